This design comes from an exercise in tuning for small area and a short achievable clock period on the open sky130 flow, not from production work. Only simulation tests tie the RTL to the original design; equivalence was not proved. The runs stand in the order in which they began. Some may have run side by side, so a run need not build on the results above it, and the first need not be the original design. The series may have gaps, and a smaller design here may also do less where the tests do not look. Power figures rest on the tool's default switching activity, not on a simulated workload.

**flow/config.mk**
```make
export PLATFORM = sky130hd
export DESIGN_NAME = RS_ArithmeticLogical
export DESIGN_NICKNAME = RS_ArithmeticLogical
export VERILOG_FILES = /design/flow/design.v
export SDC_FILE = /design/flow/constraint.sdc
export NUM_CORES = 4
export LEC_CHECK = 0
export CAP_MARGIN = 20
export CORE_MARGIN = 2
export CORE_UTILIZATION = 30
export PLACE_DENSITY = 0.4
export SETUP_SLACK_MARGIN = 0.5
export SLEW_MARGIN = 20
```
**flow/constraint.sdc**
```tcl
create_clock -name core_clock -period 28.0 [get_ports {clk}]
set_input_delay 5.6000 -clock core_clock [delete_from_list [all_inputs] [get_ports {clk}]]
set_output_delay 5.6000 -clock core_clock [all_outputs]
set_load 0.01 [all_outputs]
```
**flow/design.v**
```verilog
module RS_ArithmeticLogical #(
    parameter RS_AL_ENTRY_SIZE = 145
    ) (
    input  wire         clk,
    input  wire         reset,
    input  wire         stall,
    input  wire         flush,           
    input  wire         RS_AL_V1,
    input  wire [RS_AL_ENTRY_SIZE-1:0] RS_AL_1,
    input  wire         RS_AL_V2,
    input  wire [RS_AL_ENTRY_SIZE-1:0] RS_AL_2,
    input  wire         ALU1_D_W,
    input  wire [15:0]  ALU1_D,
    input  wire [6:0]   ALU1_D_RR,
    input  wire         ALU2_D_W,
    input  wire [15:0]  ALU2_D,
    input  wire [6:0]   ALU2_D_RR,
    input  wire         LS_D_W,
    input  wire [15:0]  LS_D,
    input  wire [6:0]   LS_D_RR,
    output wire         rs_stall,  
    output reg         ALU1_V,
    output reg [3:0]   ALU1_opcode,
    output reg [15:0]  ALU1_opr1,
    output reg [15:0]  ALU1_opr2,
    output reg [15:0]  ALU1_imm,
    output reg         ALU1_carry,
    output reg         ALU1_zero,
    output reg         ALU1_neg_opr2,
    output reg [1:0]   ALU1_CZ_cond,
    output reg [6:0]   ALU1_dest,
    output reg [2:0]   ALU1_arch_dest,
    output reg [15:0]  ALU1_prev_dest,
    output reg [15:0]  ALU1_PC,
    output reg [7:0]   ALU1_C_dest,
    output reg [7:0]   ALU1_Z_dest,
    output reg         ALU1_branch_pred,
    output reg [6:0]   ALU1_ROB_index,
    output reg         ALU2_V,
    output reg [3:0]   ALU2_opcode,
    output reg [15:0]  ALU2_opr1,
    output reg [15:0]  ALU2_opr2,
    output reg [15:0]  ALU2_imm,
    output reg         ALU2_carry,
    output reg         ALU2_zero,
    output reg         ALU2_neg_opr2,
    output reg [1:0]   ALU2_CZ_cond,
    output reg [6:0]   ALU2_dest,
    output reg [2:0]   ALU2_arch_dest,
    output reg [15:0]  ALU2_prev_dest,
    output reg [15:0]  ALU2_PC,
    output reg [7:0]   ALU2_C_dest,
    output reg [7:0]   ALU2_Z_dest,
    output reg         ALU2_branch_pred,
    output reg [6:0]   ALU2_ROB_index,
    output reg [4:0]   empty_pos1,
    output reg [4:0]   empty_pos2
);
reg         valid       [15:0];
reg [3:0]   opcode      [15:0];
reg         cw          [15:0];
reg         zw          [15:0];
reg [15:0]  opr1        [15:0];
reg         opr1_valid  [15:0];
reg [15:0]  opr2        [15:0];
reg         opr2_valid  [15:0];
reg [15:0]  imm         [15:0];
reg         neg2        [15:0];
reg         carry_cond  [15:0];
reg         zero_cond   [15:0];
reg [7:0]   carry_flag  [15:0];
reg         carry_valid [15:0];
reg [7:0]   zero_flag   [15:0];
reg         zero_valid  [15:0];
reg [6:0]   rrf_dest    [15:0];
reg [15:0]  prev_dest   [15:0];
reg         prev_dest_valid [15:0];
reg [7:0]   r_cz_carry_dest [15:0];
reg [7:0]   r_cz_zero_dest  [15:0];
reg         branch_pred [15:0];
reg [15:0]  pc          [15:0];
reg [6:0]   rob_index   [15:0];
reg [2:0]   arf_dest    [15:0];
integer i;
integer issued;
integer free_count;
always @(*) begin
    free_count = 0;
    for (i = 0; i < 16; i = i + 1) begin
        if (!valid[i]) free_count = free_count + 1;
    end
end
assign rs_stall = (free_count < 2);
integer idx1, idx2;
integer readyx1, readyx2;
task automatic find_two_free_entries(output integer out1, output integer out2);
    integer j;
    begin
        out1 = -1;
        out2 = -1;
        for (j = 0; j < 16; j = j + 1) begin
            if (!valid[j]) begin
                if (out1 == -1) out1 = j;
                else if (out2 == -1) out2 = j;
            end
        end
    end
endtask
task automatic find_two_ready_entries(output integer out1, output integer out2);
    integer j;
    begin
        out1 = -1;
        out2 = -1;
        for (j = 0; j < 16; j = j + 1) begin
            if (valid[j] && opr1_valid[j] && opr2_valid[j]) begin
                if (out1 == -1) out1 = j;
                else if (out2 == -1) out2 = j;
            end
        end
    end
endtask
always @(posedge clk or posedge reset) begin
    if (reset) begin
        for (i = 0; i < 16; i = i + 1) begin
            valid[i] <= 0;
            opcode[i] <= 0;
            cw[i] <= 0;
            zw[i] <= 0;
            opr1[i] <= 0;
            opr1_valid[i] <= 0;
            opr2[i] <= 0;
            opr2_valid[i] <= 0;
            imm[i] <= 0;
            neg2[i] <= 0;
            carry_cond[i] <= 0;
            zero_cond[i] <= 0;
            carry_flag[i] <= 0;
            carry_valid[i] <= 0;
            zero_flag[i] <= 0;
            zero_valid[i] <= 0;
            rrf_dest[i] <= 0;
            prev_dest[i] <= 0;
            prev_dest_valid[i] <= 0;
            r_cz_carry_dest[i] <= 0;
            r_cz_zero_dest[i] <= 0;
            branch_pred[i] <= 0;
            pc[i] <= 0;
            rob_index[i] <= 0;
            arf_dest[i] <= 0;
        end
        ALU1_V <= 0;
        ALU2_V <= 0;
        issued = 0;
    end else begin
        ALU1_V <= 0;
        ALU2_V <= 0;
        for (i = 0; i < 16; i = i + 1) begin
            if (valid[i]) begin
                if (!opr1_valid[i]) begin
                    if (ALU1_D_W && ALU1_D_RR == opr1[i][6:0]) begin
                        opr1[i] <= ALU1_D;
                        opr1_valid[i] <= 1;
                    end else if (ALU2_D_W && ALU2_D_RR == opr1[i][6:0]) begin
                        opr1[i] <= ALU2_D;
                        opr1_valid[i] <= 1;
                    end else if (LS_D_W && LS_D_RR == opr1[i][6:0]) begin
                        opr1[i] <= LS_D;
                        opr1_valid[i] <= 1;
                    end
                end
                if (!opr2_valid[i]) begin
                    if (ALU1_D_W && ALU1_D_RR == opr2[i][6:0]) begin
                        opr2[i] <= ALU1_D;
                        opr2_valid[i] <= 1;
                    end else if (ALU2_D_W && ALU2_D_RR == opr2[i][6:0]) begin
                        opr2[i] <= ALU2_D;
                        opr2_valid[i] <= 1;
                    end else if (LS_D_W && LS_D_RR == opr2[i][6:0]) begin
                        opr2[i] <= LS_D;
                        opr2_valid[i] <= 1;
                    end
                end
            end
        end
        issued = 0;
        readyx1 = -1;
        readyx2 = -1;
        find_two_ready_entries(readyx1, readyx2);
        if (!ALU1_V && readyx1 != -1) begin
            ALU1_V <= 1;
            ALU1_opcode <= opcode[readyx1];
            ALU1_opr1 <= opr1[readyx1];
            ALU1_opr2 <= opr2[readyx1];
            ALU1_imm <= imm[readyx1];
            ALU1_carry <= carry_valid[readyx1];
            ALU1_zero <= zero_valid[readyx1];
            ALU1_neg_opr2 <= neg2[readyx1];
            ALU1_CZ_cond <= {carry_cond[readyx1], zero_cond[readyx1]};
            ALU1_dest <= rrf_dest[readyx1];
            ALU1_arch_dest <= arf_dest[readyx1];
            ALU1_prev_dest <= prev_dest[readyx1];
            ALU1_PC <= pc[readyx1];
            ALU1_C_dest <= r_cz_carry_dest[readyx1];
            ALU1_Z_dest <= r_cz_zero_dest[readyx1];
            ALU1_branch_pred <= branch_pred[readyx1];
            ALU1_ROB_index <= rob_index[readyx1];
            valid[readyx1] <= 0;
            issued = issued + 1;
        end
        if (!ALU2_V && readyx2 != -1) begin
            ALU2_V <= 1;
            ALU2_opcode <= opcode[readyx2];
            ALU2_opr1 <= opr1[readyx2];
            ALU2_opr2 <= opr2[readyx2];
            ALU2_imm <= imm[readyx2];
            ALU2_carry <= carry_valid[readyx2];
            ALU2_zero <= zero_valid[readyx2];
            ALU2_neg_opr2 <= neg2[readyx2];
            ALU2_CZ_cond <= {carry_cond[readyx2], zero_cond[readyx2]};
            ALU2_dest <= rrf_dest[readyx2];
            ALU2_arch_dest <= arf_dest[readyx2];
            ALU2_prev_dest <= prev_dest[readyx2];
            ALU2_PC <= pc[readyx2];
            ALU2_C_dest <= r_cz_carry_dest[readyx2];
            ALU2_Z_dest <= r_cz_zero_dest[readyx2];
            ALU2_branch_pred <= branch_pred[readyx2];
            ALU2_ROB_index <= rob_index[readyx2];
            valid[readyx2] <= 0;
            issued = issued + 1;
        end
        if (!stall && free_count >= 2) begin
            idx1 = -1;
            idx2 = -1;
            find_two_free_entries(idx1, idx2);
            empty_pos1 <= (idx1 == -1) ? 5'b11111 : idx1[4:0];
            empty_pos2 <= (idx2 == -1) ? 5'b11111 : idx2[4:0];
            if (RS_AL_V1) begin
                if (idx1 != -1) begin
                    valid[idx1]          <= RS_AL_1[144];
                    opcode[idx1]         <= RS_AL_1[143:140];
                    cw[idx1]             <= RS_AL_1[139];
                    zw[idx1]             <= RS_AL_1[138];
                    opr1[idx1]           <= RS_AL_1[137:122];
                    opr1_valid[idx1]     <= RS_AL_1[121];
                    opr2[idx1]           <= RS_AL_1[120:105];
                    opr2_valid[idx1]     <= RS_AL_1[104];
                    imm[idx1]            <= RS_AL_1[103:88];
                    neg2[idx1]           <= RS_AL_1[87];
                    carry_cond[idx1]     <= RS_AL_1[86];
                    zero_cond[idx1]      <= RS_AL_1[85];
                    carry_flag[idx1]     <= RS_AL_1[84:77];
                    carry_valid[idx1]    <= RS_AL_1[76];
                    zero_flag[idx1]      <= RS_AL_1[75:68];
                    zero_valid[idx1]     <= RS_AL_1[67];
                    rrf_dest[idx1]       <= RS_AL_1[66:60];
                    prev_dest[idx1]      <= RS_AL_1[59:44];
                    prev_dest_valid[idx1]<= RS_AL_1[43];
                    r_cz_carry_dest[idx1]<= RS_AL_1[42:35];
                    r_cz_zero_dest[idx1] <= RS_AL_1[34:27];
                    branch_pred[idx1]    <= RS_AL_1[26];
                    pc[idx1]             <= RS_AL_1[25:10];
                    rob_index[idx1]      <= RS_AL_1[9:3];
                    arf_dest[idx1]       <= RS_AL_1[2:0];
                end
            end
            if (RS_AL_V2) begin
                if (idx2 != -1) begin
                    valid[idx2]          <= RS_AL_2[144];
                    opcode[idx2]         <= RS_AL_2[143:140];
                    cw[idx2]             <= RS_AL_2[139];
                    zw[idx2]             <= RS_AL_2[138];
                    opr1[idx2]           <= RS_AL_2[137:122];
                    opr1_valid[idx2]     <= RS_AL_2[121];
                    opr2[idx2]           <= RS_AL_2[120:105];
                    opr2_valid[idx2]     <= RS_AL_2[104];
                    imm[idx2]            <= RS_AL_2[103:88];
                    neg2[idx2]           <= RS_AL_2[87];
                    carry_cond[idx2]     <= RS_AL_2[86];
                    zero_cond[idx2]      <= RS_AL_2[85];
                    carry_flag[idx2]     <= RS_AL_2[84:77];
                    carry_valid[idx2]    <= RS_AL_2[76];
                    zero_flag[idx2]      <= RS_AL_2[75:68];
                    zero_valid[idx2]     <= RS_AL_2[67];
                    rrf_dest[idx2]       <= RS_AL_2[66:60];
                    prev_dest[idx2]      <= RS_AL_2[59:44];
                    prev_dest_valid[idx2]<= RS_AL_2[43];
                    r_cz_carry_dest[idx2]<= RS_AL_2[42:35];
                    r_cz_zero_dest[idx2] <= RS_AL_2[34:27];
                    branch_pred[idx2]    <= RS_AL_2[26];
                    pc[idx2]             <= RS_AL_2[25:10];
                    rob_index[idx2]      <= RS_AL_2[9:3];
                    arf_dest[idx2]       <= RS_AL_2[2:0];
                end
            end
        end
    end
end
endmodule
```
**flow/run.sh**
```bash
#!/bin/bash
# synth_recipe.tcl (not shown) runs the flow's synth.tcl, then flattens the netlist and writes it again
# the make line also repeats each setting of config.mk as NAME=value (left out here)
make -C /OpenROAD-flow-scripts/flow DESIGN_CONFIG=/design/flow/config.mk WORK_HOME=/design/flow/orfs CLKGATE_MAP_FILE= SYNTH_SCRIPT=/design/flow/synth_recipe.tcl finish
```
==> results.yml, run 1 <==
sta:
  finalHoldViolCount: 0
  period_needed_ns: 18.67
  finalSetupTns_ns: 0
  tightest_slew_ns: 1.350
  finClkSkew_ns: 0.05416
  slew_violations: 0
  timing.final.crit_share_pct: 66.69
  fmax_mhz: 53.56
  rsz0062_at_grt: "false"
  relSlewSlack_pct: 9.969
  setup-violations-final: 0
critical_path:
  end_kind: "output pin"
  crit_family: "adder cells"
  max_stage_delay_ns: 0.76
  path_class: "reg2out"
  crit_fanout: 16
  critPathMostFrequentCell: "ha_1"
  start_kind: "register"
  critPathRequiredTime_ns: 22.40
  cp.arrival_ns: 13.07
  worst-path-buf-inv: 4
  cp_slowest_cell: "fa_1"
floorplan:
  ios: 627
  die_area_um2: 506900
  fp-row-count: 260
  initial_core_util_pct: 30.05
  coreArea_um2: 500300
  die_y_um: 712.0
  die_w_um: 712.0
route:
  drt_wl_total_um: 1038000
  dr.pass1.iters: 10
  drtIter0Drc: 26280
  ant_nets: 0
  post_drt_wl_per_cell_um: 45.03
  route.detailed.drc: 0
  route.vias.total: 165400
  viasPerCell: 7.175
logic_synthesis:
  avgSynthCellArea_um2: 8.726
  synth_cells: 17230
  post-synth-top-count-cell: "dfrtp_1"
  ys.flop_type: "dfrtp_1"
  yosysSeqAreaShare_pct: 38.70
  ys_ff_latch: 2274
  yosys-top-cells-area: "dfrtp_1 (34%), o22ai_1 (8.0%), a2bb2oi_1 (7.4%)"
  async_flop_share_pct: 88.74
  syn_area_um2: 150400
  synth_top_area_share_pct: 33.58
  synth_common_cells: "dfrtp_1 (2018), o22ai_1 (1925), clkbuf_1 (1853), nor2_1 (1377), a2bb2oi_1 (1265)"
  synth_cell_types: 98
  yosys_warnings: 26
  yosysTopAreaCell: "dfrtp_1"
  synth-edff-count: 256
job:
  cap_violations: 0
cts:
  cts_resized: 0
  cts_tree: "done"
  clkTransAtPathRegs_ns: 0.06
  post-cts-setup-buffers: 0
  cts_inserted_buffers: 311
  clk_path_buf_depth: 4
  cts_sinks: 2274
  cts_hold_buf: 0
  cts_root_buffer: "clkbuf_16"
  h-tree-depth: 5
  clk_latency_ns: 1.04
run_status:
  status: "no timing/DRC/antenna violations"
placement:
  postPlaceCellArea_um2: 159500
  gp_congestion: 0.9468
  post-dp-hpwl_um: 579500
  port_buffers: 587
global_routing:
  globalRouteOverflowTotal: 0
  grt.total_usage_pct: 38.97
  antenna_found_initial: 136
  grt_pass1_wl_um: 1397000
  grt_pass1_vias: 155500
  grt_max_degree: 193
cells_and_area:
  multi_input_area_um2: 82700
  seq_area_um2: 58190
  finish.instance_area_um2: 170100
  layout-drive-gt1-share_pct: 8.506
  syn_to_final_growth_pct: 13.12
  finalNetCount: 16420
  fillers: 51810
min_path:
  hp-class: "reg2reg"
==> flip-flops by register name, indices dropped and copies added, names as in the netlist, 48 cells and up <==
| name | flops |
|---|---|
| imm | 256 |
| rob_index | 112 |
| pc | 256 |
| r_cz_carry_dest | 128 |
| opr2 | 256 |
| prev_dest | 256 |
| opcode | 64 |
| r_cz_zero_dest | 128 |
| rrf_dest | 112 |
| opr1 | 256 |
| arf_dest | 48 |
==> through the flow <==
| stage | hold slack [ns] | std cells | util, % | worst slack (ns) |
|---|---|---|---|---|
| after global placement | 0.4972 | 22390 | 31.87 | 10.17 |
| after floorplan | 0.4768 | 17230 | - | -5.618 |
| after detailed placement | 0.5003 | 22390 | 31.89 | 10.25 |
| after CTS | 0.5189 | 22960 | 33.92 | 9.160 |
| after global routing | 0.5338 | 22990 | 33.96 | 8.567 |
| final | 0.5172 | 23050 | 33.99 | 9.328 |
==> final timing paths <==
kind                                 start         endpoint  slack, ns  cells after the start
min                        prev_dest[3][6]  prev_dest[3][6]       0.52                      1
max reg2reg                       valid[2]         pc[0][6]      12.20                     51
min in group asynchronous            reset   opr1_valid[14]       5.97                      2
max in group asynchronous            reset        pc[10][5]      17.37                      7
max                               valid[2]         rs_stall       9.33                     46
min reg2reg                prev_dest[3][6]  prev_dest[3][6]       0.52                      1
==> cells in the final DEF, fill, tap and decap left out, drive strengths merged, types with 32 or more instances in the layout <==
master	n
a211oi	180
a21oi	1128
a221o	137
a221oi	432
a222oi	241
a22oi	1228
a2bb2oi	1275
a31oi	164
buf	629
clkbuf	451
clkdlybuf4s50	512
clkinv	77
dfrtp	2018
diode	89
edfxtp	256
inv	62
mux2i	647
nand2	1160
nand3	214
nand4	201
nor2	1377
nor2b	32
nor3	34
o211ai	226
o21ai	477
o22ai	1925
o2bb2ai	92
xnor2	637
xor2	72
==> kinds of logic after synthesis <==
family,share of synthesized area [%]
AO/OA/AOI/OAI,36.30
XOR/XNOR,4.315
AND/OR/NAND/NOR,8.821
flip-flops,38.70
adder cells (fa/ha/maj),0.2247
multiplexers,4.374
buffers and inverters,7.269
==> metal layers <==
metal,vias to the layer above,wire (um),global-route usage (%)
met5,-,464,0.02828
met4,70,72110,23.73
met3,3276,117600,11.77
met2,12740,439000,57.01
met1,85080,408800,50.30
li1,64230,-,-
==> layout make-up <==
type / count / share of cell area [%]
tap: 6681 / 4.915
timing repair buffer: 1141 / 6.020
sequential: 2274 / 34.21
clock inverter: 113 / 0.7364
clock buffer: 451 / 5.260
antenna: 89 / 0.1309
multi-input combinational: 12260 / 48.62
inverter: 47 / 0.1059
Power of run 1 is left out: the tool's default activity adds up to more than one toggle a clock period on the data nets, which glitch-free logic cannot reach.
==> run 2: changes to the inputs <==
==> flow/design.v (replaced) <==
module RS_ArithmeticLogical #(
    parameter RS_AL_ENTRY_SIZE = 145
    ) (
    input  wire         clk,
    input  wire         reset,
    input  wire         stall,
    input  wire         flush,
    input  wire         RS_AL_V1,
    input  wire [RS_AL_ENTRY_SIZE-1:0] RS_AL_1,
    input  wire         RS_AL_V2,
    input  wire [RS_AL_ENTRY_SIZE-1:0] RS_AL_2,
    input  wire         ALU1_D_W,
    input  wire [15:0]  ALU1_D,
    input  wire [6:0]   ALU1_D_RR,
    input  wire         ALU2_D_W,
    input  wire [15:0]  ALU2_D,
    input  wire [6:0]   ALU2_D_RR,
    input  wire         LS_D_W,
    input  wire [15:0]  LS_D,
    input  wire [6:0]   LS_D_RR,
    output reg          rs_stall,
    output reg          ALU1_V,
    output wire [3:0]   ALU1_opcode,
    output wire [15:0]  ALU1_opr1,
    output wire [15:0]  ALU1_opr2,
    output wire [15:0]  ALU1_imm,
    output wire         ALU1_carry,
    output wire         ALU1_zero,
    output wire         ALU1_neg_opr2,
    output wire [1:0]   ALU1_CZ_cond,
    output wire [6:0]   ALU1_dest,
    output wire [2:0]   ALU1_arch_dest,
    output wire [15:0]  ALU1_prev_dest,
    output wire [15:0]  ALU1_PC,
    output wire [7:0]   ALU1_C_dest,
    output wire [7:0]   ALU1_Z_dest,
    output wire         ALU1_branch_pred,
    output wire [6:0]   ALU1_ROB_index,
    output reg          ALU2_V,
    output wire [3:0]   ALU2_opcode,
    output wire [15:0]  ALU2_opr1,
    output wire [15:0]  ALU2_opr2,
    output wire [15:0]  ALU2_imm,
    output wire         ALU2_carry,
    output wire         ALU2_zero,
    output wire         ALU2_neg_opr2,
    output wire [1:0]   ALU2_CZ_cond,
    output wire [6:0]   ALU2_dest,
    output wire [2:0]   ALU2_arch_dest,
    output wire [15:0]  ALU2_prev_dest,
    output wire [15:0]  ALU2_PC,
    output wire [7:0]   ALU2_C_dest,
    output wire [7:0]   ALU2_Z_dest,
    output wire         ALU2_branch_pred,
    output wire [6:0]   ALU2_ROB_index,
    output wire [4:0]   empty_pos1,
    output wire [4:0]   empty_pos2
);
localparam PW = 91;    
function [PW-1:0] payload;
    input [RS_AL_ENTRY_SIZE-1:0] e;
    payload = {e[143:140], e[103:88], e[87], e[86], e[85], e[76], e[67],
               e[66:60], e[59:44], e[42:35], e[34:27], e[26], e[25:10],
               e[9:3], e[2:0]};
endfunction
wire [PW-1:0] pay_a = payload(RS_AL_1);
wire [PW-1:0] pay_b = payload(RS_AL_2);
reg  [15:0]   valid;
reg  [15:0]   ov1, ov2;
reg  [PW-1:0] pay  [0:15];
reg  [15:0]   opr1 [0:15];
reg  [15:0]   opr2 [0:15];
reg  [15:0]   sel1, sel2;
reg  [3:0]    ep1, ep2;
assign empty_pos1 = {1'b0, ep1};
assign empty_pos2 = {1'b0, ep2};
wire [15:0] free  = ~valid;
wire [15:0] ready = valid & ov1 & ov2;
reg [15:0] f1oh, f2oh, r1oh, r2oh;
reg [3:0]  f1, f2;
reg        seen_f, seen2_f, seen_r, seen2_r;
integer j;
always @(*) begin
    seen_f = 1'b0; seen2_f = 1'b0; seen_r = 1'b0; seen2_r = 1'b0;
    f1 = 4'd0; f2 = 4'd0;
    for (j = 0; j < 16; j = j + 1) begin
        f1oh[j] = free[j] & ~seen_f;
        f2oh[j] = free[j] & seen_f & ~seen2_f;
        if (f1oh[j]) f1 = j;
        if (f2oh[j]) f2 = j;
        seen2_f = seen2_f | (free[j] & seen_f);
        seen_f  = seen_f | free[j];
        r1oh[j] = ready[j] & ~seen_r;
        r2oh[j] = ready[j] & seen_r & ~seen2_r;
        seen2_r = seen2_r | (ready[j] & seen_r);
        seen_r  = seen_r | ready[j];
    end
end
wire iss1 = ~ALU1_V & seen_r;
wire iss2 = ~ALU2_V & seen2_r;
wire [15:0] clr = (iss1 ? r1oh : 16'd0) | (iss2 ? r2oh : 16'd0);
wire disp = ~stall & ~rs_stall;
wire [15:0] setv = disp ? ((RS_AL_V1 & RS_AL_1[144] ? f1oh : 16'd0) |
                           (RS_AL_V2 & RS_AL_2[144] ? f2oh : 16'd0)) : 16'd0;
wire [15:0] valid_n = (valid & ~clr) | setv;
reg [4:0] nfree_n;
integer k;
always @(*) begin
    nfree_n = 5'd0;
    for (k = 0; k < 16; k = k + 1) nfree_n = nfree_n + {4'd0, ~valid_n[k]};
end
always @(posedge clk or posedge reset) begin
    if (reset) begin
        valid    <= 16'd0;
        ALU1_V   <= 1'b0;
        ALU2_V   <= 1'b0;
        rs_stall <= 1'b0;
    end else begin
        valid    <= valid_n;
        ALU1_V   <= iss1;
        ALU2_V   <= iss2;
        rs_stall <= (nfree_n < 5'd2);
    end
end
always @(posedge clk) begin
    sel1 <= r1oh;
    sel2 <= r2oh;
    if (disp) begin
        ep1 <= f1;
        ep2 <= f2;
    end
end
genvar g;
generate for (g = 0; g < 16; g = g + 1) begin : ent
    wire first = (g == 0) ? 1'b1 : &valid[(g == 0 ? 0 : g - 1):0];
    wire m11 = ALU1_D_W & (ALU1_D_RR == opr1[g][6:0]);
    wire m12 = ALU2_D_W & (ALU2_D_RR == opr1[g][6:0]);
    wire m13 = LS_D_W   & (LS_D_RR   == opr1[g][6:0]);
    wire m21 = ALU1_D_W & (ALU1_D_RR == opr2[g][6:0]);
    wire m22 = ALU2_D_W & (ALU2_D_RR == opr2[g][6:0]);
    wire m23 = LS_D_W   & (LS_D_RR   == opr2[g][6:0]);
    always @(posedge clk) begin
        if (!valid[g]) begin
            pay[g]  <= first ? pay_a : pay_b;
            opr1[g] <= first ? RS_AL_1[137:122] : RS_AL_2[137:122];
            ov1[g]  <= first ? RS_AL_1[121] : RS_AL_2[121];
            opr2[g] <= first ? RS_AL_1[120:105] : RS_AL_2[120:105];
            ov2[g]  <= first ? RS_AL_1[104] : RS_AL_2[104];
        end else begin
            if (!ov1[g] && (m11 || m12 || m13)) begin
                opr1[g] <= m11 ? ALU1_D : m12 ? ALU2_D : LS_D;
                ov1[g]  <= 1'b1;
            end
            if (!ov2[g] && (m21 || m22 || m23)) begin
                opr2[g] <= m21 ? ALU1_D : m22 ? ALU2_D : LS_D;
                ov2[g]  <= 1'b1;
            end
        end
    end
end endgenerate
reg [PW-1:0] rp1, rp2;
reg [15:0]   ro11, ro12, ro21, ro22;
integer m;
always @(*) begin
    rp1 = {PW{1'b0}}; rp2 = {PW{1'b0}};
    ro11 = 16'd0; ro12 = 16'd0; ro21 = 16'd0; ro22 = 16'd0;
    for (m = 0; m < 16; m = m + 1) begin
        rp1  = rp1  | ({PW{sel1[m]}} & pay[m]);
        ro11 = ro11 | ({16{sel1[m]}} & opr1[m]);
        ro12 = ro12 | ({16{sel1[m]}} & opr2[m]);
        rp2  = rp2  | ({PW{sel2[m]}} & pay[m]);
        ro21 = ro21 | ({16{sel2[m]}} & opr1[m]);
        ro22 = ro22 | ({16{sel2[m]}} & opr2[m]);
    end
end
assign {ALU1_opcode, ALU1_imm, ALU1_neg_opr2, ALU1_CZ_cond, ALU1_carry, ALU1_zero,
        ALU1_dest, ALU1_prev_dest, ALU1_C_dest, ALU1_Z_dest, ALU1_branch_pred,
        ALU1_PC, ALU1_ROB_index, ALU1_arch_dest} = rp1;
assign ALU1_opr1 = ro11;
assign ALU1_opr2 = ro12;
assign {ALU2_opcode, ALU2_imm, ALU2_neg_opr2, ALU2_CZ_cond, ALU2_carry, ALU2_zero,
        ALU2_dest, ALU2_prev_dest, ALU2_C_dest, ALU2_Z_dest, ALU2_branch_pred,
        ALU2_PC, ALU2_ROB_index, ALU2_arch_dest} = rp2;
assign ALU2_opr1 = ro21;
assign ALU2_opr2 = ro22;
endmodule
==> results.yml, run 2 <==
sta:
  finClkSkew_ns: 0.06503
  slew_violations: 0
  timing.final.crit_share_pct: 39.52
  relSlewSlack_pct: 8.895
  tightest_slew_ns: 1.367
  setup-violations-final: 0
  finalSetupTns_ns: 0
  finalHoldViolCount: 0
  fmax_mhz: 90.38
  period_needed_ns: 11.06
  rsz0062_at_grt: "false"
global_routing:
  globalRouteOverflowTotal: 0
  grt_pass1_wl_um: 1075000
  grt_pass1_vias: 116000
  antenna_found_initial: 115
  grt.total_usage_pct: 35.37
  grt_max_degree: 90
logic_synthesis:
  synth_cell_types: 83
  synthSimpleGateAreaFrac_pct: 12.26
  avgSynthCellArea_um2: 10.07
  synth_top_family_by_area: "compound AO/OA/AOI/OAI gates"
  synth-edff-count: 2008
  yosys_warnings: 4
  synth_compound_area_share_pct: 16.91
  synth_mux_area_share_pct: 14.04
  synth_adder_area_share_pct: 0.2455
  synth_cells: 13000
  async_flop_share_pct: 0.9232
  ys.flop_type: "edfxtp_1"
  post-synth-top-count-cell: "nand2_1"
  syn_area_um2: 131000
  synth_top_area_share_pct: 46.03
  yosysSeqAreaShare_pct: 46.87
  yosys-top-cells-area: "edfxtp_1 (46%), nand2_1 (8.2%), mux2i_1 (7.5%)"
  ys_ff_latch: 2058
  synth_common_cells: "nand2_1 (2859), edfxtp_1 (2008), clkbuf_1 (1210), mux2i_1 (983), o21ai_0 (879)"
  yosysTopAreaCell: "edfxtp_1"
  synth_xor_area_share_pct: 4.533
cells_and_area:
  reg.largest.list: "pay x1456, opr1 x256, opr2 x256"
  regMostFlops: "pay"
  finish.instance_area_um2: 149400
  layout_commonest_cell: "nand2_1"
  largest_reg_flops: 1456
  layout-drive-gt1-share_pct: 13.37
  syn_to_final_growth_pct: 14.05
  finalNetCount: 12910
  layout_common_cells: "nand2_1 (2851), edfxtp_1 (2008), mux2i_1 (983)"
cts:
  cts_hold_buf: 0
  h-tree-depth: 5
  cts_sinks: 2058
  cts_tree: "done"
  cts_root_buffer: "clkbuf_16"
  clk_latency_ns: 0.97
  cts_resized: 0
  post-cts-setup-buffers: 0
  cts_inserted_buffers: 271
  clk_path_buf_depth: 4
  clkTransAtPathRegs_ns: 0.06
route:
  drt_wl_total_um: 817000
  ant_nets: 0
  viasPerCell: 6.640
  post_drt_wl_per_cell_um: 44.07
  route.detailed.drc: 0
  dr.pass1.iters: 11
  drtIter0Drc: 21820
  route.vias.total: 123100
critical_path:
  worstSetupStartpoint: "stall"
  cp_slowest_cell: "nor2_1"
  worst_r2r_endpoint: "rs_stall"
  crit_family: "adder cells"
  critPathMostFrequentCell: "fa_1"
  critPathRequiredTime_ns: 28.81
  path_cells: "clkdlybuf4s50_1 > nor2_1 > nand3_1 > o31ai_1 > and2_1 > o311ai_0 > fa_1 > fa_1 > fa_1 > fa_1 > nand2b_1 > fa_1 > nor2_1 > a31oi_1 > nor4b_1"
  max_stage_delay_ns: 0.80
  r2r_start: "valid[1]"
  path_class: "in2reg"
  crit_fanout: 9
  r2r_slack_ns: 20.58
  worst-path-buf-inv: 1
  cp.depth: 15
  cp.arrival_ns: 11.87
  end_kind: "register"
  reg2reg_depth: 17
  start_kind: "primary input"
floorplan:
  die_w_um: 664.8
  die_y_um: 664.8
  initial_core_util_pct: 30.15
  ios: 627
  die_area_um2: 442000
  coreArea_um2: 434500
  fp-row-count: 242
power:
  p_clk_share_pct: 22.0
  netSwitchingFraction_pct: 44.62
  internal_power_mw: 8.743
  p_leak_nw: 51.27
  switchingPower_mw: 7.043
  share_comb_of_total_power_pct: 41.1
  seqPwrFrac_pct: 36.9
  irDropWorstVdd_v: 0.00008303
  power.density_nw_per_um2: 105.7
job:
  cap_violations: 0
placement:
  post-dp-hpwl_um: 437900
  port_buffers: 585
  gp_congestion: 0.9315
  postPlaceCellArea_um2: 140900
min_path:
  holdPathEnd: "ov2[2]"
  hold_depth: 1
  hp-start: "ov2[2]"
  hp-class: "reg2reg"
run_status:
  status: "no timing/DRC/antenna violations"
-- run 2: final cells by class --
| type | instances | area, um^2 |
|---|---|---|
| Antenna cell | 64 | 160.2 |
| Clock buffer | 344 | 7234 |
| Clock inverter | 140 | 1116 |
| Fill cell | 43020 | 285100 |
| Inverter | 29 | 229.0 |
| Multi-Input combinational cell | 9228 | 63280 |
| Sequential cell | 2058 | 61570 |
| Tap cell | 5734 | 7174 |
| Timing Repair Buffer | 943 | 8641 |
-- run 2: power by group through the flow --
| stage | sequential (mW) | combinational (mW) | clock (mW) |
|---|---|---|---|
| 2_1_floorplan | 4.98 | 3.25 | 0 |
| 3_3_place_gp | 5.79 | 6.29 | 0 |
| 3_5_place_dp | 5.78 | 6.31 | 0 |
| 4_1_cts | 5.73 | 6.33 | 3.50 |
| 5_1_grt | 5.83 | 6.62 | 3.60 |
| 6_report | 5.83 | 6.48 | 3.48 |
-- run 2: how the worst max path moves through the flow --
| stage | end | slack (ns) |
|---|---|---|
| finish | rs_stall | 16.94 |
| global route | rs_stall | 16.59 |
| CTS | rs_stall | 16.92 |
| detailed placement | rs_stall | 15.96 |
| global placement | rs_stall | 15.99 |
| floorplan | rs_stall | 17.97 |
-- run 2: cells by family after synthesis --
logic type,after synthesis
AOI/OAI and AO/OA,3011
xor gates and xnor gates,678
adders and majority gates,21
buffers and inverters,1718
DFF,2058
muxes,1743
other,1
and+or+nand+nor,3773
-- run 2: worst register-to-register path, stage by stage, from the launching register on --
cell,delay [ns]
dfrtp_4,0.95
buf_4,0.74
nand4_2,0.36
nor3_4,0.31
buf_4,0.82
mux2i_1,0.32
nor2_1,0.08
or4_1,0.51
a21o_1,0.20
fa_1,0.46
fa_1,0.56
fa_1,0.45
fa_1,0.55
nand2b_1,0.09
fa_1,0.44
nor2_1,0.10
a31oi_1,0.10
nor4b_1,0.28
-- run 2: through the flow --
stage                     hold slack [ns]  worst slack, ns  util (%)  cells  power, mW
after floorplan                    0.5885            17.97         -  13000      8.234
after global placement             0.5994            15.99     32.41  17990      12.07
after detailed placement           0.6171            15.96     32.43  17990      12.09
after CTS                          0.6294            16.92     34.35  18480      15.56
after global routing               0.6392            16.59     34.36  18500      16.06
final                              0.6362            16.94     34.38  18540      15.79
-- run 2: layer usage --
layer,global-route usage [%],up-vias,share of wire [%]
li1,-,47900,-
met1,45.55,61830,38
met2,52.45,10620,43
met3,8.990,2684,12
met4,23.08,68,7.5
met5,0,-,0.052
==> run 3: changes to the inputs <==
==> flow/design.v (replaced) <==
module RS_ArithmeticLogical #(
    parameter RS_AL_ENTRY_SIZE = 145
    ) (
    input  wire         clk,
    input  wire         reset,
    input  wire         stall,
    input  wire         flush,
    input  wire         RS_AL_V1,
    input  wire [RS_AL_ENTRY_SIZE-1:0] RS_AL_1,
    input  wire         RS_AL_V2,
    input  wire [RS_AL_ENTRY_SIZE-1:0] RS_AL_2,
    input  wire         ALU1_D_W,
    input  wire [15:0]  ALU1_D,
    input  wire [6:0]   ALU1_D_RR,
    input  wire         ALU2_D_W,
    input  wire [15:0]  ALU2_D,
    input  wire [6:0]   ALU2_D_RR,
    input  wire         LS_D_W,
    input  wire [15:0]  LS_D,
    input  wire [6:0]   LS_D_RR,
    output reg          rs_stall,
    output reg          ALU1_V,
    output reg  [3:0]   ALU1_opcode,
    output reg  [15:0]  ALU1_opr1,
    output reg  [15:0]  ALU1_opr2,
    output reg  [15:0]  ALU1_imm,
    output reg          ALU1_carry,
    output reg          ALU1_zero,
    output reg          ALU1_neg_opr2,
    output reg  [1:0]   ALU1_CZ_cond,
    output reg  [6:0]   ALU1_dest,
    output reg  [2:0]   ALU1_arch_dest,
    output reg  [15:0]  ALU1_prev_dest,
    output reg  [15:0]  ALU1_PC,
    output reg  [7:0]   ALU1_C_dest,
    output reg  [7:0]   ALU1_Z_dest,
    output reg          ALU1_branch_pred,
    output reg  [6:0]   ALU1_ROB_index,
    output reg          ALU2_V,
    output reg  [3:0]   ALU2_opcode,
    output reg  [15:0]  ALU2_opr1,
    output reg  [15:0]  ALU2_opr2,
    output reg  [15:0]  ALU2_imm,
    output reg          ALU2_carry,
    output reg          ALU2_zero,
    output reg          ALU2_neg_opr2,
    output reg  [1:0]   ALU2_CZ_cond,
    output reg  [6:0]   ALU2_dest,
    output reg  [2:0]   ALU2_arch_dest,
    output reg  [15:0]  ALU2_prev_dest,
    output reg  [15:0]  ALU2_PC,
    output reg  [7:0]   ALU2_C_dest,
    output reg  [7:0]   ALU2_Z_dest,
    output reg          ALU2_branch_pred,
    output reg  [6:0]   ALU2_ROB_index,
    output wire [4:0]   empty_pos1,
    output wire [4:0]   empty_pos2
);
localparam PW = 91;    
function [PW-1:0] payload;
    input [RS_AL_ENTRY_SIZE-1:0] e;
    payload = {e[143:140], e[103:88], e[87], e[86], e[85], e[76], e[67],
               e[66:60], e[59:44], e[42:35], e[34:27], e[26], e[25:10],
               e[9:3], e[2:0]};
endfunction
wire [PW-1:0] pay_a = payload(RS_AL_1);
wire [PW-1:0] pay_b = payload(RS_AL_2);
reg  [15:0]   valid;
reg  [15:0]   ov1, ov2;
reg  [PW-1:0] pay  [0:15];
reg  [15:0]   opr1 [0:15];
reg  [15:0]   opr2 [0:15];
reg  [4:0]    nfree;           
reg  [3:0]    ep1, ep2;
assign empty_pos1 = {1'b0, ep1};
assign empty_pos2 = {1'b0, ep2};
wire [15:0] free  = ~valid;
reg        bw1, bw2, bw3;
reg [15:0] bd1, bd2, bd3;
reg [6:0]  brr1, brr2, brr3;
reg [15:0] fresh;              
always @(posedge clk) begin
    bw1 <= ALU1_D_W; bd1 <= ALU1_D; brr1 <= ALU1_D_RR;
    bw2 <= ALU2_D_W; bd2 <= ALU2_D; brr2 <= ALU2_D_RR;
    bw3 <= LS_D_W;   bd3 <= LS_D;   brr3 <= LS_D_RR;
end
wire [15:0] eov1, eov2;
wire [15:0] ready = valid & eov1 & eov2;
function [31:0] pick2;
    input [15:0] x;
    reg   [15:0] o1, o2, y;
    integer q;
    begin
        for (q = 0; q < 16; q = q + 1)
            o1[q] = x[q] & ~((x << (16 - q)) != 16'd0);
        y = x & ~o1;
        for (q = 0; q < 16; q = q + 1)
            o2[q] = y[q] & ~((y << (16 - q)) != 16'd0);
        pick2 = {o2, o1};
    end
endfunction
wire [15:0] f1oh, f2oh, r1oh, r2oh;
assign {f2oh, f1oh} = pick2(free);
assign {r2oh, r1oh} = pick2(ready);
function [3:0] enc;
    input [15:0] x;
    integer q;
    begin
        enc = 4'd0;
        for (q = 0; q < 16; q = q + 1)
            if (x[q]) enc = enc | q[3:0];
    end
endfunction
wire has_r1 = |ready;
wire has_r2 = |(ready & ~r1oh);
wire iss1 = ~ALU1_V & has_r1;
wire iss2 = ~ALU2_V & has_r2;
wire [15:0] clr = (iss1 ? r1oh : 16'd0) | (iss2 ? r2oh : 16'd0);
wire disp = ~stall & ~rs_stall;
wire a1 = RS_AL_V1 & RS_AL_1[144];
wire a2 = RS_AL_V2 & RS_AL_2[144];
wire [15:0] setv = disp ? ((a1 ? f1oh : 16'd0) | (a2 ? f2oh : 16'd0)) : 16'd0;
wire [4:0] nfi = nfree + {4'd0, iss1} + {4'd0, iss2};
wire [1:0] nd  = disp ? {1'b0, a1} + {1'b0, a2} : 2'd0;
wire [4:0] nfree_n = nfi - {3'd0, nd};
wire stall_n = (nd == 2'd0) ? (nfi < 5'd2) :
               (nd == 2'd1) ? (nfi < 5'd3) : (nfi < 5'd4);
always @(posedge clk or posedge reset) begin
    if (reset) begin
        valid    <= 16'd0;
        fresh    <= 16'd0;
        nfree    <= 5'd16;
        ALU1_V   <= 1'b0;
        ALU2_V   <= 1'b0;
        rs_stall <= 1'b0;
    end else begin
        valid    <= (valid & ~clr) | setv;
        fresh    <= setv;
        nfree    <= nfree_n;
        ALU1_V   <= iss1;
        ALU2_V   <= iss2;
        rs_stall <= stall_n;
    end
end
always @(posedge clk) begin
    if (disp) begin
        ep1 <= enc(f1oh);
        ep2 <= enc(f2oh);
    end
end
wire [15:0] o1n [0:15];
wire [15:0] o2n [0:15];
genvar g;
generate for (g = 0; g < 16; g = g + 1) begin : ent
    wire first = (g == 0) ? 1'b1 : &valid[(g == 0 ? 0 : g - 1):0];
    wire sa = ~valid[g] & first;
    wire sb = ~valid[g] & ~first;
    wire m11 = bw1 & (brr1 == opr1[g][6:0]);
    wire m12 = bw2 & (brr2 == opr1[g][6:0]);
    wire m13 = bw3 & (brr3 == opr1[g][6:0]);
    wire m21 = bw1 & (brr1 == opr2[g][6:0]);
    wire m22 = bw2 & (brr2 == opr2[g][6:0]);
    wire m23 = bw3 & (brr3 == opr2[g][6:0]);
    wire w1  = ~ov1[g] & ~fresh[g];
    wire w2  = ~ov2[g] & ~fresh[g];
    assign eov1[g] = ov1[g] | (w1 & (m11 | m12 | m13));
    assign eov2[g] = ov2[g] | (w2 & (m21 | m22 | m23));
    wire s11 = w1 & m11;
    wire s12 = w1 & ~m11 & m12;
    wire s13 = w1 & ~m11 & ~m12 & m13;
    wire h1  = ~(s11 | s12 | s13);
    wire s21 = w2 & m21;
    wire s22 = w2 & ~m21 & m22;
    wire s23 = w2 & ~m21 & ~m22 & m23;
    wire h2  = ~(s21 | s22 | s23);
    assign o1n[g] = ({16{h1}} & opr1[g]) | ({16{s11}} & bd1) |
                    ({16{s12}} & bd2) | ({16{s13}} & bd3);
    assign o2n[g] = ({16{h2}} & opr2[g]) | ({16{s21}} & bd1) |
                    ({16{s22}} & bd2) | ({16{s23}} & bd3);
    always @(posedge clk) begin
        pay[g]  <= ({PW{valid[g]}} & pay[g]) | ({PW{sa}} & pay_a) | ({PW{sb}} & pay_b);
        opr1[g] <= ({16{valid[g]}} & o1n[g]) | ({16{sa}} & RS_AL_1[137:122]) |
                   ({16{sb}} & RS_AL_2[137:122]);
        ov1[g]  <= (valid[g] & eov1[g]) | (sa & RS_AL_1[121]) | (sb & RS_AL_2[121]);
        opr2[g] <= ({16{valid[g]}} & o2n[g]) | ({16{sa}} & RS_AL_1[120:105]) |
                   ({16{sb}} & RS_AL_2[120:105]);
        ov2[g]  <= (valid[g] & eov2[g]) | (sa & RS_AL_1[104]) | (sb & RS_AL_2[104]);
    end
end endgenerate
reg [PW-1:0] rp1, rp2;
reg [15:0]   ro11, ro12, ro21, ro22;
integer m;
always @(*) begin
    rp1 = {PW{1'b0}}; rp2 = {PW{1'b0}};
    ro11 = 16'd0; ro12 = 16'd0; ro21 = 16'd0; ro22 = 16'd0;
    for (m = 0; m < 16; m = m + 1) begin
        rp1  = rp1  | ({PW{r1oh[m]}} & pay[m]);
        ro11 = ro11 | ({16{r1oh[m]}} & o1n[m]);
        ro12 = ro12 | ({16{r1oh[m]}} & o2n[m]);
        rp2  = rp2  | ({PW{r2oh[m]}} & pay[m]);
        ro21 = ro21 | ({16{r2oh[m]}} & o1n[m]);
        ro22 = ro22 | ({16{r2oh[m]}} & o2n[m]);
    end
end
always @(posedge clk) begin
    {ALU1_opcode, ALU1_imm, ALU1_neg_opr2, ALU1_CZ_cond, ALU1_carry, ALU1_zero,
     ALU1_dest, ALU1_prev_dest, ALU1_C_dest, ALU1_Z_dest, ALU1_branch_pred,
     ALU1_PC, ALU1_ROB_index, ALU1_arch_dest} <= rp1;
    ALU1_opr1 <= ro11;
    ALU1_opr2 <= ro12;
    {ALU2_opcode, ALU2_imm, ALU2_neg_opr2, ALU2_CZ_cond, ALU2_carry, ALU2_zero,
     ALU2_dest, ALU2_prev_dest, ALU2_C_dest, ALU2_Z_dest, ALU2_branch_pred,
     ALU2_PC, ALU2_ROB_index, ALU2_arch_dest} <= rp2;
    ALU2_opr1 <= ro21;
    ALU2_opr2 <= ro22;
end
endmodule
==> flow/flow/run.sh (new file) <==
#!/bin/bash
# The standard layout (standard.sh), with two changes to how it is made:
#  - ports are buffered with sky130_fd_sc_hd__buf_2 instead of the default cell;
#  - timing repair aims for a setup slack of 21 ns (a 7 ns period) instead of
#    0.5 ns, so that the resizer also shortens paths that already meet 28 ns.
# The constraints (constraint.sdc) are unchanged. Each tool's log is in
# orfs/logs/; make's own output is in standard.log.
set -euo pipefail
export BUFFER_PORTS_ARGS="-buffer_cell sky130_fd_sc_hd__buf_2"
bash standard.sh SETUP_SLACK_MARGIN=21 finish > standard.log 2>&1
==> flow/standard.sh (new file) <==
#!/bin/bash
# synth_recipe.tcl (not shown) runs the flow's synth.tcl, then flattens the netlist and writes it again
# the make line also repeats each setting of config.mk as NAME=value (left out here)
make -C /OpenROAD-flow-scripts/flow DESIGN_CONFIG=/design/flow/config.mk WORK_HOME=/design/flow/orfs CLKGATE_MAP_FILE= SYNTH_SCRIPT=/design/flow/synth_recipe.tcl "${@:-finish}"
--- a/flow/config.mk
+++ b/flow/config.mk
@@ -7,7 +7,7 @@
 export LEC_CHECK = 0
 export CAP_MARGIN = 20
 export CORE_MARGIN = 2
-export CORE_UTILIZATION = 30
-export PLACE_DENSITY = 0.4
+export CORE_UTILIZATION = 40
+export PLACE_DENSITY = 0.5
 export SETUP_SLACK_MARGIN = 0.5
 export SLEW_MARGIN = 20
removed: flow/run.sh
==> results.yml, run 3 <==
logic_synthesis:
  yosys_warnings: 4
  synth_top_family_by_area: "compound AO/OA/AOI/OAI gates"
  synth_cell_types: 102
  synth_common_cells: "nand2_1 (2725), dfxtp_1 (2227), o21ai_0 (1701), mux2i_1 (1614), clkbuf_1 (1504)"
  synth_adder_area_share_pct: 0.07518
  synth_mux_area_share_pct: 12.18
  synth_compound_area_share_pct: 25.96
  ys.flop_type: "dfxtp_1"
  synthSimpleGateAreaFrac_pct: 14.89
  synth-edff-count: 99
  syn_area_um2: 133200
  post-synth-top-count-cell: "nand2_1"
  ys_ff_latch: 2366
  avgSynthCellArea_um2: 8.362
  synth_top_area_share_pct: 33.48
  async_flop_share_pct: 1.691
  synth_xor_area_share_pct: 4.512
  yosysTopAreaCell: "dfxtp_1"
  yosys-top-cells-area: "dfxtp_1 (33%), mux2i_1 (12%), nand2_1 (7.7%)"
  yosysSeqAreaShare_pct: 36.47
  synth_cells: 15920
global_routing:
  antenna_found_initial: 111
  grt_pass1_wl_um: 974100
  grt_pass1_vias: 129300
  globalRouteOverflowTotal: 0
  grt.total_usage_pct: 39.10
  grt_max_degree: 202
critical_path:
  critPathRequiredTime_ns: 22.40
  path_class: "reg2out"
  crit_family: "flip-flops"
  end_kind: "output pin"
  cp.arrival_ns: 1.58
  worst-path-buf-inv: 1
  cp_slowest_cell: "dfrtp_1"
  start_kind: "register"
  max_stage_delay_ns: 0.43
  crit_fanout: 2
  path_cells: "buf_6"
job:
  cap_violations: 0
floorplan:
  die_area_um2: 337500
  coreArea_um2: 330800
  die_w_um: 581.0
  fp-row-count: 211
  die_y_um: 581.0
  initial_core_util_pct: 40.25
  ios: 627
route:
  ant_nets: 0
  drtIter0Drc: 22100
  top_layer_used: "met5"
  wl_met3_um: 74000
  post_drt_wl_per_cell_um: 34.64
  dr.pass1.iters: 15
  met2WireLength_um: 300000
  viasPerCell: 6.844
  route.vias.total: 137200
  route.detailed.drc: 0
  met1Wirelength_um: 266900
  drt_wl_total_um: 694100
cells_and_area:
  layout_common_cells: "nand2_1 (2717), dfxtp_1 (2052), o21ai_0 (1700)"
  layout-drive-gt1-share_pct: 12.30
  final_util_pct: 45.08
  layout_commonest_cell: "nand2_1"
  finalNetCount: 15760
  seq_area_um2: 48870
  syn_to_final_growth_pct: 12.00
  finish.instance_area_um2: 149100
  final_cells: 20040
  fillers: 33250
  largest_reg_flops: 1365
  reg.largest.list: "pay x1365, opr1 x256, opr2 x256"
  regMostFlops: "pay"
  multi_input_area_um2: 77640
sta:
  timing.final.crit_share_pct: 25.64
  slew_violations: 0
  hold_ws_ns: 0.4799
  fmax_mhz: 139.3
  period_needed_ns: 7.178
  rsz0062_at_grt: "true"
  finalSetupTns_ns: 0
  finClkSkew_ns: 0.07380
  tightest_slew_ns: 1.239
  finalHoldViolCount: 0
  relSlewSlack_pct: 17.42
  setup-violations-final: 0
placement:
  placed_cells: 19450
  postPlaceCellArea_um2: 138300
  gp_congestion: 0.9730
  port_buffers: 585
  post-dp-hpwl_um: 410900
min_path:
  hp-class: "reg2reg"
cts:
  cts_hold_buf: 0
  cts_tree: "done"
  clk_latency_ns: 1.01
  cts_root_buffer: "clkbuf_16"
  cts_inserted_buffers: 289
  clkTransAtPathRegs_ns: 0.07
  cts_sinks: 2366
  clk_path_buf_depth: 4
  h-tree-depth: 5
power:
  irDropWorstVdd_v: 0.0001969
  power.density_nw_per_um2: 120.7
  p_leak_nw: 61.50
run_status:
  status: "no timing/DRC/antenna violations"
==> run 3: cell count changes after synthesis, sizes merged, moves of 324 or more <==
| cell | change |
|---|---|
| a21oi | +324 |
| a22o | -342 |
| o21ai | +818 |
| mux2i | +631 |
| dfxtp | +2196 |
| a222oi | +445 |
| mux2 | -754 |
| edfxtp | -1909 |
==> run 3: layout make-up <==
| class | count | share of cell area (%) |
|---|---|---|
| multi-input cells | 11640 | 52.06 |
| flip-flops and latches | 2366 | 32.77 |
| clock buffers | 439 | 5.818 |
| repair buffers | 996 | 4.700 |
| well taps | 4366 | 3.663 |
| clock inverters | 81 | 0.6477 |
| inverters | 95 | 0.2475 |
| diodes | 55 | 0.09229 |
==> run 3: cell families after synthesis <==
kind of cell | Yosys count
other | 1
AND/OR/NAND/NOR | 4455
multiplexers | 1620
adder cells (fa/ha/maj) | 7
flip-flops | 2366
AO/OA/AOI/OAI | 4869
XOR/XNOR | 686
buffers and inverters | 1920
==> run 3: metrics by stage <==
| step | setup slack (ns) | total power [mW] |
|---|---|---|
| final | 20.82 | 18.00 |
| after global routing | 20.82 | 18.61 |
| after CTS | 20.80 | 17.62 |
| after detailed placement | 19.99 | 13.59 |
| after global placement | 19.99 | 13.55 |
| after floorplan | 20.83 | 10.26 |
==> run 3: repair_timing <==
item	in CTS	in global routing
pin swaps	3	0
gates resized for setup	212	69
setup buffers	4	2
setup endpoints to repair	431	132
cloned	3	0
==> run 3: routing by layer <==
metal  global-route usage, %  vias to the layer above
li1                        -                    58370
met1                   48.84                    66560
met2                   59.94                     9508
met3                   8.882                     2648
met4                   26.49                       70
met5                       0                        -
==> run 3: worst paths after layout <==
path | start | endpoint | slack [ns] | cells past startpoint
max | ALU2_V | ALU2_V | 20.82 | 1
min | pay[7][54] | pay[7][54] | 0.48 | 2
max reg2reg | brr1[1] | ALU2_Z_dest[5] | 20.91 | 16
min reg2reg | pay[7][54] | pay[7][54] | 0.48 | 2
max in group asynchronous | reset | valid[12] | 22.49 | 3
min in group asynchronous | reset | rs_stall | 4.78 | 3
==> run 3: power breakdown <==
| group | switching (mW) | internal (mW) |
|---|---|---|
| registers | 1.25 | 4.89 |
| clock network | 1.64 | 2.29 |
| logic | 5.51 | 2.42 |
| total | 8.40 | 9.60 |
==> run 4: changes to the inputs <==
==> flow/flow/run.sh (replaced) <==
#!/bin/bash
# The standard layout (standard.sh), with three changes to how it is made:
#  - ports are buffered with sky130_fd_sc_hd__buf_2 instead of the default cell;
#  - timing repair aims for a setup slack of 21 ns (a 7 ns period) instead of
#    0.5 ns, so that the resizer also shortens paths that already meet 28 ns;
#  - clock tree synthesis clusters up to 20 flip-flops within 80 um per leaf
#    buffer and inserts no dummy loads (fewer clock buffers).
# The constraints (constraint.sdc) are unchanged. Each tool's log is in
# orfs/logs/; make's own output is in standard.log.
set -euo pipefail
export BUFFER_PORTS_ARGS="-buffer_cell sky130_fd_sc_hd__buf_2"
export CTS_ARGS="-sink_clustering_enable -repair_clock_nets -sink_clustering_size 20 -sink_clustering_max_diameter 80 -dont_use_dummy_load"
bash standard.sh SETUP_SLACK_MARGIN=21 finish > standard.log 2>&1
==> results.yml, run 4 <==
cts:
  cts_tree: "done"
  cts_root_buffer: "clkbuf_16"
  cts_sinks: 2366
  clkTransAtPathRegs_ns: 0.08
  cts_inserted_buffers: 170
  clk_path_buf_depth: 4
  clk_latency_ns: 0.99
  h-tree-depth: 4
route:
  viasPerCell: 6.918
  dr.pass1.iters: 13
  post_drt_wl_per_cell_um: 35.12
  route.detailed.drc: 0
  route.vias.total: 136200
  drtIter0Drc: 21650
  ant_nets: 0
  drt_wl_total_um: 691500
global_routing:
  grt_pass1_wl_um: 969200
  globalRouteOverflowTotal: 0
  grtUsageMet1_pct: 48.76
  met3_usage_pct: 9.007
  antenna_found_initial: 104
  busiest_layer: "met2"
  grt_max_degree: 202
  grt.total_usage_pct: 38.95
  grt_use_met2_pct: 60.05
  grt_pass1_vias: 127600
min_path:
  hp-class: "reg2reg"
logic_synthesis:
  synth_adder_area_share_pct: 0.07518
  post-synth-top-count-cell: "nand2_1"
  ys.flop_type: "dfxtp_1"
  syn_area_um2: 133200
  synth_cells: 15920
  synth_top_area_share_pct: 33.48
  synth_xor_area_share_pct: 4.512
  avgSynthCellArea_um2: 8.362
  synth-edff-count: 99
  yosys-top-cells-area: "dfxtp_1 (33%), mux2i_1 (12%), nand2_1 (7.7%)"
  ys_ff_latch: 2366
  yosysSeqAreaShare_pct: 36.47
  synthSimpleGateAreaFrac_pct: 14.89
  synth_common_cells: "nand2_1 (2725), dfxtp_1 (2227), o21ai_0 (1701), mux2i_1 (1614), clkbuf_1 (1504)"
  async_flop_share_pct: 1.691
  yosys_warnings: 4
  yosysTopAreaCell: "dfxtp_1"
  synth_top_family_by_area: "compound AO/OA/AOI/OAI gates"
  synth_mux_area_share_pct: 12.18
  synth_compound_area_share_pct: 25.96
  synth_cell_types: 102
sta:
  slew_violations: 0
  finalSetupTns_ns: 0
  period_needed_ns: 7.150
  setup-violations-final: 0
  finalHoldViolCount: 0
  fmax_mhz: 139.9
  timing.final.crit_share_pct: 25.54
  relSlewSlack_pct: 16.64
  setup_slack_ns: 20.85
  finClkSkew_ns: 0.08596
  rsz0062_at_grt: "true"
  tightest_slew_ns: 1.250
floorplan:
  initial_core_util_pct: 40.25
  die_y_um: 581.0
  die_area_um2: 337500
  fp-row-count: 211
  coreArea_um2: 330800
  die_w_um: 581.0
  ios: 627
critical_path:
  path_class: "reg2out"
  crit_fanout: 2
  critPathRequiredTime_ns: 22.40
  cp_slowest_cell: "dfrtp_1"
  worst-path-buf-inv: 1
  path_cells: "buf_6"
  crit_family: "flip-flops"
  start_kind: "register"
  cp.arrival_ns: 1.55
  end_kind: "output pin"
  max_stage_delay_ns: 0.43
power:
  irDropWorstVdd_v: 0.0001944
  power.density_nw_per_um2: 114.5
  p_leak_nw: 58.87
cells_and_area:
  largest_reg_flops: 1365
  regMostFlops: "pay"
  layout_common_cells: "nand2_1 (2717), dfxtp_1 (2041), o21ai_0 (1700)"
  layout_commonest_cell: "nand2_1"
  reg.largest.list: "pay x1365, opr1 x256, opr2 x256"
  finalNetCount: 15650
  layout-drive-gt1-share_pct: 10.83
  syn_to_final_growth_pct: 8.031
placement:
  port_buffers: 585
  post-dp-hpwl_um: 410900
  gp_congestion: 0.9730
  preCtsSetupSlack_ns: 19.99
job:
  cap_violations: 0
run_status:
  status: "no timing/DRC/antenna violations"
[run 4: path summary, 6_finish.rpt]
path                              from          endpoint  slack (ns)  cells after the start
setup / recovery                ALU2_V            ALU2_V       20.85                      1
hold / removal             pay[14][77]       pay[14][77]        0.49                      2
setup reg to reg               brr1[1]  ALU2_branch_pred       20.97                     16
hold reg to reg            pay[14][77]       pay[14][77]        0.49                      2
max in group asynchronous        reset         valid[13]       22.47                      3
min in group asynchronous        reset          rs_stall        4.79                      3
[run 4: layout make-up]
| class | instances | area [um^2] |
|---|---|---|
| tap | 4366 | 5463 |
| multi-input combinational | 11640 | 77630 |
| inverter | 95 | 369.1 |
| timing repair buffer | 996 | 7104 |
| sequential | 2366 | 48880 |
| antenna | 55 | 137.6 |
| fill | 33690 | 187000 |
| clock buffer | 170 | 4254 |
[run 4: stage by stage]
stage / hold slack, ns / instances / cell area (um^2) / util, % / total power, mW
floorplan: 0.4427 / 15930 / 133200 / - / 10.26
global placement: 0.4597 / 19450 / 138300 / 41.81 / 13.55
detailed placement: 0.4647 / 19450 / 138300 / 41.81 / 13.59
CTS: 0.4852 / 19630 / 143200 / 43.30 / 16.08
global route: 0.5013 / 19660 / 143800 / 43.46 / 17.07
finish: 0.4864 / 19690 / 143800 / 43.48 / 16.47
[run 4: what timing repair did]
item | in CTS | in global routing
setup buffers | 3 | 3
setup endpoints to repair | 433 | 219
hold buffers | 0 | 0
gates resized for setup | 204 | 101
pin swaps | 3 | 0
gates cloned | 3 | 0
[run 4: cell families after synthesis]
family | count (synthesis)
simple gates | 4455
fa+ha+maj | 7
flops | 2366
buf+inv | 1920
mux | 1620
other cells | 1
xor+xnor | 686
compound gates | 4869
[run 4: layer usage]
layer | vias to the layer above | part of all wire, %
met5 | - | 0.059
met4 | 68 | 7.3
met3 | 2515 | 11
met2 | 9114 | 43
met1 | 66640 | 38
li1 | 57890 | -
[run 4: where the power goes]
group          internal [mW]  switching [mW]  total, mW
registers               4.88            1.25       6.13
clock network           1.08            1.33       2.40
logic                   2.43            5.51       7.94
total                   8.39            8.08       16.5
[run 4: worst min-delay path: cells and delay by family (launching register included)]
kind	cells	cell delay [ns]
AOI/OAI and AO/OA	1	0.06
and+or+nand+nor	1	0.05
DFF	1	0.35
==> run 5: changes to the inputs <==
==> flow/flow/run.sh (replaced) <==
#!/bin/bash
# The standard layout (standard.sh), with three changes to how it is made:
#  - ports are buffered with sky130_fd_sc_hd__buf_2 instead of the default cell;
#  - timing repair aims for a setup slack of 21 ns (a 7 ns period) instead of
#    0.5 ns, so that the resizer also shortens paths that already meet 28 ns;
#  - clock tree synthesis clusters up to 22 flip-flops within 80 um per leaf
#    buffer and inserts no dummy loads (fewer clock buffers).
# The constraints (constraint.sdc) are unchanged. Each tool's log is in
# orfs/logs/; make's own output is in standard.log.
set -euo pipefail
export BUFFER_PORTS_ARGS="-buffer_cell sky130_fd_sc_hd__buf_2"
export CTS_ARGS="-sink_clustering_enable -repair_clock_nets -sink_clustering_size 22 -sink_clustering_max_diameter 80 -dont_use_dummy_load"
bash standard.sh SETUP_SLACK_MARGIN=21 finish > standard.log 2>&1
--- a/flow/config.mk
+++ b/flow/config.mk
@@ -7,7 +7,7 @@
 export LEC_CHECK = 0
 export CAP_MARGIN = 20
 export CORE_MARGIN = 2
-export CORE_UTILIZATION = 40
-export PLACE_DENSITY = 0.5
+export CORE_UTILIZATION = 45
+export PLACE_DENSITY = 0.55
 export SETUP_SLACK_MARGIN = 0.5
 export SLEW_MARGIN = 20
==> results.yml, run 5 <==
cells_and_area:
  multi_input_area_um2: 77680
  seq_area_um2: 48820
  layout_commonest_cell: "nand2_1"
  reg.largest.list: "pay x1365, opr1 x256, opr2 x256"
  layout_common_cells: "nand2_1 (2717), dfxtp_1 (2090), o21ai_0 (1700)"
  fillers: 29140
  syn_to_final_growth_pct: 7.147
  finalNetCount: 15620
  layout-drive-gt1-share_pct: 10.35
  largest_reg_flops: 1365
  regMostFlops: "pay"
logic_synthesis:
  ys_ff_latch: 2366
  synth_common_cells: "nand2_1 (2725), dfxtp_1 (2227), o21ai_0 (1701), mux2i_1 (1614), clkbuf_1 (1504)"
  async_flop_share_pct: 1.691
  synth_cell_types: 102
  yosysTopAreaCell: "dfxtp_1"
  synth_top_area_share_pct: 33.48
  yosys_warnings: 4
  yosysSeqAreaShare_pct: 36.47
  ys.flop_type: "dfxtp_1"
  avgSynthCellArea_um2: 8.362
  synth-edff-count: 99
  post-synth-top-count-cell: "nand2_1"
  syn_area_um2: 133200
  synth_cells: 15920
  yosys-top-cells-area: "dfxtp_1 (33%), mux2i_1 (12%), nand2_1 (7.7%)"
power:
  p_leak_nw: 58.65
  power.density_nw_per_um2: 114.5
  irDropWorstVdd_v: 0.0001352
global_routing:
  grt_pass1_wl_um: 940400
  globalRouteOverflowTotal: 0
  grt_max_degree: 187
  antenna_found_initial: 109
  grt.total_usage_pct: 42.38
  grt_pass1_vias: 126500
critical_path:
  start_kind: "register"
  crit_fanout: 2
  end_kind: "output pin"
  crit_family: "flip-flops"
  max_stage_delay_ns: 0.40
  critPathRequiredTime_ns: 22.40
  cp.arrival_ns: 1.60
  cp_slowest_cell: "dfrtp_1"
  path_cells: "buf_12 > buf_8"
  path_class: "reg2out"
  worst-path-buf-inv: 2
placement:
  port_buffers: 585
  gp_congestion: 1.003
  preCtsSetupSlack_ns: 20.07
  post-dp-hpwl_um: 384900
sta:
  finalSetupTns_ns: 0
  tightest_slew_ns: 1.307
  setup_slack_ns: 20.80
  relSlewSlack_pct: 12.65
  finClkSkew_ns: 0.1018
  slew_violations: 0
  finalHoldViolCount: 0
  timing.final.crit_share_pct: 25.73
  period_needed_ns: 7.204
  fmax_mhz: 138.8
  rsz0062_at_grt: "true"
  setup-violations-final: 0
cts:
  clk_path_buf_depth: 4
  cts_root_buffer: "clkbuf_16"
  clk_latency_ns: 0.95
  clkTransAtPathRegs_ns: 0.09
  cts_inserted_buffers: 162
  h-tree-depth: 4
  cts_tree: "done"
  cts_sinks: 2366
route:
  viasPerCell: 7.114
  route.detailed.drc: 0
  route.vias.total: 136600
  ant_nets: 0
  dr.pass1.iters: 12
  drtIter0Drc: 24210
  post_drt_wl_per_cell_um: 34.82
  drt_wl_total_um: 668500
floorplan:
  ios: 627
  initial_core_util_pct: 45.28
  fp-row-count: 199
  die_w_um: 548.0
  die_area_um2: 300300
  die_y_um: 548.0
  coreArea_um2: 294100
run_status:
  status: "no timing/DRC/antenna violations"
job:
  cap_violations: 0
min_path:
  hp-class: "reg2reg"
[run 5: cell counts after synthesis]
Identical to the previous run, type by type.
[run 5: per-stage QoR]
step / utilization (%) / cells / instance area [um^2] / hold slack, ns / total power [mW]
after detailed placement: 46.78 / 18980 / 137600 / 0.4687 / 13.45
after floorplan: - / 15930 / 133200 / 0.4427 / 10.26
after global routing: 48.49 / 19180 / 142600 / 0.5064 / 16.89
final: 48.52 / 19200 / 142700 / 0.4855 / 16.34
after global placement: 46.78 / 18980 / 137600 / 0.4601 / 13.39
after CTS: 48.36 / 19150 / 142200 / 0.4850 / 15.87
[run 5: layout make-up]
class	count	area share, %
multi-input cells	11640	54.45
flip-flops and latches	2366	34.22
repair buffers	977	4.725
well taps	3919	3.437
clock buffers	162	2.842
inverters	95	0.2535
diodes	42	0.07367
[run 5: worst paths after layout]
| path | from | endpoint | depth (start not counted) | slack [ns] |
|---|---|---|---|---|
| worst max-delay path | ALU2_V | ALU2_V | 2 | 20.80 |
| worst min-delay path | opr2[0][14] | opr2[0][14] | 2 | 0.49 |
| worst max register to register | brr2[5] | ALU2_C_dest[2] | 15 | 20.89 |
| worst min register to register | opr2[0][14] | opr2[0][14] | 2 | 0.49 |
| max in group asynchronous | reset | valid[15] | 3 | 22.54 |
| min in group asynchronous | reset | nfree[3] | 3 | 4.81 |
[run 5: worst reg2reg max path: stages, from the launching register on]
cell and delay [ns]:
dfxtp_2 0.42, buf_4 0.77, xnor2_1 0.24, nand4_1 0.13, nor2_1 0.11, o41ai_2 0.83
or2_1 0.60, a21oi_1 0.07, o21ai_0 0.76, nand3_1 0.15, buf_4 0.28, a2111oi_4 0.36
buf_4 0.52, buf_4 0.93, a222oi_1 0.41, nand3_1 0.39
[run 5: routing by layer]
layer	GRT usage, %	share of wire, %	up-vias
met1	53.28	38	65600
li1	-	-	57800
met5	0.4907	0.11	-
met3	11.37	12	2788
met2	63.00	42	10310
met4	29.34	8.1	92
[run 5: cells by family after synthesis]
logic type,count (synthesis),synth area share (%)
compound gates,4869,25.96
simple gates,4455,14.89
flops,2366,36.47
buf+inv,1920,5.910
mux,1620,12.18
xor+xnor,686,4.512
fa+ha+maj,7,0.07518
other cells,1,0.002816
[run 5: report_power, final]
part / internal [mW] / total, mW / switching (mW)
registers: 4.88 / 6.14 / 1.26
logic: 2.42 / 7.88 / 5.46
clock network: 1.03 / 2.32 / 1.29
[run 5: what timing repair did]
action / CTS / global route
buffers inserted: 4 / 2
hold buffers: 0 / 0
gates resized for setup: 155 / 74
cloned: 3 / 0
pin swaps: 2 / 1
setup endpoints to repair: 230 / 148
==> run 6: changes to the inputs <==
==> flow/flow/run.sh (replaced) <==
#!/bin/bash
# The standard layout (standard.sh), with three changes to how it is made:
#  - ports are buffered with sky130_fd_sc_hd__buf_2 instead of the default cell;
#  - timing repair aims for a setup slack of 21 ns (a 7 ns period) instead of
#    0.5 ns, so that the resizer also shortens paths that already meet 28 ns;
#  - clock tree synthesis clusters up to 20 flip-flops within 80 um per leaf
#    buffer and inserts no dummy loads (fewer clock buffers).
# The constraints (constraint.sdc) are unchanged. Each tool's log is in
# orfs/logs/; make's own output is in standard.log.
set -euo pipefail
export BUFFER_PORTS_ARGS="-buffer_cell sky130_fd_sc_hd__buf_2"
export CTS_ARGS="-sink_clustering_enable -repair_clock_nets -sink_clustering_size 20 -sink_clustering_max_diameter 80 -dont_use_dummy_load"
bash standard.sh SETUP_SLACK_MARGIN=21 finish > standard.log 2>&1
==> flow/config.mk (replaced) <==
export PLATFORM = sky130hd
export DESIGN_NAME = RS_ArithmeticLogical
export DESIGN_NICKNAME = RS_ArithmeticLogical
export VERILOG_FILES = /design/flow/design.v
export SDC_FILE = /design/flow/constraint.sdc
export NUM_CORES = 4
export LEC_CHECK = 0
export CAP_MARGIN = 10
export CORE_MARGIN = 2
export CORE_UTILIZATION = 40
export PLACE_DENSITY = 0.5
export SETUP_SLACK_MARGIN = 0.5
export SLEW_MARGIN = 10
==> results.yml, run 6 <==
cts:
  cts_inserted_buffers: 170
  cts_tree: "done"
  cts_hold_buf: 0
  clk_latency_ns: 0.99
  h-tree-depth: 4
  cts_sinks: 2366
  clk_path_buf_depth: 4
  clkTransAtPathRegs_ns: 0.07
  cts_root_buffer: "clkbuf_16"
sta:
  timing.final.crit_share_pct: 25.55
  period_needed_ns: 7.154
  slew_violations: 0
  setup_slack_ns: 20.85
  tightest_slew_ns: 1.257
  rsz0062_at_grt: "true"
  fmax_mhz: 139.8
  setup-violations-final: 0
  finalSetupTns_ns: 0
  finalHoldViolCount: 0
  finClkSkew_ns: 0.08298
  relSlewSlack_pct: 16.23
logic_synthesis:
  post-synth-top-count-cell: "nand2_1"
  synth_top_family_by_area: "compound AO/OA/AOI/OAI gates"
  synth-edff-count: 99
  yosysTopAreaCell: "dfxtp_1"
  synth_cells: 15920
  syn_area_um2: 133200
  synth_cell_types: 102
  synth_xor_area_share_pct: 4.512
  yosys_warnings: 4
  synth_adder_area_share_pct: 0.07518
  yosys-top-cells-area: "dfxtp_1 (33%), mux2i_1 (12%), nand2_1 (7.7%)"
  synth_top_area_share_pct: 33.48
  synth_compound_area_share_pct: 25.96
  synth_common_cells: "nand2_1 (2725), dfxtp_1 (2227), o21ai_0 (1701), mux2i_1 (1614), clkbuf_1 (1504)"
  ys.flop_type: "dfxtp_1"
  synthSimpleGateAreaFrac_pct: 14.89
  avgSynthCellArea_um2: 8.362
  ys_ff_latch: 2366
  async_flop_share_pct: 1.691
  synth_mux_area_share_pct: 12.18
  yosysSeqAreaShare_pct: 36.47
floorplan:
  die_area_um2: 337500
  die_w_um: 581.0
  fp-row-count: 211
  coreArea_um2: 330800
  initial_core_util_pct: 40.25
  ios: 627
  die_y_um: 581.0
critical_path:
  worst-path-buf-inv: 1
  cp.depth: 1
  r2r_slack_ns: 20.97
  reg2reg_depth: 16
  cp_slowest_cell: "dfrtp_1"
  crit_family: "flip-flops"
  worst_r2r_endpoint: "ALU2_C_dest[3]"
  crit_fanout: 2
  start_kind: "register"
  path_class: "reg2out"
  r2r_start: "brr1[1]"
  cp.arrival_ns: 1.55
  critPathRequiredTime_ns: 22.40
  path_cells: "buf_6"
  max_stage_delay_ns: 0.43
  end_kind: "output pin"
min_path:
  hp-class: "reg2reg"
  hp-start: "pay[12][16]"
  holdPathEnd: "pay[12][16]"
  hold_depth: 2
cells_and_area:
  layout_common_cells: "nand2_1 (2717), dfxtp_1 (2041), o21ai_0 (1700)"
  finish.instance_area_um2: 143800
  layout_commonest_cell: "nand2_1"
  finalNetCount: 15650
  syn_to_final_growth_pct: 8.010
  reg.largest.list: "pay x1365, opr1 x256, opr2 x256"
  final_util_pct: 43.48
  final_cells: 19690
  layout-drive-gt1-share_pct: 10.82
  largest_reg_flops: 1365
  regMostFlops: "pay"
  fillers: 33680
power:
  netSwitchingFraction_pct: 49.06
  power.density_nw_per_um2: 114.5
  p_clk_share_pct: 14.6
  share_comb_of_total_power_pct: 48.2
  irDropWorstVdd_v: 0.0001951
  switchingPower_mw: 8.080
  p_leak_nw: 58.86
  seqPwrFrac_pct: 37.2
  internal_power_mw: 8.389
placement:
  placed_cells: 19450
  port_buffers: 585
  post-dp-hpwl_um: 410900
  preCtsSetupSlack_ns: 19.99
  gp_congestion: 0.9730
  postPlaceCellArea_um2: 138300
global_routing:
  grt_max_degree: 202
  grt.total_usage_pct: 38.95
  antenna_found_initial: 105
  globalRouteOverflowTotal: 0
  grt_pass1_wl_um: 969200
  grt_pass1_vias: 127600
route:
  viasPerCell: 6.929
  post_drt_wl_per_cell_um: 35.13
  route.vias.total: 136400
  drtIter0Drc: 21770
  dr.pass1.iters: 14
  drt_wl_total_um: 691700
  route.detailed.drc: 0
  ant_nets: 0
job:
  cap_violations: 0
run_status:
  status: "no timing/DRC/antenna violations"
-- run 6: metrics by stage --
step	hold WS (ns)	total power [mW]
after CTS	0.4852	16.08
after global placement	0.4597	13.55
after global routing	0.5013	17.06
after detailed placement	0.4647	13.59
final	0.4870	16.47
after floorplan	0.4427	10.26
-- run 6: kinds of logic after synthesis --
logic type | count (synthesis)
buffers and inverters | 1920
other | 1
flip-flops | 2366
adder cells (fa/ha/maj) | 7
AO/OA/AOI/OAI | 4869
multiplexers | 1620
XOR/XNOR | 686
AND/OR/NAND/NOR | 4455
-- run 6: layout make-up --
type	instances	area (um^2)	share of cell area, %
multi-input cells	11640	77620	53.97
flip-flops and latches	2366	48880	33.99
clock buffers	170	4254	2.958
repair buffers	996	7087	4.928
well taps	4366	5463	3.798
inverters	95	369.1	0.2567
diodes	56	140.1	0.09744
-- run 6: worst max-delay path by stage --
stage,start,slack (ns),to
after global routing,ep1[0],20.82,empty_pos1[0]
after detailed placement,brr3[1],19.99,ALU2_Z_dest[5]
after global placement,brr3[1],19.99,ALU2_Z_dest[5]
after CTS,ep1[0],20.80,empty_pos1[0]
final,ALU2_V,20.85,ALU2_V
after floorplan,RS_AL_V1,20.83,nfree[4]
-- run 6: layer usage --
layer	vias to the layer above	track usage (%)	wire length [um]
met4	72	25.08	50130
met5	-	0	431
met1	66640	48.76	266100
li1	57850	-	-
met3	2503	9.007	74030
met2	9366	60.05	301000
-- run 6: what timing repair did --
| item | 4_1_cts | 5_1_grt |
|---|---|---|
| gates cloned | 3 | 0 |
| gates resized for setup | 204 | 101 |
| setup endpoints to repair | 433 | 224 |
| setup buffers | 3 | 3 |
| pin swaps | 3 | 0 |
-- run 6: power groups by stage --
stage               sequential, mW  clock (mW)  combinational [mW]
floorplan                     5.74           0                4.52
global placement              6.11           0                7.45
detailed placement            6.10           0                7.48
CTS                           6.06        2.43                7.58
global route                  6.26        2.54                8.27
finish                        6.13        2.40                7.93
-- run 6: worst min-delay path, delay by kind of cell, from the launching register on --
kind	cells	cell delay [ns]
DFF	1	0.35
and+or+nand+nor	1	0.06
AOI/OAI and AO/OA	1	0.05

[port drivers added, routing unchanged]
Ports are ideal in the flow. The routed layouts listed here were re-timed in OpenROAD.
Step 1: set_driving_cell puts a clkbuf_16 on clk and a buf_2 on each other input, an assumption about the parent block.
Step 2 also shifts input and output timing later by t, the mid clock arrival at the registers, as if the neighbouring blocks saw the same clock.
a / b / c = no drivers / after step 1 / after step 2; a / b = the first two.
| run | t (ns) | setup WS [ns] | hold WS [ns] | clock arrival spread, ns | worst slew at a driven data input, ns |
|---|---|---|---|---|---|
| run 1 | 1.150 | 9.328 / 9.185 / 10.334 | 0.517 / 0.517 / 0.517 | 0.059 / 0.059 | 0.42 |
| run 2 | 1.062 | 16.935 / 16.850 / 15.971 | 0.636 / 0.636 / 0.636 | 0.072 / 0.073 | 0.29 |
| run 3 | 1.065 | 20.822 / 20.728 / 19.970 | 0.480 / 0.480 / 0.480 | 0.078 / 0.077 | 0.22 |
| run 4 | 1.037 | 20.850 / 20.757 / 19.988 | 0.486 / 0.486 / 0.486 | 0.088 / 0.088 | 0.22 |
| run 5 | 1.014 | 20.796 / 20.686 / 20.120 | 0.486 / 0.486 / 0.486 | 0.109 / 0.109 | 0.27 |
| run 6 | 1.040 | 20.846 / 20.753 / 20.045 | 0.487 / 0.487 / 0.487 | 0.086 / 0.085 | 0.23 |
After both steps every run listed still meets setup and hold. For run 2, which loses most, drivers alone change the setup slack by -0.085 ns; drivers and shift together by -0.964 ns.
